Source: an optimization exercise on an open RTL-to-GDS flow (aim: small area). Production flows keep margins and buffers that such runs may drop.
Where RTL was checked, it was by simulation tests only, not by an equivalence proof against the original.
Runs are listed by start time; runs that overlapped did not see each other's results, and the first one shown may already differ from the original design.
Not every run is shown, and edits may drop behaviour that the tests do not exercise.
Only the layout flow was run in run 2; the RTL was not checked for function there.
The clock port is modelled as an ideal driver; clocking choices that lean on that would not hold on a real chip.
Power figures rest on the tool's default switching activity, not on a simulated workload.

==> flow/constraint.sdc <==
create_clock -name core_clock -period 25.0 [get_ports {clk}]
set_input_delay 5.0000 -clock core_clock [delete_from_list [all_inputs] [get_ports {clk}]]
set_output_delay 5.0000 -clock core_clock [all_outputs]
set_load 0.01 [all_outputs]
==> flow/config.mk <==
export PLATFORM = sky130hd
export DESIGN_NAME = radar_system
export DESIGN_NICKNAME = radar_system
export VERILOG_FILES = /design/flow/design.v
export SDC_FILE = /design/flow/constraint.sdc
export NUM_CORES = 4
export LEC_CHECK = 0
export CAP_MARGIN = 20
export CORE_MARGIN = 2
export CORE_UTILIZATION = 40
export SLEW_MARGIN = 20
==> flow/design.v <==
module servo_motor (
    input wire clk,                  
    input wire rst,                  
    input wire [7:0] duty_cycle,     
    output reg servo_control         
);
    parameter CLOCK_FREQ = 100_000_000;  
    parameter PWM_PERIOD = 2_000_000;    
    reg [31:0] counter;              
    reg [31:0] pwm_high_time;        
    always @(posedge clk or posedge rst) begin
        if (rst) begin
            counter <= 0;
            pwm_high_time <= 0;
            servo_control <= 0;
        end
        else begin
        pwm_high_time <= (1000 + (duty_cycle * 1000 / 180)) * (CLOCK_FREQ / 1_000_000);
        if (counter >= PWM_PERIOD) begin
            counter <= 0;
        end else begin
            counter <= counter + 1;
        end
        if (counter < pwm_high_time) begin
            servo_control <= 1;
        end else begin
            servo_control <= 0;
        end
        end
    end
endmodule
module ultrasonic_sensor(
    input clk,
    input rst,
    output reg trig,
    input echo, 
    output reg [15:0] distance
    );
    reg [19:0] trig_counter;
    reg [19:0] echo_counter;
    reg measuring;
    always @(posedge clk or posedge rst) begin
        if (rst) begin
            trig_counter <= 0;
            echo_counter <= 0;
            trig <= 0;
            measuring <= 0;
            distance <= 0;
        end
        else begin
            if (trig_counter < 1000)   
                trig <= 1;
            else
                trig <= 0;
            trig_counter <= trig_counter + 1;
            if (echo == 1) begin
                echo_counter <= echo_counter + 1;
                measuring <= 1;
            end
            else if (measuring) begin
                distance <= echo_counter / 58;   
                echo_counter <= 0;
                measuring <= 0;
            end
            if (trig_counter >= 1200000)   
                trig_counter <= 0;
        end
    end
endmodule
module radar_system(
    input wire clk,              
    input wire rst,              
    output wire pwm,             
    output wire trig,            
    input wire echo,             
    input wire [7:0] angle,      
    output wire [15:0] distance  
);
    servo_motor servo_inst(
        .clk(clk),
        .rst(rst),
        .duty_cycle(angle),
        .servo_control(pwm)
    );
    ultrasonic_sensor sensor_inst(
        .clk(clk),
        .rst(rst),
        .trig(trig),
        .echo(echo),
        .distance(distance)
    );
endmodule
==> flow/run.sh <==
#!/bin/bash
# synth_recipe.tcl (not shown) runs the flow's synth.tcl, then flattens the netlist and writes it again
# the make line also repeats each setting of config.mk as NAME=value (left out here)
make -C /OpenROAD-flow-scripts/flow DESIGN_CONFIG=/design/flow/config.mk WORK_HOME=/design/flow/orfs CLKGATE_MAP_FILE= SYNTH_SCRIPT=/design/flow/synth_recipe.tcl finish
==> results of run 1 <==
-- layer usage --
metal | vias to the layer above | share of wire
met5 | - | 0
met4 | 0 | 0.014
met3 | 51 | 0.040
met2 | 329 | 0.46
met1 | 5965 | 0.48
li1 | 6211 | -
-- kinds of logic (layout without fill, tap and decap cells) --
kind of cell    after synthesis  in the layout  share of synthesized area
buf+inv                     168            141                     0.0518
flops                       108            108                      0.198
simple gates                584            584                      0.216
fa+ha+maj                   143            143                      0.146
compound gates              521            521                      0.287
other cells                   1             12                   0.000275
xor+xnor                    105            105                     0.0711
mux                          41             41                     0.0313
-- stage by stage --
step / utilization / setup WS [ns]
after global placement: 0.423 / 3.47
after detailed placement: 0.423 / 3.29
after CTS: 0.433 / 3.63
final: 0.433 / 3.50
after floorplan: - / 6.37
after global routing: 0.433 / 2.10
-- critical path, delay by kind of cell --
kind            cells  cell delay [ns]
buf+inv             4             0.98
compound gates     31             7.87
fa+ha+maj          10             4.07
simple gates        9             3.48
xor+xnor            2             0.38
-- layout by cell type, fill, tap and decap left out, drive strengths merged, types with 16 or more instances in the layout --
cell type and instances:
nor4 23, a21o 20, fa 29, mux2i 30, and3 21, xnor2 79
nor3 40, o211ai 22, nor2 140, nand2b 17, nand2 132, nor2b 18
a211oi 26, inv 92, ha 106, or2 20, nand3 72, a21oi 81
xor2 25, o21a 16, a31oi 18, o21ai 106, or3 24, and2 22
dfrtp 108, o31ai 30, nand4 25, clkdlybuf4s50 27
-- sequential cells by signal, indices dropped and copies added, names as in the netlist --
signal / flops
sensor_inst.distance: 15
sensor_inst.echo_counter: 20
sensor_inst.measuring: 1
sensor_inst.trig: 1
sensor_inst.trig_counter: 20
servo_inst.counter: 32
servo_inst.pwm_high_time: 18
servo_inst.servo_control: 1
-- path summary, 6_finish.rpt --
path	slack, ns	from	endpoint
worst max-delay path	3.50	angle[1]	servo_inst.pwm_high_time[18]
worst min-delay path	0.48	sensor_inst.distance[4]	sensor_inst.distance[4]
worst max register to register	14.16	sensor_inst.echo_counter[19]	sensor_inst.distance[0]
worst min register to register	0.48	sensor_inst.distance[4]	sensor_inst.distance[4]
max in group asynchronous	18.73	rst	sensor_inst.echo_counter[16]
min in group asynchronous	5.09	rst	sensor_inst.distance[10]
-- final cells by class --
cell class                      count  share of cell area
Multi-Input combinational cell   1406               0.707
Clock inverter                      7             0.00688
Sequential cell                   108               0.186
Inverter                           89              0.0231
Clock buffer                        9              0.0155
Tap cell                          448              0.0385
Timing Repair Buffer               36              0.0232
==> impl_metrics.env, run 1 <==
export IMPL_outcome="no timing/DRC/antenna violations"
export IMPL_cts_tree="done"
export IMPL_post_route_drc_count=0
export IMPL_grt_max_degree=59
export IMPL_placed_area_um2=14200
export IMPL_synth_seq_cells=108
export IMPL_dr_pass1_iters=6
export IMPL_met2_usage=0.312
export IMPL_final_nets=1796
export IMPL_die_h_um=189
export IMPL_fin_skew_ns=0.0140
export IMPL_cp_slowest_cell="nor4bb_1"
export IMPL_slew_headroom=0.347
export IMPL_avgSynthCellArea_um2=8.17
export IMPL_drt_wl_total_um=33000
export IMPL_synth_most_common_cell="nor2_1"
export IMPL_grt_antenna_before_repair=0
export IMPL_ys_dominant_reg_cell="dfrtp_1"
export IMPL_numCtsBuffers=9
export IMPL_multi_input_area_um2=10300
export IMPL_timing_setup_tns_ns=0
export IMPL_vias=12600
export IMPL_synth_edf_count=0
export IMPL_cp_data_required_time_ns=25.28
export IMPL_yosys_area_top_type="dfrtp_1"
export IMPL_via_per_inst=5.97
export IMPL_hold_path_class="register to register"
export IMPL_clkSinkCount=108
export IMPL_clockBufferDepth=2
export IMPL_tightestPinTransition_ns=0.973
export IMPL_ctsResizeCount=0
export IMPL_regArea_um2=2700
export IMPL_grt_ovfl_total=0
export IMPL_busiest_layer="met2"
export IMPL_start_kind="input port"
export IMPL_netlist_top_cells_count="138 x nor2_1, 130 x nand2_1, 108 x dfrtp_1"
export IMPL_io_pins=29
export IMPL_synth_cells=1671
export IMPL_fmax_mhz=46.5
export IMPL_cpPeakStageDelay_ns=0.83
export IMPL_grt_use_met1=0.256
export IMPL_final_cell_area_um2=14600
export IMPL_gp_congestion=0.918
export IMPL_setup_violations=0
export IMPL_first_global_vias=11900
export IMPL_slew_viol_final=0
export IMPL_cts_setup_buffers=0
export IMPL_finalHoldViolations=0
export IMPL_clk_latency_ns=0.36
export IMPL_dieArea_um2=35600
export IMPL_critPathCaptureType="register"
export IMPL_dieWidth_um=189
export IMPL_core_area_um2=33600
export IMPL_ys_seq_area_frac=0.198
export IMPL_grtUsageMet3=0.0197
export IMPL_crit_top_cell="a21oi_1"
export IMPL_htree_num_levels=3
export IMPL_cp_max_fo=15
export IMPL_area_growth_pct=6.55
export IMPL_period_share=0.860
export IMPL_async_reset_ff_frac=1.00
export IMPL_n_antenna_cell=0
export IMPL_timing_hold_ws_ns=0.480
export IMPL_antenna_left=0
export IMPL_r2r_cells=32
export IMPL_clk_pin_slew_ns=0.08
export IMPL_syn_area_um2=13700
export IMPL_fillers=3349
export IMPL_grt_pass1_wl_um=56700
export IMPL_drtIter0Drc=1138
export IMPL_drive_gt1_frac=0.0647
export IMPL_max_cap_violations=0
export IMPL_fin_cells=2103
export IMPL_critical_path_class="input port to register"
export IMPL_place_inst=2087
export IMPL_dpl_hpwl_um=25000
export IMPL_synthTopCellsByArea="dfrtp_1 20%, ha_1 9.7%, xnor2_1 4.7%"
export IMPL_initial_utilization=0.406
export IMPL_synth_cell_type_count=123
export IMPL_rsz0062_at_grt="false"
export IMPL_synth_top_area_share=0.198
export IMPL_port_buffers=27
export IMPL_fin_crit_ns=21.50
export IMPL_rows=67
export IMPL_grt_use_total=0.185
export IMPL_ctsHoldBuffers=0
export IMPL_min_path_cells=2
export IMPL_yosysWarningCount=2
export IMPL_arrival_ns=21.78
export IMPL_drt_wirelength_per_cell_um=15.7
export IMPL_cts_root_buf="clkbuf_16"
Power of run 1 is not shown: default switching activity piles up to over one toggle a cycle in this logic, so the estimate is an artifact.
==> run 2, diff against run 1 <==
==> flow/design.v (replaced) <==
module servo_motor (
    input wire clk,
    input wire rst,
    input wire [7:0] duty_cycle,
    output reg servo_control
);
    reg [6:0]  clo;    
    reg [5:0]  r;      
    reg [11:0] g;      
    reg [7:0]  a;      
    wire step = (clo[6] & clo[5] & clo[1] & clo[0]);            
    wire wrap = g[11] & g[10] & ~g[9] & g[8] & g[6] & g[4] & g[3] & g[2] & g[0];  
    wire first = g[11] & g[10] & g[9] & ~g[8];                  
    wire rlast = r[5] & r[4] & r[0];                             
    wire ginc = step & (r == 6'd4 || r == 6'd10 || r == 6'd15 || r == 6'd21 || r == 6'd26 ||
                        r == 6'd32 || r == 6'd37 || r == 6'd43 || r == 6'd49);
    wire neg  = g[11] & g[10] & g[9] & g[8];                     
    wire mid  = (g[11:8] == 4'd0);                               
    always @(posedge clk or posedge rst) begin
        if (rst) begin
            clo <= 0;
            r <= 0;
            g <= 12'hE4D;
            servo_control <= 0;
        end else begin
            clo <= step ? 7'd0 : clo + {6'd0, ~wrap};
            if (step) r <= rlast ? 6'd0 : r + 6'd1;
            g <= (wrap | first) ? 12'hF4D : g + {11'd0, ginc};
            servo_control <= neg | (mid & (a >= g[7:0]));
        end
    end
    always @(posedge clk) a <= duty_cycle;
endmodule
module ultrasonic_sensor(
    input clk,
    input rst,
    output trig,
    input echo,
    output reg [15:0] distance
    );
    reg [19:0] t;
    reg [14:0] q;
    reg [5:0]  e;
    reg        m;      
    assign trig = (t[19:10] == 10'd0) & (t[9:0] != 10'd0) & (t[9:0] <= 10'd1000);
    wire elast = e[5] & e[4] & e[3] & e[0];                        
    wire ewrap = q[14] & q[10] & q[9] & q[7] & q[4] & q[3] & q[2] & q[1]
               & e[5] & e[4] & e[1] & e[0];                         
    always @(posedge clk or posedge rst) begin
        if (rst) begin
            t <= 0;
            m <= 0;
            distance <= 0;
        end else begin
            t <= t + 20'd1;
            m <= echo;
            if (~echo & m) distance <= {1'b0, q};
        end
    end
    always @(posedge clk) begin
        if (~m) begin
            q <= 0;
            e <= 6'd1;
        end else if (ewrap) begin
            q <= 0;
            e <= 0;
        end else if (elast) begin
            q <= q + 15'd1;
            e <= 0;
        end else
            e <= e + 6'd1;
    end
endmodule
module radar_system(
    input wire clk,              
    input wire rst,              
    output wire pwm,             
    output wire trig,            
    input wire echo,             
    input wire [7:0] angle,      
    output wire [15:0] distance  
);
    servo_motor servo_inst(
        .clk(clk),
        .rst(rst),
        .duty_cycle(angle),
        .servo_control(pwm)
    );
    ultrasonic_sensor sensor_inst(
        .clk(clk),
        .rst(rst),
        .trig(trig),
        .echo(echo),
        .distance(distance)
    );
endmodule
==> impl_metrics.env, run 2 <==
export IMPL_outcome="no timing/DRC/antenna violations"
export IMPL_grt_ovfl_total=0
export IMPL_antenna_left=0
export IMPL_dpl_hpwl_um=4960
export IMPL_power_frac_clock=0.394
export IMPL_ys_dominant_reg_cell="dfrtp_1"
export IMPL_gp_congestion=0.778
export IMPL_dieArea_um2=11200
export IMPL_regMostFlops="sensor_inst.t"
export IMPL_port_buffers=27
export IMPL_n_antenna_cell=0
export IMPL_core_area_um2=10200
export IMPL_timing_setup_tns_ns=0
export IMPL_htree_num_levels=3
export IMPL_cts_root_buf="clkbuf_8"
export IMPL_largest_register_ffs=20
export IMPL_numCtsBuffers=9
export IMPL_synth_seq_cells=91
export IMPL_grt_use_met1=0.193
export IMPL_synth_cell_type_count=39
export IMPL_vias=2844
export IMPL_synth_edf_count=0
export IMPL_ctsResizeCount=0
export IMPL_final_common_cell="dfrtp_1"
export IMPL_area_growth_pct=15.0
export IMPL_power_share_switching=0.241
export IMPL_hold_path_class="register to register"
export IMPL_final_util=0.468
export IMPL_hp_start="sensor_inst.e[0]"
export IMPL_start_kind="register"
export IMPL_post_route_drc_count=0
export IMPL_grt_pass1_wl_um=12900
export IMPL_dieWidth_um=106
export IMPL_internal_power_mw=0.197
export IMPL_initial_utilization=0.407
export IMPL_pre_cts_slack_ns=18.39
export IMPL_setup_violations=0
export IMPL_r2r_start="servo_inst.r[0]"
export IMPL_grt_max_degree=63
export IMPL_r2r_cells=12
export IMPL_clockBufferDepth=2
export IMPL_grt_antenna_before_repair=0
export IMPL_slew_headroom=0.469
export IMPL_cp_max_fo=4
export IMPL_fmax_mhz=143
export IMPL_yosysWarningCount=2
export IMPL_synthTopCellsByArea="dfrtp_1 33%, dfxtp_1 14%, xnor2_1 7.4%"
export IMPL_final_nets=457
export IMPL_tightestPinTransition_ns=0.796
export IMPL_async_reset_ff_frac=0.681
export IMPL_cts_setup_buffers=0
export IMPL_first_global_vias=2784
export IMPL_clkSinkCount=91
export IMPL_p_total_mw=0.259
export IMPL_critPathCaptureType="primary output"
export IMPL_synth_most_common_cell="dfrtp_1"
export IMPL_p_sw_mw=0.0626
export IMPL_setup_worst_path_start="sensor_inst.t[0]"
export IMPL_synth_top_area_share=0.332
export IMPL_fin_crit_ns=6.99
export IMPL_ys_seq_area_frac=0.516
export IMPL_max_cap_violations=0
export IMPL_peakVddDrop_v=0.0000290
export IMPL_synth_cells=397
export IMPL_drtIter0Drc=61
export IMPL_yosys_area_top_type="dfrtp_1"
export IMPL_drt_wl_total_um=7180
export IMPL_die_h_um=106
export IMPL_cp_data_required_time_ns=20.00
export IMPL_drt_wirelength_per_cell_um=12.7
export IMPL_mostFrequentLayoutCells="55 x dfrtp_1, 35 x xnor2_1, 34 x nor2_1, 30 x nand3_1, 29 x dfxtp_1"
export IMPL_rows=37
export IMPL_io_pins=29
export IMPL_cts_tree="done"
export IMPL_ctsHoldBuffers=0
export IMPL_setup_ws_ns=18.01
export IMPL_via_per_inst=5.02
export IMPL_reg_top3="sensor_inst.t: 20 flops, sensor_inst.distance: 15 flops, sensor_inst.q: 15 flops"
export IMPL_fin_skew_ns=0.0139
export IMPL_grt_use_total=0.142
export IMPL_pwr_density_cell_nw_per_um2=54.3
export IMPL_dr_pass1_iters=4
export IMPL_p_seq_frac=0.575
export IMPL_comb_power_share=0.032
export IMPL_drive_gt1_frac=0.107
export IMPL_syn_area_um2=4150
export IMPL_arrival_ns=1.99
export IMPL_netlist_top_cells_count="55 x dfrtp_1, 35 x xnor2_1, 34 x nor2_1"
export IMPL_critical_path_class="register to primary output"
export IMPL_clk_latency_ns=0.36
export IMPL_slew_viol_final=0
export IMPL_met2_usage=0.218
export IMPL_clk_pin_slew_ns=0.09
export IMPL_grtUsageMet3=0.0241
export IMPL_leakage_nw=1.95
export IMPL_avgSynthCellArea_um2=10.5
export IMPL_rsz0062_at_grt="false"
export IMPL_min_path_cells=1
export IMPL_finalHoldViolations=0
export IMPL_busiest_layer="met2"
export IMPL_period_share=0.280
run 2: cells by family (layout without fill, tap and decap cells):
logic type | after synthesis | in the layout | share of synthesized area
flip-flops | 91 | 91 | 0.516
adder cells (fa/ha/maj) | 20 | 20 | 0.0603
other | 1 | 1 | 0.000904
multiplexers | 18 | 18 | 0.0482
buffers and inverters | 34 | 68 | 0.0317
XOR/XNOR | 49 | 49 | 0.103
AND/OR/NAND/NOR | 155 | 155 | 0.192
AO/OA/AOI/OAI | 29 | 29 | 0.0473
run 2: path summary, 6_finish.rpt:
check / end / slack, ns
min reg2reg: sensor_inst.e[0] / 0.46
min in group asynchronous: sensor_inst.t[1] / 5.16
min: sensor_inst.e[0] / 0.46
max reg2reg: servo_inst.g[8] / 22.37
max: trig / 18.01
max in group asynchronous: sensor_inst.distance[4] / 19.29
run 2: per-layer routing:
layer / vias up / part of all wire
li1: 1433 / -
met5: - / 0
met3: 9 / 0.018
met4: 0 / 0.018
met2: 30 / 0.45
met1: 1372 / 0.51
run 2: worst max-delay path, cell delays in order, from the launching register on:
cell             delay [ns]
dfrtp_1                0.40
inv_1                  0.07
ha_1                   0.19
nand2b_1               0.08
nand3b_1               0.11
nand4_1                0.09
a21oi_1                0.15
clkdlybuf4s50_1        0.56
run 2: power groups by stage:
| stage | sequential [mW] | clock (mW) | combinational [mW] |
|---|---|---|---|
| global route | 0.149 | 0.112 | 0.00948 |
| global placement | 0.152 | 0 | 0.00821 |
| detailed placement | 0.152 | 0 | 0.00846 |
| finish | 0.149 | 0.102 | 0.00817 |
| floorplan | 0.152 | 0 | 0.00508 |
| CTS | 0.149 | 0.107 | 0.00852 |
run 2: layout make-up:
type	count	area, µm²
Inverter	22	82.6
Sequential cell	91	2140
Clock buffer	10	149
Clock inverter	6	57.6
Multi-Input combinational cell	272	1880
Timing Repair Buffer	30	293
Tap cell	136	170
Fill cell	974	5410
run 2: per-stage QoR:
stage / std cells / hold WS, ns / cell area (µm²)
after global placement: 551 / 0.432 / 4560
final: 567 / 0.462 / 4770
after CTS: 567 / 0.462 / 4770
after floorplan: 397 / 0.408 / 4150
after detailed placement: 551 / 0.442 / 4560
after global routing: 567 / 0.503 / 4770
==> run 3, diff against run 2 <==
--- a/flow/design.v
+++ b/flow/design.v
@@ -34,7 +34,7 @@
 module ultrasonic_sensor(
     input clk,
     input rst,
-    output trig,
+    output reg trig,
     input echo,
     output reg [15:0] distance
     );
@@ -42,17 +42,21 @@
     reg [14:0] q;
     reg [5:0]  e;
     reg        m;      
-    assign trig = (t[19:10] == 10'd0) & (t[9:0] != 10'd0) & (t[9:0] <= 10'd1000);
-    wire elast = e[5] & e[4] & e[3] & e[0];                        
+    wire tz = (t[18:0] == 19'd0);
+    wire tset = tz & ~t[19];                                        
+    wire tclr = t[16] & t[15] & t[10] & t[7] & t[6] & t[2];         
+    wire elast = e[4] & e[3] & e[2] & e[1] & e[0];                 
     wire ewrap = q[14] & q[10] & q[9] & q[7] & q[4] & q[3] & q[2] & q[1]
-               & e[5] & e[4] & e[1] & e[0];                         
+               & e[3] & e[2] & e[1] & e[0];                         
     always @(posedge clk or posedge rst) begin
         if (rst) begin
             t <= 0;
+            trig <= 0;
             m <= 0;
             distance <= 0;
         end else begin
-            t <= t + 20'd1;
+            t <= {t[18:0], t[19] ^ t[16] ^ tz};
+            trig <= tset | (trig & ~tclr);
             m <= echo;
             if (~echo & m) distance <= {1'b0, q};
         end
@@ -60,7 +64,7 @@
     always @(posedge clk) begin
         if (~m) begin
             q <= 0;
-            e <= 6'd1;
+            e <= 6'd1;                                              
         end else if (ewrap) begin
             q <= 0;
             e <= 0;
@@ -68,7 +72,7 @@
             q <= q + 15'd1;
             e <= 0;
         end else
-            e <= e + 6'd1;
+            e <= {e[4:0], ~(e[5] ^ e[0])};
     end
 endmodule
 module radar_system(
==> flow/flow/run.sh (new file) <==
#!/bin/bash
# The standard layout (standard.sh, unchanged synthesis), with two changes:
# each port gets a buf_1 as its port buffer, and clock tree synthesis adds no dummy loads.
set -euo pipefail
export BUFFER_PORTS_ARGS="-buffer_cell sky130_fd_sc_hd__buf_1"
export CTS_ARGS="-sink_clustering_enable -repair_clock_nets -dont_use_dummy_load"
bash standard.sh > standard_make.log 2>&1
==> flow/standard.sh (new file) <==
#!/bin/bash
# synth_recipe.tcl (not shown) runs the flow's synth.tcl, then flattens the netlist and writes it again
# the make line also repeats each setting of config.mk as NAME=value (left out here)
make -C /OpenROAD-flow-scripts/flow DESIGN_CONFIG=/design/flow/config.mk WORK_HOME=/design/flow/orfs CLKGATE_MAP_FILE= SYNTH_SCRIPT=/design/flow/synth_recipe.tcl "${@:-finish}"
removed: flow/run.sh
==> impl_metrics.env, run 3 <==
export IMPL_die_h_um=102
export IMPL_fin_skew_ns=0.0292
export IMPL_synth_cell_type_count=44
export IMPL_synth_top_area_share=0.366
export IMPL_cp_buffers_inverters=1
export IMPL_initial_utilization=0.414
export IMPL_synth_most_common_cell="dfrtp_1"
export IMPL_grt_ovfl_total=0
export IMPL_avgSynthCellArea_um2=11.0
export IMPL_clockBufferDepth=2
export IMPL_dieWidth_um=102
export IMPL_ys_dominant_reg_cell="dfrtp_1"
export IMPL_regMostFlops="sensor_inst.t"
export IMPL_top_layer="met4"
export IMPL_r2r_cells=12
export IMPL_timing_setup_tns_ns=0
export IMPL_via_per_inst=4.87
export IMPL_grt_pass1_wl_um=11200
export IMPL_critical_path_class="register to primary output"
export IMPL_cp_slowest_cell="dfrtp_1"
export IMPL_synthTopCellsByArea="dfrtp_1 37%, dfxtp_1 15%, ha_1 5.6%"
export IMPL_min_path_cells=0
export IMPL_syn_area_um2=3830
export IMPL_clk_latency_ns=0.36
export IMPL_async_reset_ff_frac=0.685
export IMPL_setup_ws_ns=19.12
export IMPL_final_common_cell="dfrtp_1"
export IMPL_drt_wl_total_um=6450
export IMPL_yosysWarningCount=2
export IMPL_place_inst=493
export IMPL_dpl_hpwl_um=4380
export IMPL_cp_max_fo=2
export IMPL_grt_max_degree=64
export IMPL_cts_setup_buffers=0
export IMPL_fin_cells=502
export IMPL_vias=2443
export IMPL_drt_met1_wl_um=3370
export IMPL_htree_num_levels=3
export IMPL_ctsResizeCount=0
export IMPL_port_buffers=27
export IMPL_slew_viol_final=0
export IMPL_wl_met2_um=2730
export IMPL_hold_path_class="register to register"
export IMPL_dr_pass1_iters=4
export IMPL_mostFrequentLayoutCells="56 x dfrtp_1, 29 x dfxtp_1, 27 x buf_1, 25 x nand2_1, 24 x nand3_1"
export IMPL_grt_antenna_before_repair=0
export IMPL_io_pins=29
export IMPL_r2r_slack_ns=22.56
export IMPL_p_total_mw=0.232
export IMPL_antenna_left=0
export IMPL_start_kind="register"
export IMPL_first_global_vias=2353
export IMPL_drive_gt1_frac=0.105
export IMPL_synth_seq_cells=92
export IMPL_ctsHoldBuffers=0
export IMPL_clkSinkCount=92
export IMPL_rows=35
export IMPL_ys_seq_area_frac=0.566
export IMPL_numCtsBuffers=9
export IMPL_gp_congestion=0.792
export IMPL_period_share=0.235
export IMPL_area_growth_pct=9.19
export IMPL_peakVddDrop_v=0.0000240
export IMPL_yosys_area_top_type="dfrtp_1"
export IMPL_setup_violations=0
export IMPL_max_cap_violations=0
export IMPL_synth_edf_count=0
export IMPL_final_nets=403
export IMPL_critPathCaptureType="primary output"
export IMPL_clk_pin_slew_ns=0.09
export IMPL_synth_cells=347
export IMPL_largest_register_ffs=20
export IMPL_cts_tree="done"
export IMPL_wl_met3_um=225
export IMPL_drt_wirelength_per_cell_um=12.9
export IMPL_outcome="no timing/DRC/antenna violations"
export IMPL_cpPeakStageDelay_ns=0.39
export IMPL_core_area_um2=9240
export IMPL_pre_cts_slack_ns=19.07
export IMPL_fmax_mhz=170
export IMPL_netlist_top_cells_count="56 x dfrtp_1, 29 x dfxtp_1, 25 x nand2_1"
export IMPL_path_cells="buf_1"
export IMPL_pwr_density_cell_nw_per_um2=55.6
export IMPL_path_delay_family="flip-flops"
export IMPL_drtIter0Drc=73
export IMPL_cp_data_required_time_ns=20.00
export IMPL_arrival_ns=0.88
export IMPL_dieArea_um2=10400
export IMPL_n_antenna_cell=0
export IMPL_post_route_drc_count=0
export IMPL_slew_headroom=0.304
export IMPL_cp_depth=1
export IMPL_fin_crit_ns=5.88
export IMPL_reg_top3="sensor_inst.t: 20 flops, sensor_inst.distance: 15 flops, sensor_inst.q: 15 flops"
export IMPL_tightestPinTransition_ns=1.04
export IMPL_grt_use_total=0.139
export IMPL_leakage_nw=1.76
export IMPL_rsz0062_at_grt="false"
export IMPL_cts_root_buf="clkbuf_8"
export IMPL_finalHoldViolations=0
==> run 3: cell types whose count changed after synthesis, moves of 3 or more <==
cell | before | now
nand3_1 | 30 | 24
nor2_1 | 34 | 22
xor2_1 | 14 | 10
nand4_1 | 17 | 6
inv_1 | 22 | 19
ha_1 | 20 | 17
o21ai_0 | 6 | 13
nor4_1 | 13 | 6
xnor2_1 | 35 | 18
==> run 3: kinds of logic after synthesis <==
| logic type | share of synthesized area |
|---|---|
| multiplexers | 0.0494 |
| buffers and inverters | 0.0317 |
| AO/OA/AOI/OAI | 0.0602 |
| adder cells (fa/ha/maj) | 0.0556 |
| XOR/XNOR | 0.0641 |
| flip-flops | 0.566 |
| other | 0.000980 |
| AND/OR/NAND/NOR | 0.172 |
==> run 3: power by group <==
group | switching (mW) | internal, mW | leakage [nW]
sequential | 0.000734 | 0.149 | 1.06
clock | 0.0436 | 0.0323 | 0.0647
combinational | 0.00410 | 0.00206 | 0.638
==> run 3: area by class of cell <==
type	instances	area [µm²]
multi-input cells	224	1540
clock buffers	9	124
repair buffers	29	116
inverters	19	71.3
fillers	895	5060
flip-flops and latches	92	2170
well taps	129	161
==> run 3: per-stage QoR <==
step	area [µm²]	utilization	hold WS, ns
2_1_floorplan	3830	-	0.346
3_3_place_gp	4050	0.439	0.353
3_5_place_dp	4050	0.439	0.356
4_1_cts	4180	0.452	0.376
5_1_grt	4180	0.452	0.384
6_report	4180	0.452	0.372
==> run 3: final timing paths <==
check | to | start
max | distance[1] | sensor_inst.distance[1]
min | sensor_inst.t[4] | sensor_inst.t[3]
min in group asynchronous | sensor_inst.distance[1] | rst
max reg2reg | servo_inst.g[10] | servo_inst.r[0]
min reg2reg | sensor_inst.t[4] | sensor_inst.t[3]
max in group asynchronous | sensor_inst.distance[6] | rst
==> run 3: layer usage <==
layer,global-route usage,vias up
met5,0,-
met4,0.0655,0
met3,0.0366,10
met2,0.191,29
met1,0.203,1156
li1,-,1248
==> run 4, diff against run 3 <==
==> flow/flow/run.sh (replaced) <==
#!/bin/bash
# The standard layout (standard.sh) with three changes:
#  - synthesis is synth_recipe.tcl unchanged, but abc uses flow/area.abc (area-oriented mapping);
#  - each port gets a buf_1 as its port buffer;
#  - clock tree synthesis adds no dummy loads.
set -euo pipefail
W=$PWD
export AREA_ABC_SCRIPT=$W/flow/area.abc
export FLOW_SYNTH_TCL=$W/synth_recipe.tcl
export BUFFER_PORTS_ARGS="-buffer_cell sky130_fd_sc_hd__buf_1"
export CTS_ARGS="-sink_clustering_enable -repair_clock_nets -dont_use_dummy_load"
sed "s#SYNTH_SCRIPT=[^ ]*#SYNTH_SCRIPT=$W/flow/synth.tcl#" standard.sh > standard_area.sh
grep -q "SYNTH_SCRIPT=$W/flow/synth.tcl" standard_area.sh
bash standard_area.sh > standard_make.log 2>&1
==> flow/flow/area.abc (new file) <==
strash
&get -n
&deepsyn -T 30
&put
dch -f
amap
strash
dch -f
amap
topo
stime -c
==> flow/flow/synth.tcl (new file) <==
# The standard synthesis (synth_recipe.tcl, sourced unchanged), except that abc maps the
# logic with flow/area.abc, an area-oriented script, instead of ORFS's speed script.
proc abc {args} {
  set i [lsearch $args -script]
  if {$i >= 0} { lset args [expr {$i + 1}] $::env(AREA_ABC_SCRIPT) }
  yosys abc {*}$args
}
source $::env(FLOW_SYNTH_TCL)
==> impl_metrics.env, run 4 <==
export IMPL_cp_max_fo=22
export IMPL_drive_gt1_frac=0.0525
export IMPL_async_reset_ff_frac=0.685
export IMPL_avgSynthCellArea_um2=10.4
export IMPL_fillers=848
export IMPL_ctsResizeCount=0
export IMPL_critPathCaptureType="register"
export IMPL_r2r_cells=17
export IMPL_gp_congestion=0.768
export IMPL_first_global_vias=2406
export IMPL_min_path_cells=0
export IMPL_peakVddDrop_v=0.0000217
export IMPL_area_growth_pct=10.5
export IMPL_final_nets=411
export IMPL_hp_start="sensor_inst.t[9]"
export IMPL_grt_use_total=0.132
export IMPL_r2r_slack_ns=22.21
export IMPL_io_pins=29
export IMPL_final_common_cell="dfrtp_1"
export IMPL_drt_wl_total_um=5870
export IMPL_htree_num_levels=3
export IMPL_arrival_ns=6.62
export IMPL_cp_data_required_time_ns=25.22
export IMPL_clk_pin_slew_ns=0.09
export IMPL_reg_top3="sensor_inst.t: 20 flops, sensor_inst.distance: 15 flops, sensor_inst.q: 15 flops"
export IMPL_clk_latency_ns=0.35
export IMPL_setup_worst_path_start="echo"
export IMPL_n_antenna_cell=0
export IMPL_die_h_um=98.4
export IMPL_rsz0062_at_grt="false"
export IMPL_synth_cells=343
export IMPL_max_cap_violations=0
export IMPL_drtIter0Drc=105
export IMPL_clockBufferDepth=2
export IMPL_leakage_nw=1.61
export IMPL_ys_dominant_reg_cell="dfrtp_1"
export IMPL_post_route_drc_count=0
export IMPL_yosys_area_top_type="dfrtp_1"
export IMPL_grt_max_degree=64
export IMPL_via_per_inst=4.93
export IMPL_rows=34
export IMPL_mostFrequentLayoutCells="56 x dfrtp_1, 38 x clkinv_1, 38 x nor2_1, 34 x nand2_1, 29 x dfxtp_1"
export IMPL_fmax_mhz=156
export IMPL_critical_path_class="input port to register"
export IMPL_synth_top_area_share=0.393
export IMPL_grt_antenna_before_repair=0
export IMPL_initial_utilization=0.410
export IMPL_ctsHoldBuffers=0
export IMPL_dieArea_um2=9680
export IMPL_grt_ovfl_total=0
export IMPL_regMostFlops="sensor_inst.t"
export IMPL_yosysWarningCount=2
export IMPL_drt_wirelength_per_cell_um=12.0
export IMPL_start_kind="input port"
export IMPL_timing_rr_end="servo_inst.g[11]"
export IMPL_grt_pass1_wl_um=10400
export IMPL_slew_headroom=0.488
export IMPL_slew_viol_final=0
export IMPL_cts_root_buf="clkbuf_8"
export IMPL_numCtsBuffers=9
export IMPL_cts_setup_buffers=0
export IMPL_antenna_left=0
export IMPL_synth_edf_count=0
export IMPL_holdPathEnd="sensor_inst.t[10]"
export IMPL_ys_seq_area_frac=0.608
export IMPL_synth_cell_type_count=29
export IMPL_synthTopCellsByArea="dfrtp_1 39%, dfxtp_1 16%, ha_1 6.0%"
export IMPL_setup_violations=0
export IMPL_dieWidth_um=98.4
export IMPL_outcome="no timing/DRC/antenna violations"
export IMPL_port_buffers=27
export IMPL_dr_pass1_iters=4
export IMPL_dpl_hpwl_um=4110
export IMPL_finalHoldViolations=0
export IMPL_tightestPinTransition_ns=0.767
export IMPL_synth_seq_cells=92
export IMPL_timing_setup_tns_ns=0
export IMPL_core_area_um2=8680
export IMPL_synth_most_common_cell="dfrtp_1"
export IMPL_fin_skew_ns=0.0202
export IMPL_largest_register_ffs=20
export IMPL_pwr_density_cell_nw_per_um2=58.9
export IMPL_p_total_mw=0.232
export IMPL_cts_tree="done"
export IMPL_fin_crit_ns=6.41
export IMPL_period_share=0.256
export IMPL_vias=2411
export IMPL_syn_area_um2=3560
export IMPL_netlist_top_cells_count="56 x dfrtp_1, 39 x clkinv_1, 38 x nor2_1"
export IMPL_r2r_start="servo_inst.r[1]"
export IMPL_clkSinkCount=92
export IMPL_hold_path_class="register to register"
==> run 4: cell count changes after synthesis, sizes merged, moves of 15 or more <==
cell,previous run,this run
inv,19,0
mux2,15,0
nor2,22,38
clkinv,0,39
nand3,24,8
xnor2,18,0
==> run 4: worst max-delay path: stages <==
cell	delay, ns
buf_1	0.08
nor2b_1	0.51
clkinv_1	0.64
a22o_1	0.38
==> run 4: power by group <==
group          switching [mW]  internal, mW
Sequential           0.000477         0.149
Clock                  0.0434        0.0323
Combinational         0.00432       0.00182
==> run 4: layout make-up <==
| type | count | area, µm² | share of cell area |
|---|---|---|---|
| clock buffers | 9 | 124 | 0.0315 |
| inverters | 39 | 146 | 0.0372 |
| multi-input cells | 211 | 1240 | 0.316 |
| flip-flops and latches | 92 | 2170 | 0.550 |
| well taps | 108 | 135 | 0.0343 |
| repair buffers | 30 | 121 | 0.0308 |
==> run 4: worst max path at each step <==
| stage | endpoint | slack [ns] | depth (start not counted) |
|---|---|---|---|
| after detailed placement | sensor_inst.distance[1] | 18.22 | 4 |
| after CTS | sensor_inst.distance[10] | 18.56 | 4 |
| final | sensor_inst.distance[7] | 18.59 | 4 |
| after global placement | sensor_inst.distance[10] | 18.40 | 4 |
| after floorplan | sensor_inst.distance[10] | 18.78 | 3 |
| after global routing | sensor_inst.distance[10] | 18.36 | 4 |
==> run 4: cell families after synthesis <==
group           share of synthesized area
flops                               0.608
simple gates                        0.154
buf+inv                            0.0432
fa+ha+maj                          0.0597
compound gates                      0.134
other cells                       0.00105
==> run 4: layer usage <==
layer / global-route usage / share of wire
met1: 0.173 / 0.50
met2: 0.210 / 0.45
met3: 0.0293 / 0.030
met4: 0.0601 / 0.017
met5: 0 / 0
==> run 4: metrics by stage <==
stage / cells / hold slack (ns) / setup WS, ns / utilization / instance area (µm²)
2_1_floorplan: 343 / 0.354 / 18.78 / - / 3560
4_1_cts: 488 / 0.365 / 18.56 / 0.453 / 3930
6_report: 489 / 0.360 / 18.59 / 0.453 / 3940
3_3_place_gp: 479 / 0.359 / 18.40 / 0.439 / 3810
5_1_grt: 489 / 0.362 / 18.36 / 0.453 / 3940
3_5_place_dp: 479 / 0.362 / 18.22 / 0.439 / 3810
==> run 5, diff against run 4 <==
==> flow/flow/run.sh (replaced) <==
#!/bin/bash
# The standard layout (standard.sh) with three changes:
#  - synthesis is synth_recipe.tcl unchanged, but abc uses flow/area.abc (area-oriented mapping),
#    and adders are left to abc instead of being mapped to ha/fa cells first (no ADDER_MAP_FILE);
#  - each port gets a buf_1 as its port buffer;
#  - clock tree synthesis adds no dummy loads.
set -euo pipefail
W=$PWD
export AREA_ABC_SCRIPT=$W/flow/area.abc
export FLOW_SYNTH_TCL=$W/synth_recipe.tcl
export ADDER_MAP_FILE=
export BUFFER_PORTS_ARGS="-buffer_cell sky130_fd_sc_hd__buf_1"
export CTS_ARGS="-sink_clustering_enable -repair_clock_nets -dont_use_dummy_load"
sed "s#SYNTH_SCRIPT=[^ ]*#SYNTH_SCRIPT=$W/flow/synth.tcl#" standard.sh > standard_area.sh
grep -q "SYNTH_SCRIPT=$W/flow/synth.tcl" standard_area.sh
bash standard_area.sh > standard_make.log 2>&1
==> impl_metrics.env, run 5 <==
export IMPL_outcome="no timing/DRC/antenna violations"
export IMPL_critPathCaptureType="register"
export IMPL_timing_setup_tns_ns=0
export IMPL_hold_path_class="register to register"
export IMPL_timing_hold_ws_ns=0.370
export IMPL_dieArea_um2=9100
export IMPL_async_reset_ff_frac=0.685
export IMPL_period_share=0.239
export IMPL_ctsResizeCount=0
export IMPL_synth_cells=336
export IMPL_final_nets=385
export IMPL_avgSynthCellArea_um2=9.95
export IMPL_cts_tree="done"
export IMPL_busiest_layer="met2"
export IMPL_arrival_ns=6.23
export IMPL_clkSinkCount=92
export IMPL_synth_seq_cells=92
export IMPL_fin_crit_ns=5.98
export IMPL_final_cell_area_um2=3700
export IMPL_grt_use_total=0.137
export IMPL_clk_pin_slew_ns=0.09
export IMPL_yosysWarningCount=2
export IMPL_synth_edf_count=0
export IMPL_start_kind="input port"
export IMPL_largest_register_ffs=20
export IMPL_leakage_nw=1.46
export IMPL_synth_top_area_share=0.419
export IMPL_cp_data_required_time_ns=25.25
export IMPL_rsz0062_at_grt="false"
export IMPL_finalHoldViolations=0
export IMPL_grtUsageMet3=0.0451
export IMPL_dr_pass1_iters=4
export IMPL_drt_wl_total_um=5760
export IMPL_port_buffers=27
export IMPL_fin_skew_ns=0.0301
export IMPL_vias=2311
export IMPL_regMostFlops="sensor_inst.t"
export IMPL_drt_wirelength_per_cell_um=12.1
export IMPL_critical_path_class="input port to register"
export IMPL_drive_gt1_frac=0.0484
export IMPL_initial_utilization=0.409
export IMPL_ys_dominant_reg_cell="dfrtp_1"
export IMPL_drtIter0Drc=111
export IMPL_synth_cell_type_count=30
export IMPL_via_per_inst=4.84
export IMPL_clockBufferDepth=2
export IMPL_ctsHoldBuffers=0
export IMPL_grt_use_met1=0.187
export IMPL_ys_seq_area_frac=0.648
export IMPL_syn_area_um2=3340
export IMPL_die_h_um=95.4
export IMPL_n_antenna_cell=0
export IMPL_gp_congestion=0.788
export IMPL_cts_setup_buffers=0
export IMPL_dieWidth_um=95.4
export IMPL_area_growth_pct=10.7
export IMPL_grt_antenna_before_repair=0
export IMPL_first_global_vias=2113
export IMPL_tightestPinTransition_ns=1.01
export IMPL_grt_ovfl_total=0
export IMPL_fmax_mhz=167
export IMPL_cp_max_fo=28
export IMPL_synth_most_common_cell="dfrtp_1"
export IMPL_netlist_top_cells_count="56 x dfrtp_1, 52 x nor2_1, 44 x clkinv_1"
export IMPL_final_common_cell="dfrtp_1"
export IMPL_met2_usage=0.212
export IMPL_core_area_um2=8180
export IMPL_setup_violations=0
export IMPL_reg_top3="sensor_inst.t: 20 flops, sensor_inst.distance: 15 flops, sensor_inst.q: 15 flops"
export IMPL_numCtsBuffers=9
export IMPL_peakVddDrop_v=0.0000256
export IMPL_fillers=817
export IMPL_grt_max_degree=64
export IMPL_placed_area_um2=3570
export IMPL_pre_cts_slack_ns=18.62
export IMPL_synthTopCellsByArea="dfrtp_1 42%, dfxtp_1 17%, nor2_1 5.8%"
export IMPL_slew_viol_final=0
export IMPL_clk_latency_ns=0.36
export IMPL_mostFrequentLayoutCells="56 x dfrtp_1, 52 x nor2_1, 43 x clkinv_1, 35 x nand2_1, 29 x dfxtp_1"
export IMPL_cts_root_buf="clkbuf_8"
export IMPL_htree_num_levels=3
export IMPL_max_cap_violations=0
export IMPL_dpl_hpwl_um=4030
export IMPL_post_route_drc_count=0
export IMPL_rows=33
export IMPL_setup_ws_ns=19.02
export IMPL_antenna_left=0
export IMPL_slew_headroom=0.321
export IMPL_pwr_density_cell_nw_per_um2=62.4
export IMPL_yosys_area_top_type="dfrtp_1"
export IMPL_grt_pass1_wl_um=9670
export IMPL_io_pins=29
run 5: changes by cell type after synthesis, sizes merged, moves of 3 or more:
cell	delta
ha	-17
nor2	+14
a22o	-6
nand3	-6
o21ai	+6
clkinv	+5
o21a	-5
a211oi	+4
a21oi	-4
nor2b	-4
nor3	+4
a22oi	-3
a311oi	-3
and2	+3
run 5: through the flow:
stage               total power [mW]  std cells   util
finish                         0.231        477  0.452
floorplan                      0.156        336      -
detailed placement             0.158        468  0.437
global placement               0.158        468  0.437
global route                   0.240        477  0.452
CTS                            0.234        477  0.452
run 5: cells by family after synthesis:
logic type      after synthesis  share of synthesized area
compound gates               63                      0.118
buf+inv                      45                     0.0517
flops                        92                      0.648
other cells                   1                    0.00112
simple gates                135                      0.182
run 5: path summary, 6_finish.rpt:
| kind | from | to | slack [ns] | depth (start not counted) |
|---|---|---|---|---|
| max in group asynchronous | rst | servo_inst.g[5] | 19.61 | 3 |
| worst max-delay path | echo | sensor_inst.distance[2] | 19.02 | 4 |
| worst max register to register | servo_inst.r[0] | servo_inst.g[11] | 21.72 | 18 |
| worst min-delay path | sensor_inst.t[1] | sensor_inst.t[2] | 0.37 | 0 |
| worst min register to register | sensor_inst.t[1] | sensor_inst.t[2] | 0.37 | 0 |
| min in group asynchronous | rst | sensor_inst.distance[2] | 4.86 | 3 |
run 5: layer usage:
layer / vias to the layer above / part of all wire
met5: - / 0
met4: 0 / 0.0076
met3: 4 / 0.033
met2: 27 / 0.46
met1: 1083 / 0.50
li1: 1197 / -
run 5: report_power, final:
group,switching [mW],internal (mW)
clock network,0.0441,0.0323
registers,0.000546,0.149
logic,0.00384,0.000858
run 5: critical path: stages:
cell and delay [ns]:
buf_1 0.09, nor2_1 0.18, clkinv_1 0.55, a22o_1 0.40
run 5: layout make-up:
class	count	area [µm²]	share of cell area
flip-flops and latches	92	2170	0.586
multi-input cells	199	1000	0.271
inverters	44	165	0.0447
well taps	105	131	0.0355
clock buffers	9	124	0.0335
repair buffers	28	109	0.0294
==> run 6, diff against run 5 <==
--- a/flow/design.v
+++ b/flow/design.v
@@ -4,29 +4,28 @@
     input wire [7:0] duty_cycle,
     output reg servo_control
 );
-    reg [6:0]  clo;    
-    reg [5:0]  r;      
-    reg [11:0] g;      
-    reg [7:0]  a;      
-    wire step = (clo[6] & clo[5] & clo[1] & clo[0]);            
-    wire wrap = g[11] & g[10] & ~g[9] & g[8] & g[6] & g[4] & g[3] & g[2] & g[0];  
-    wire first = g[11] & g[10] & g[9] & ~g[8];                  
-    wire rlast = r[5] & r[4] & r[0];                             
-    wire ginc = step & (r == 6'd4 || r == 6'd10 || r == 6'd15 || r == 6'd21 || r == 6'd26 ||
-                        r == 6'd32 || r == 6'd37 || r == 6'd43 || r == 6'd49);
-    wire neg  = g[11] & g[10] & g[9] & g[8];                     
-    wire mid  = (g[11:8] == 4'd0);                               
+    reg [6:0] clo;    
+    reg [5:0] f;
+    reg [9:0] h;
+    reg [7:0] a;      
+    wire step  = clo[6] & clo[5] & clo[1] & clo[0];       
+    wire wrap  = h[9] & ~h[8] & h[6] & h[5];               
+    wire first = h[9] & h[8] & ~h[7];                      
+    wire neg   = h[9] & h[8] & h[7];                       
+    wire mid   = ~h[9] & ~h[8];                            
+    wire fine  = (f < 6'd9);
+    wire hinc  = step & (mid ? fine : (f == 6'd0));
     always @(posedge clk or posedge rst) begin
         if (rst) begin
             clo <= 0;
-            r <= 0;
-            g <= 12'hE4D;
+            f <= 6'd41;
+            h <= 10'd768;
             servo_control <= 0;
         end else begin
             clo <= step ? 7'd0 : clo + {6'd0, ~wrap};
-            if (step) r <= rlast ? 6'd0 : r + 6'd1;
-            g <= (wrap | first) ? 12'hF4D : g + {11'd0, ginc};
-            servo_control <= neg | (mid & (a >= g[7:0]));
+            if (step) f <= fine ? f + 6'd41 : f - 6'd9;
+            h <= (wrap | first) ? 10'd1004 : h + {9'd0, hinc};
+            servo_control <= neg | (mid & (a > h[7:0]));
         end
     end
     always @(posedge clk) a <= duty_cycle;
==> impl_metrics.env, run 6 <==
export IMPL_first_global_vias=2046
export IMPL_die_h_um=93.9
export IMPL_ctsResizeCount=0
export IMPL_antenna_left=0
export IMPL_htree_num_levels=3
export IMPL_setup_ws_ns=19.00
export IMPL_outcome="no timing/DRC/antenna violations"
export IMPL_initial_utilization=0.416
export IMPL_synth_edf_count=0
export IMPL_mostFrequentLayoutCells="56 x dfrtp_1, 42 x nor2_1, 40 x nand2_1, 39 x clkinv_1, 30 x o21ai_0"
export IMPL_cts_tree="done"
export IMPL_power_frac_clock=0.329
export IMPL_timing_setup_tns_ns=0
export IMPL_tightestPinTransition_ns=0.813
export IMPL_timing_hold_ws_ns=0.379
export IMPL_dpl_hpwl_um=3690
export IMPL_peakVddDrop_v=0.0000273
export IMPL_synthTopCellsByArea="dfrtp_1 43%, dfxtp_1 18%, nor2_1 4.9%"
export IMPL_final_nets=370
export IMPL_syn_area_um2=3230
export IMPL_arrival_ns=6.22
export IMPL_core_area_um2=7770
export IMPL_rsz0062_at_grt="false"
export IMPL_regMostFlops="sensor_inst.t"
export IMPL_p_seq_frac=0.650
export IMPL_port_buffers=27
export IMPL_drt_wirelength_per_cell_um=11.5
export IMPL_ys_dominant_reg_cell="dfrtp_1"
export IMPL_clk_latency_ns=0.34
export IMPL_via_per_inst=4.82
export IMPL_period_share=0.240
export IMPL_async_reset_ff_frac=0.678
export IMPL_pwr_density_cell_nw_per_um2=62.9
export IMPL_ctsHoldBuffers=0
export IMPL_drt_wl_total_um=5260
export IMPL_dr_pass1_iters=4
export IMPL_leakage_nw=1.49
export IMPL_fmax_mhz=167
export IMPL_gp_congestion=0.733
export IMPL_post_route_drc_count=0
export IMPL_hold_path_class="register to register"
export IMPL_cts_root_buf="clkbuf_8"
export IMPL_slew_headroom=0.453
export IMPL_clockBufferDepth=2
export IMPL_comb_power_share=0.021
export IMPL_start_kind="input port"
export IMPL_fin_cells=459
export IMPL_clkSinkCount=90
export IMPL_largest_register_ffs=20
export IMPL_dieArea_um2=8810
export IMPL_final_cell_area_um2=3580
export IMPL_p_total_mw=0.225
export IMPL_n_antenna_cell=0
export IMPL_max_cap_violations=0
export IMPL_final_util=0.461
export IMPL_ys_seq_area_frac=0.654
export IMPL_synth_most_common_cell="dfrtp_1"
export IMPL_synth_cells=321
export IMPL_p_sw_mw=0.0461
export IMPL_synth_cell_type_count=30
export IMPL_grt_antenna_before_repair=0
export IMPL_yosysWarningCount=2
export IMPL_dieWidth_um=93.9
export IMPL_fin_crit_ns=6.00
export IMPL_finalHoldViolations=0
export IMPL_grt_max_degree=62
export IMPL_grt_ovfl_total=0
export IMPL_power_share_switching=0.205
export IMPL_placed_area_um2=3460
export IMPL_numCtsBuffers=9
export IMPL_drtIter0Drc=78
export IMPL_grt_use_total=0.134
export IMPL_clk_pin_slew_ns=0.08
export IMPL_synth_seq_cells=90
export IMPL_grt_pass1_wl_um=9210
export IMPL_critPathCaptureType="register"
export IMPL_area_growth_pct=10.9
export IMPL_internal_power_mw=0.179
export IMPL_drive_gt1_frac=0.0448
export IMPL_cp_data_required_time_ns=25.23
export IMPL_yosys_area_top_type="dfrtp_1"
export IMPL_slew_viol_final=0
export IMPL_vias=2213
export IMPL_place_inst=450
export IMPL_io_pins=29
export IMPL_reg_top3="sensor_inst.t: 20 flops, sensor_inst.distance: 15 flops, sensor_inst.q: 15 flops"
export IMPL_rows=32
export IMPL_cts_setup_buffers=0
export IMPL_pre_cts_slack_ns=18.63
export IMPL_final_common_cell="dfrtp_1"
export IMPL_avgSynthCellArea_um2=10.1
export IMPL_critical_path_class="input port to register"
export IMPL_synth_top_area_share=0.434
export IMPL_netlist_top_cells_count="56 x dfrtp_1, 42 x nor2_1, 40 x clkinv_1, 40 x nand2_1, 30 x o21ai_0"
export IMPL_setup_violations=0
export IMPL_cp_max_fo=28
export IMPL_fin_skew_ns=0.0180
## run 6: cell count changes after synthesis, sizes merged, moves of 2 or more
cell | before | now
nand2 | 35 | 40
nor3 | 17 | 10
a31oi | 3 | 1
a21boi | 0 | 2
a211oi | 12 | 8
nor2 | 52 | 42
dfstp | 7 | 5
o211a | 0 | 3
clkinv | 44 | 40
or3 | 2 | 0
nor4 | 5 | 9
o21ai | 26 | 30
## run 6: path summary, 6_finish.rpt
| kind | depth (start not counted) | from | slack, ns | endpoint |
|---|---|---|---|---|
| setup / recovery | 4 | echo | 19.00 | sensor_inst.distance[3] |
| hold / removal | 0 | sensor_inst.t[8] | 0.38 | sensor_inst.t[9] |
| setup reg to reg | 13 | sensor_inst.e[2] | 21.66 | sensor_inst.q[14] |
| hold reg to reg | 0 | sensor_inst.t[8] | 0.38 | sensor_inst.t[9] |
| max in group asynchronous | 3 | rst | 19.65 | servo_inst.clo[1] |
| min in group asynchronous | 3 | rst | 4.83 | sensor_inst.t[14] |
## run 6: logic make-up (layout without fill, tap and decap cells)
family / Yosys count / in the layout / synth area share
other: 1 / 1 / 0.00116
and+or+nand+nor: 121 / 121 / 0.167
buffers and inverters: 41 / 77 / 0.0488
DFF: 90 / 90 / 0.654
AOI/OAI and AO/OA: 68 / 68 / 0.129
## run 6: final cells by class
class	instances	area, µm²
inverter	40	150
sequential	90	2110
tap	102	128
multi-input combinational	190	958
fill	779	4190
clock buffer	9	124
timing repair buffer	28	109
## run 6: critical path: stages
cell and delay, ns:
buf_1 0.08, nor2_1 0.18, clkinv_1 0.55, a22o_1 0.40
## run 6: power by group through the flow
stage	Combinational (mW)	Sequential, mW	Clock [mW]
3_5_place_dp	0.00494	0.150	0
5_1_grt	0.00557	0.147	0.0840
3_3_place_gp	0.00481	0.149	0
4_1_cts	0.00493	0.147	0.0771
6_report	0.00469	0.147	0.0741
2_1_floorplan	0.00329	0.149	0
## run 6: metal layers
| metal | wire length (µm) | share of wire | vias to the layer above | track usage |
|---|---|---|---|---|
| met5 | 0 | 0 | - | 0 |
| met4 | 104 | 0.020 | 0 | 0.0652 |
| met3 | 155 | 0.029 | 9 | 0.0337 |
| met2 | 2370 | 0.45 | 25 | 0.201 |
| met1 | 2630 | 0.50 | 1025 | 0.182 |
| li1 | - | - | 1154 | - |
==> run 7, diff against run 6 <==
--- a/flow/design.v
+++ b/flow/design.v
@@ -7,7 +7,7 @@
     reg [6:0] clo;    
     reg [5:0] f;
     reg [9:0] h;
-    reg [7:0] a;      
+    reg       gt;     
     wire step  = clo[6] & clo[5] & clo[1] & clo[0];       
     wire wrap  = h[9] & ~h[8] & h[6] & h[5];               
     wire first = h[9] & h[8] & ~h[7];                      
@@ -15,6 +15,7 @@
     wire mid   = ~h[9] & ~h[8];                            
     wire fine  = (f < 6'd9);
     wire hinc  = step & (mid ? fine : (f == 6'd0));
+    wire [9:0] hn = (wrap | first) ? 10'd1004 : h + {9'd0, hinc};
     always @(posedge clk or posedge rst) begin
         if (rst) begin
             clo <= 0;
@@ -24,11 +25,11 @@
         end else begin
             clo <= step ? 7'd0 : clo + {6'd0, ~wrap};
             if (step) f <= fine ? f + 6'd41 : f - 6'd9;
-            h <= (wrap | first) ? 10'd1004 : h + {9'd0, hinc};
-            servo_control <= neg | (mid & (a > h[7:0]));
+            h <= hn;
+            servo_control <= neg | (mid & gt);
         end
     end
-    always @(posedge clk) a <= duty_cycle;
+    always @(posedge clk) gt <= duty_cycle > hn[7:0];
 endmodule
 module ultrasonic_sensor(
     input clk,
@@ -38,7 +39,8 @@
     output reg [15:0] distance
     );
     reg [19:0] t;
-    reg [14:0] q;
+    reg [14:0] qn;    
+    wire [14:0] q = ~qn;
     reg [5:0]  e;
     reg        m;      
     wire tz = (t[18:0] == 19'd0);
@@ -62,13 +64,13 @@
     end
     always @(posedge clk) begin
         if (~m) begin
-            q <= 0;
+            qn <= 15'h7fff;
             e <= 6'd1;                                              
         end else if (ewrap) begin
-            q <= 0;
+            qn <= 15'h7fff;
             e <= 0;
         end else if (elast) begin
-            q <= q + 15'd1;
+            qn <= qn - 15'd1;
             e <= 0;
         end else
             e <= {e[4:0], ~(e[5] ^ e[0])};
==> flow/flow/run.sh (replaced) <==
#!/bin/bash
# The standard layout (standard.sh) with these changes:
#  - synthesis is synth_recipe.tcl unchanged except for the abc call that maps the logic
#    (flow/synth.tcl): it tries the area-oriented scripts flow/abc_*.abc and keeps the
#    smallest result; adders are left to abc (no ADDER_MAP_FILE), not mapped to ha/fa cells;
#  - each port gets a buf_1 as its port buffer;
#  - the clock is distributed by flow/clock_tree.tcl (run just before the CTS step): the
#    registers are split by position into CLK_GROUPS groups, each driven by one clock buffer
#    at its centre, and a root buffer drives the group buffers, so the clock port drives one
#    cell; TritonCTS then finds the clock already buffered and adds nothing.
set -euo pipefail
W=$PWD
export FLOW_SYNTH_TCL=$W/synth_recipe.tcl
export AREA_ABC_SCRIPTS="$(ls $W/flow/abc_*.abc | tr '\n' ' ')"
export ADDER_MAP_FILE=
export BUFFER_PORTS_ARGS="-buffer_cell sky130_fd_sc_hd__buf_1"
export PRE_CTS_TCL=$W/flow/clock_tree.tcl
export CLK_GROUPS=6
export CLK_BUF_CELL=sky130_fd_sc_hd__clkbuf_8
export CLK_ROOT_CELL=sky130_fd_sc_hd__clkbuf_4
export CTS_ARGS="-sink_clustering_enable -repair_clock_nets -dont_use_dummy_load"
sed "s#SYNTH_SCRIPT=[^ ]*#SYNTH_SCRIPT=$W/flow/synth.tcl#" standard.sh > standard_area.sh
grep -q "SYNTH_SCRIPT=$W/flow/synth.tcl" standard_area.sh
bash standard_area.sh > standard_make.log 2>&1
==> flow/flow/abc_a1.abc (new file) <==
strash
&get -n
&deepsyn -T 30
&put
dch -f
amap
strash
dch -f
amap
topo
stime -c
==> flow/flow/abc_a3.abc (new file) <==
strash
&get -n
&deepsyn -T 90
&put
dch -f
amap
topo
stime -c
==> flow/flow/abc_a4.abc (new file) <==
strash
&get -n
&deepsyn -T 30
&dch -f
&nf -R 1000
&put
topo
stime -c
==> flow/flow/abc_a7.abc (new file) <==
strash
&get -n
&deepsyn -T 45 -S 7
&put
dch -f
amap
topo
stime -c
==> flow/flow/abc_a8.abc (new file) <==
strash
&get -n
&deepsyn -T 45 -S 3
&dch -f
&nf -R 1000
&put
topo
stime -c
==> flow/flow/clock_tree.tcl (new file) <==
# Clock distribution made here instead of by TritonCTS: the registers are split into
# CLK_GROUPS groups by position (k-means), and one clock buffer at each group's centre
# drives that group's clock pins; the clock port drives only those buffers.
set block [ord::get_db_block]
set dbu [$block getDbUnitsPerMicron]
set regs {}
foreach i [$block getInsts] {
  if {[string match "sky130_fd_sc_hd__df*" [[$i getMaster] getName]]} {
    set bb [$i getBBox]
    lappend regs [list [$i getName] [expr {([$bb xMin] + [$bb xMax]) / 2.0 / $dbu}] [expr {([$bb yMin] + [$bb yMax]) / 2.0 / $dbu}]]
  }
}
set k $::env(CLK_GROUPS)
# initial centres: registers spread along the sorted x+y order
set sorted [lsort -real -index 1 $regs]
set n [llength $regs]
set cent {}
for {set j 0} {$j < $k} {incr j} {
  set r [lindex $sorted [expr {int(($j + 0.5) * $n / $k)}]]
  lappend cent [list [lindex $r 1] [lindex $r 2]]
}
for {set it 0} {$it < 50} {incr it} {
  set groups {}
  for {set j 0} {$j < $k} {incr j} { lappend groups {} }
  foreach r $regs {
    set best 0; set bd 1e18
    for {set j 0} {$j < $k} {incr j} {
      set c [lindex $cent $j]
      set d [expr {pow([lindex $r 1] - [lindex $c 0], 2) + pow([lindex $r 2] - [lindex $c 1], 2)}]
      if {$d < $bd} { set bd $d; set best $j }
    }
    lset groups $best [concat [lindex $groups $best] [list $r]]
  }
  set cent {}
  foreach g $groups {
    set sx 0; set sy 0
    foreach r $g { set sx [expr {$sx + [lindex $r 1]}]; set sy [expr {$sy + [lindex $r 2]}] }
    set m [expr {max(1, [llength $g])}]
    lappend cent [list [expr {$sx / $m}] [expr {$sy / $m}]]
  }
}
for {set j 0} {$j < $k} {incr j} {
  set g [lindex $groups $j]
  if {[llength $g] == 0} continue
  set pins {}
  foreach r $g { lappend pins [get_pins [lindex $r 0]/CLK] }
  set c [lindex $cent $j]
  puts "clock buffer $j at $c drives [llength $g] registers"
  insert_buffer -buffer_cell $::env(CLK_BUF_CELL) -net clk -load_pins $pins -location $c \
    -buffer_name clkbuf_leaf_$j -net_name clk_leaf_$j
}
if {[info exists ::env(CLK_ROOT_CELL)] && $::env(CLK_ROOT_CELL) ne ""} {
  set sx 0; set sy 0; set m 0
  foreach c $cent { set sx [expr {$sx + [lindex $c 0]}]; set sy [expr {$sy + [lindex $c 1]}]; incr m }
  set pins [get_pins -of_objects [get_nets clk] -filter "direction == input"]
  puts "root clock buffer drives [llength $pins] pins"
  insert_buffer -buffer_cell $::env(CLK_ROOT_CELL) -net clk -load_pins $pins \
    -location [list [expr {$sx / $m}] [expr {$sy / $m}]] -buffer_name clkbuf_root -net_name clk_root
}
==> flow/flow/synth.tcl (replaced) <==
# The standard synthesis (synth_recipe.tcl, sourced unchanged), except for the one abc call
# that maps the logic: it is run once with each area-oriented script in AREA_ABC_SCRIPTS,
# each time from the same netlist, and the smallest result is kept. Registers are mapped
# before this step, so they are the standard synthesis's.
proc abc {args} {
  set i [lsearch $args -script]
  if {$i < 0} { yosys abc {*}$args; return }
  set lib [lindex $args [expr {[lsearch $args -liberty] + 1}]]
  yosys design -save pre_abc
  set best ""
  set best_area 1e30
  foreach s $::env(AREA_ABC_SCRIPTS) {
    yosys design -load pre_abc
    lset args [expr {$i + 1}] $s
    yosys abc {*}$args
    set rpt $::env(OBJECTS_DIR)/abc_area_[file rootname [file tail $s]].txt
    yosys tee -q -o $rpt stat -liberty $lib
    set f [open $rpt r]; set txt [read $f]; close $f
    if {[regexp {Chip area for module '[^']*': ([0-9.]+)} $txt -> area]} {
      puts "abc script $s: area $area"
      if {$area < $best_area} {
        set best_area $area
        set best $s
        yosys design -save best_abc
      }
    }
  }
  puts "abc: keeping the result of $best (area $best_area)"
  yosys design -load best_abc
}
source $::env(FLOW_SYNTH_TCL)
removed: flow/flow/area.abc
==> impl_metrics.env, run 7 <==
export IMPL_outcome="no timing/DRC/antenna violations"
export IMPL_timing_hold_ws_ns=0.382
export IMPL_reg_top3="sensor_inst.t: 20 flops, sensor_inst.distance: 15 flops, sensor_inst.qn: 15 flops"
export IMPL_synth_xor_area_frac=0
export IMPL_fin_cells=432
export IMPL_dr_pass1_iters=4
export IMPL_final_util=0.459
export IMPL_leakage_nw=1.40
export IMPL_final_common_cell="nor2_1"
export IMPL_yosys_area_top_type="dfrtp_1"
export IMPL_drtIter0Drc=66
export IMPL_largest_register_ffs=20
export IMPL_synth_edf_count=0
export IMPL_fin_skew_ns=0.0122
export IMPL_port_buffers=27
export IMPL_grt_pass1_wl_um=8800
export IMPL_internal_power_mw=0.164
export IMPL_tightestPinTransition_ns=0.880
export IMPL_cp_slowest_cell="dfrtp_1"
export IMPL_place_inst=425
export IMPL_synth_top_family_by_area="simple AND/OR/NAND/NOR gates"
export IMPL_path_cells="buf_1"
export IMPL_critPathCaptureType="primary output"
export IMPL_slew_viol_final=0
export IMPL_clk_pin_slew_ns=0.09
export IMPL_antenna_left=0
export IMPL_grt_antenna_before_repair=0
export IMPL_dpl_hpwl_um=3430
export IMPL_dieWidth_um=90.9
export IMPL_grt_use_total=0.122
export IMPL_grt_max_degree=62
export IMPL_start_kind="register"
export IMPL_final_nets=346
export IMPL_slew_headroom=0.407
export IMPL_hold_path_class="register to register"
export IMPL_via_per_inst=4.84
export IMPL_fmax_mhz=168
export IMPL_avgSynthCellArea_um2=10.1
export IMPL_vias=2090
export IMPL_cp_buffers_inverters=1
export IMPL_path_delay_family="flip-flops"
export IMPL_comb_power_share=0.054
export IMPL_yosysWarningCount=2
export IMPL_drt_wl_total_um=4900
export IMPL_setup_ws_ns=19.04
export IMPL_final_cell_area_um2=3350
export IMPL_area_growth_pct=10.9
export IMPL_muxShareOfSynthArea=0
export IMPL_gp_congestion=0.703
export IMPL_syn_area_um2=3020
export IMPL_critical_path_class="register to primary output"
export IMPL_cp_data_required_time_ns=20.00
export IMPL_timing_setup_tns_ns=0
export IMPL_mostFrequentLayoutCells="58 x nor2_1, 56 x dfrtp_1, 30 x clkinv_1, 27 x buf_1, 23 x a21oi_1"
export IMPL_period_share=0.238
export IMPL_synthTopCellsByArea="dfrtp_1 46%, dfxtp_1 15%, nor2_1 7.3%"
export IMPL_pre_cts_slack_ns=18.75
export IMPL_p_total_mw=0.212
export IMPL_finalHoldViolations=0
export IMPL_cts_setup_buffers=0
export IMPL_n_antenna_cell=0
export IMPL_pwr_density_cell_nw_per_um2=63.2
export IMPL_first_global_vias=1927
export IMPL_p_seq_frac=0.656
export IMPL_clk_latency_ns=0.41
export IMPL_placed_area_um2=3250
export IMPL_netlist_top_cells_count="59 x nor2_1, 56 x dfrtp_1, 31 x clkinv_1"
export IMPL_post_route_drc_count=0
export IMPL_synth_compound_area_frac=0.131
export IMPL_arrival_ns=0.96
export IMPL_rsz0062_at_grt="false"
export IMPL_rows=31
export IMPL_p_sw_mw=0.0479
export IMPL_synth_most_common_cell="nor2_1"
export IMPL_io_pins=29
export IMPL_synth_top_area_share=0.464
export IMPL_synth_seq_cells=83
export IMPL_drive_gt1_frac=0.0480
export IMPL_fin_crit_ns=5.96
export IMPL_power_share_switching=0.226
export IMPL_ctsHoldBuffers=0
export IMPL_ys_seq_area_frac=0.654
export IMPL_dieArea_um2=8260
export IMPL_synth_cell_type_count=30
export IMPL_synth_cells=298
export IMPL_initial_utilization=0.414
export IMPL_cpPeakStageDelay_ns=0.39
export IMPL_ys_dominant_reg_cell="dfrtp_1"
export IMPL_max_cap_violations=0
export IMPL_regMostFlops="sensor_inst.t"
export IMPL_die_h_um=90.9
export IMPL_power_frac_clock=0.290
export IMPL_synth_simple_gate_area_share=0.173
export IMPL_grt_ovfl_total=0
export IMPL_core_area_um2=7290
export IMPL_ctsResizeCount=0
export IMPL_cp_max_fo=2
export IMPL_peakVddDrop_v=0.0000378
export IMPL_synthAdderAreaFrac=0
export IMPL_setup_violations=0
export IMPL_async_reset_ff_frac=0.735
export IMPL_drt_wirelength_per_cell_um=11.3
run 7: changes by cell type after synthesis, sizes merged, moves of 3 or more:
cell / previous run / this run
clkinv: 40 / 31
or2: 6 / 2
o22ai: 3 / 6
dfxtp: 29 / 22
o21ai: 30 / 12
o211ai: 0 / 6
nand2: 40 / 22
o211a: 3 / 0
nor2: 42 / 59
a211oi: 8 / 0
a211o: 0 / 6
and3: 3 / 6
a21oi: 10 / 23
run 7: worst paths after layout:
path                                    startpoint            endpoint  slack [ns]  depth (start not counted)
max                        sensor_inst.distance[2]         distance[2]       19.04                          1
min                               sensor_inst.t[5]    sensor_inst.t[6]        0.38                          0
max reg2reg                       sensor_inst.e[2]  sensor_inst.qn[13]       21.64                         17
min reg2reg                       sensor_inst.t[5]    sensor_inst.t[6]        0.38                          0
max in group asynchronous                      rst     servo_inst.h[5]       19.75                          3
min in group asynchronous                      rst     servo_inst.f[2]        4.77                          3
run 7: routing by layer:
layer,GRT usage,part of all wire,vias up
met5,0,0,-
met4,0.0189,0.020,0
met3,0.0167,0.040,9
met2,0.200,0.46,26
met1,0.177,0.48,966
li1,-,-,1089
run 7: cells by family (layout without fill, tap and decap cells):
logic type / Yosys count / in the layout
simple gates: 118 / 118
flops: 83 / 83
compound gates: 64 / 64
buf+inv: 32 / 67
other cells: 1 / 1
run 7: cell type report, clock buffers not listed:
class,instances,area [µm²]
sequential,83,1970
inverter,31,116
multi-input combinational,183,930
tap,99,124
fill,728,3940
timing repair buffer,29,116
run 7: power by group through the flow:
stage / combinational (mW) / clock, mW / sequential, mW
floorplan: 0.00575 / 0 / 0.143
global placement: 0.0114 / 0 / 0.142
detailed placement: 0.0116 / 0 / 0.142
CTS: 0.0117 / 0.0470 / 0.142
global route: 0.0132 / 0.0692 / 0.139
finish: 0.0114 / 0.0615 / 0.139
==> run 8, diff against run 7 <==
--- a/flow/design.v
+++ b/flow/design.v
@@ -5,8 +5,10 @@
     output reg servo_control
 );
     reg [6:0] clo;    
-    reg [5:0] f;
-    reg [9:0] h;
+    reg [5:0] fb;     
+    wire [5:0] f = ~fb;
+    reg [9:0] hb;     
+    wire [9:0] h = ~hb;
     reg       gt;     
     wire step  = clo[6] & clo[5] & clo[1] & clo[0];       
     wire wrap  = h[9] & ~h[8] & h[6] & h[5];               
@@ -19,13 +21,13 @@
     always @(posedge clk or posedge rst) begin
         if (rst) begin
             clo <= 0;
-            f <= 6'd41;
-            h <= 10'd768;
+            fb <= ~6'd41;
+            hb <= ~10'd768;
             servo_control <= 0;
         end else begin
             clo <= step ? 7'd0 : clo + {6'd0, ~wrap};
-            if (step) f <= fine ? f + 6'd41 : f - 6'd9;
-            h <= hn;
+            if (step) fb <= ~(fine ? f + 6'd41 : f - 6'd9);
+            hb <= ~hn;
             servo_control <= neg | (mid & gt);
         end
     end
==> impl_metrics.env, run 8 <==
export IMPL_synth_most_common_cell="dfrtp_1"
export IMPL_area_growth_pct=11.1
export IMPL_wl_met2_um=2290
export IMPL_die_h_um=90.4
export IMPL_fin_crit_ns=5.96
export IMPL_dr_pass1_iters=4
export IMPL_yosysWarningCount=2
export IMPL_synth_compound_area_frac=0.134
export IMPL_path_delay_family="flip-flops"
export IMPL_setup_violations=0
export IMPL_ys_seq_area_frac=0.664
export IMPL_pwr_density_cell_nw_per_um2=63.4
export IMPL_drt_wl_total_um=4930
export IMPL_cp_buffers_inverters=1
export IMPL_arrival_ns=0.96
export IMPL_final_util=0.457
export IMPL_ctsHoldBuffers=0
export IMPL_rows=31
export IMPL_synth_top_family_by_area="simple AND/OR/NAND/NOR gates"
export IMPL_power_share_switching=0.220
export IMPL_cts_setup_buffers=0
export IMPL_reg_top3="sensor_inst.t: 20 flops, sensor_inst.distance: 15 flops, sensor_inst.qn: 15 flops"
export IMPL_syn_area_um2=2980
export IMPL_dieWidth_um=90.4
export IMPL_period_share=0.238
export IMPL_fmax_mhz=168
export IMPL_cp_slowest_cell="dfrtp_1"
export IMPL_yosys_area_top_type="dfrtp_1"
export IMPL_vias=1998
export IMPL_synth_top_area_share=0.419
export IMPL_first_global_vias=1923
export IMPL_post_route_drc_count=0
export IMPL_synth_seq_cells=83
export IMPL_rsz0062_at_grt="false"
export IMPL_synth_edf_count=0
export IMPL_path_cells="buf_1"
export IMPL_start_kind="register"
export IMPL_outcome="no timing/DRC/antenna violations"
export IMPL_dieArea_um2=8170
export IMPL_leakage_nw=1.40
export IMPL_via_per_inst=4.96
export IMPL_internal_power_mw=0.164
export IMPL_initial_utilization=0.411
export IMPL_avgSynthCellArea_um2=11.1
export IMPL_ys_dominant_reg_cell="dfrtp_1"
export IMPL_place_inst=396
export IMPL_grt_antenna_before_repair=0
export IMPL_drive_gt1_frac=0.0724
export IMPL_n_antenna_cell=0
export IMPL_ctsResizeCount=0
export IMPL_mostFrequentLayoutCells="50 x dfrtp_1, 30 x nor2_1, 29 x a21oi_1, 27 x buf_1, 26 x o21ai_0"
export IMPL_port_buffers=27
export IMPL_clk_latency_ns=0.40
export IMPL_synthAdderAreaFrac=0.00335
export IMPL_final_nets=317
export IMPL_fin_skew_ns=0.00735
export IMPL_grt_pass1_wl_um=8760
export IMPL_largest_register_ffs=20
export IMPL_wl_met3_um=179
export IMPL_r2r_slack_ns=21.12
export IMPL_synth_xor_area_frac=0.0294
export IMPL_io_pins=29
export IMPL_tightestPinTransition_ns=0.734
export IMPL_top_layer="met4"
export IMPL_grt_ovfl_total=0
export IMPL_p_seq_frac=0.661
export IMPL_core_area_um2=7250
export IMPL_cp_data_required_time_ns=20.00
export IMPL_finalHoldViolations=0
export IMPL_synth_cell_type_count=31
export IMPL_max_cap_violations=0
export IMPL_p_sw_mw=0.0463
export IMPL_critical_path_class="register to primary output"
export IMPL_comb_power_share=0.053
export IMPL_async_reset_ff_frac=0.735
export IMPL_fillers=729
export IMPL_fin_cells=403
export IMPL_regMostFlops="sensor_inst.t"
export IMPL_slew_headroom=0.511
export IMPL_power_frac_clock=0.286
export IMPL_drtIter0Drc=82
export IMPL_grt_max_degree=62
export IMPL_drt_wirelength_per_cell_um=12.2
export IMPL_cp_max_fo=2
export IMPL_drt_met1_wl_um=2360
export IMPL_final_common_cell="dfrtp_1"
export IMPL_timing_setup_tns_ns=0
export IMPL_dpl_hpwl_um=3410
export IMPL_netlist_top_cells_count="50 x dfrtp_1, 31 x nor2_1, 29 x a21oi_1"
export IMPL_grt_use_total=0.123
export IMPL_antenna_left=0
export IMPL_synth_cells=269
export IMPL_gp_congestion=0.767
export IMPL_cpPeakStageDelay_ns=0.39
export IMPL_synthTopCellsByArea="dfrtp_1 42%, dfxtp_1 15%, dfstp_2 9.7%"
export IMPL_slew_viol_final=0
export IMPL_placed_area_um2=3220
export IMPL_muxShareOfSynthArea=0
export IMPL_peakVddDrop_v=0.0000402
export IMPL_hold_path_class="register to register"
export IMPL_critPathCaptureType="primary output"
export IMPL_final_cell_area_um2=3310
export IMPL_synth_simple_gate_area_share=0.164
export IMPL_clk_pin_slew_ns=0.08
run 8: layer usage:
metal / global-route usage / vias to the layer above
li1: - / 1023
met1: 0.174 / 945
met2: 0.207 / 21
met3: 0.0159 / 9
met4: 0.0218 / 0
met5: 0 / -
run 8: per-stage QoR:
stage	setup WS, ns	hold slack (ns)	power (mW)
after global placement	18.75	0.358	0.153
final	19.04	0.379	0.210
after detailed placement	18.72	0.362	0.153
after CTS	18.71	0.362	0.200
after floorplan	18.74	0.354	0.148
after global routing	18.99	0.391	0.222
run 8: cell type report, clock buffers not listed:
cell class | instances | area (µm²) | share of cell area
multi-input combinational | 183 | 996 | 0.300
sequential | 83 | 1980 | 0.598
inverter | 2 | 7.51 | 0.00227
tap | 99 | 124 | 0.0374
timing repair buffer | 29 | 116 | 0.0351
run 8: power groups by stage:
stage	combinational [mW]	sequential (mW)	clock, mW
6_report	0.0111	0.139	0.0601
3_5_place_dp	0.0114	0.142	0
2_1_floorplan	0.00550	0.143	0
4_1_cts	0.0114	0.142	0.0470
5_1_grt	0.0128	0.139	0.0697
3_3_place_gp	0.0111	0.142	0
run 8: kinds of logic after synthesis:
family,count (synthesis)
fa+ha+maj,1
compound gates,72
simple gates,99
xor+xnor,10
other cells,1
flops,83
buf+inv,3
run 8: worst paths after layout:
path,endpoint,cells after the start,startpoint
worst max-delay path,distance[5],1,sensor_inst.distance[5]
worst min-delay path,sensor_inst.t[1],0,sensor_inst.t[0]
worst max register to register,sensor_inst.qn[14],12,sensor_inst.e[0]
worst min register to register,sensor_inst.t[1],0,sensor_inst.t[0]
max in group asynchronous,sensor_inst.distance[5],3,rst
min in group asynchronous,sensor_inst.t[5],3,rst
==> run 9, diff against run 8 <==
--- a/flow/design.v
+++ b/flow/design.v
@@ -22,7 +22,7 @@
         if (rst) begin
             clo <= 0;
             fb <= ~6'd41;
-            hb <= ~10'd768;
+            hb <= ~10'd895;
             servo_control <= 0;
         end else begin
             clo <= step ? 7'd0 : clo + {6'd0, ~wrap};
==> impl_metrics.env, run 9 <==
export IMPL_cp_slowest_cell="dfrtp_1"
export IMPL_cts_setup_buffers=0
export IMPL_finalHoldViolations=0
export IMPL_dpl_hpwl_um=3420
export IMPL_start_kind="register"
export IMPL_async_reset_ff_frac=0.735
export IMPL_via_per_inst=4.97
export IMPL_p_total_mw=0.211
export IMPL_ctsResizeCount=0
export IMPL_syn_area_um2=2980
export IMPL_synth_top_family_by_area="simple AND/OR/NAND/NOR gates"
export IMPL_synth_edf_count=0
export IMPL_area_growth_pct=11.1
export IMPL_hold_path_class="register to register"
export IMPL_cpPeakStageDelay_ns=0.39
export IMPL_post_route_drc_count=0
export IMPL_synthTopCellsByArea="dfrtp_1 48%, dfxtp_1 15%, a21oi_1 4.9%"
export IMPL_vias=2004
export IMPL_rows=31
export IMPL_yosysWarningCount=2
export IMPL_fillers=708
export IMPL_drt_wirelength_per_cell_um=12.6
export IMPL_tightestPinTransition_ns=0.768
export IMPL_outcome="no timing/DRC/antenna violations"
export IMPL_initial_utilization=0.412
export IMPL_io_pins=29
export IMPL_synth_compound_area_frac=0.134
export IMPL_path_delay_family="flip-flops"
export IMPL_drtIter0Drc=121
export IMPL_rsz0062_at_grt="false"
export IMPL_grt_antenna_before_repair=0
export IMPL_pwr_density_cell_nw_per_um2=63.9
export IMPL_drt_wl_total_um=5090
export IMPL_avgSynthCellArea_um2=11.1
export IMPL_reg_top3="sensor_inst.t: 20 flops, sensor_inst.distance: 15 flops, sensor_inst.qn: 15 flops"
export IMPL_leakage_nw=1.43
export IMPL_clk_latency_ns=0.41
export IMPL_gp_congestion=0.755
export IMPL_fmax_mhz=167
export IMPL_mostFrequentLayoutCells="57 x dfrtp_1, 30 x nor2_1, 29 x a21oi_1, 27 x buf_1, 26 x o21ai_0"
export IMPL_drive_gt1_frac=0.0493
export IMPL_multi_input_area_um2=996
export IMPL_grt_max_degree=62
export IMPL_path_cells="buf_1"
export IMPL_clk_pin_slew_ns=0.09
export IMPL_synth_most_common_cell="dfrtp_1"
export IMPL_cp_buffers_inverters=1
export IMPL_muxShareOfSynthArea=0
export IMPL_cp_max_fo=2
export IMPL_synth_top_area_share=0.479
export IMPL_ctsHoldBuffers=0
export IMPL_synth_cells=269
export IMPL_final_common_cell="dfrtp_1"
export IMPL_final_nets=317
export IMPL_core_area_um2=7210
export IMPL_setup_violations=0
export IMPL_slew_viol_final=0
export IMPL_ys_seq_area_frac=0.663
export IMPL_grt_use_total=0.127
export IMPL_synthAdderAreaFrac=0.00336
export IMPL_peakVddDrop_v=0.0000353
export IMPL_dr_pass1_iters=4
export IMPL_dieArea_um2=8140
export IMPL_die_h_um=90.2
export IMPL_synth_xor_area_frac=0.0294
export IMPL_synth_seq_cells=83
export IMPL_regMostFlops="sensor_inst.t"
export IMPL_grt_pass1_wl_um=9040
export IMPL_ys_dominant_reg_cell="dfrtp_1"
export IMPL_arrival_ns=0.97
export IMPL_dieWidth_um=90.2
export IMPL_fin_crit_ns=5.97
export IMPL_synth_simple_gate_area_share=0.164
export IMPL_synth_cell_type_count=31
export IMPL_max_cap_violations=0
export IMPL_critical_path_class="register to primary output"
export IMPL_fin_skew_ns=0.0186
export IMPL_timing_setup_tns_ns=0
export IMPL_period_share=0.239
export IMPL_n_antenna_cell=0
export IMPL_grt_ovfl_total=0
export IMPL_critPathCaptureType="primary output"
export IMPL_netlist_top_cells_count="57 x dfrtp_1, 31 x nor2_1, 29 x a21oi_1"
export IMPL_slew_headroom=0.488
export IMPL_largest_register_ffs=20
export IMPL_cp_data_required_time_ns=20.00
export IMPL_first_global_vias=2016
export IMPL_yosys_area_top_type="dfrtp_1"
export IMPL_regArea_um2=1970
export IMPL_antenna_left=0
export IMPL_port_buffers=27
## run 9: changes by cell type after synthesis
cell / change
dfstp_2: -7
dfrtp_1: +7
## run 9: logic make-up after synthesis
family	count (synthesis)
simple gates	99
compound gates	72
other cells	1
buf+inv	3
fa+ha+maj	1
flops	83
xor+xnor	10
## run 9: report_power, final
part	total, mW	switching, mW	leakage [nW]	internal [mW]
Combinational	0.0112	0.00760	0.427	0.00358
Sequential	0.139	0.00198	0.952	0.137
Clock	0.0611	0.0378	0.0477	0.0233
## run 9: cell type report, clock buffers not listed
class,count,share of cell area
well taps,99,0.0375
repair buffers,29,0.0352
inverters,2,0.00227
flip-flops and latches,83,0.597
multi-input cells,183,0.301
## run 9: worst paths after layout
check	from	end	slack, ns	depth (start not counted)
hold reg to reg	sensor_inst.t[0]	sensor_inst.t[1]	0.38	0
setup reg to reg	sensor_inst.e[0]	sensor_inst.qn[13]	21.13	12
setup / recovery	sensor_inst.distance[5]	distance[5]	19.03	1
min in group asynchronous	rst	sensor_inst.t[16]	4.78	3
hold / removal	sensor_inst.t[0]	sensor_inst.t[1]	0.38	0
max in group asynchronous	rst	sensor_inst.distance[12]	19.70	3
## run 9: metal layers
metal	vias up	global-route usage	part of all wire
li1	1024	-	-
met1	953	0.184	0.49
met2	20	0.208	0.45
met3	7	0.0184	0.037
met4	0	0.0205	0.017
met5	-	0	0
## run 9: metrics by stage
stage,util,std cells,hold WS [ns],area (µm²),worst slack (ns)
2_1_floorplan,-,269,0.354,2980,18.74
6_report,0.458,403,0.380,3310,19.03
3_5_place_dp,0.445,396,0.359,3210,18.71
4_1_cts,0.458,403,0.363,3300,18.70
3_3_place_gp,0.445,396,0.359,3210,18.76
5_1_grt,0.458,403,0.394,3310,18.94
==> run 10, diff against run 9 <==
--- a/flow/design.v
+++ b/flow/design.v
@@ -10,7 +10,8 @@
     reg [9:0] hb;     
     wire [9:0] h = ~hb;
     reg       gt;     
-    wire step  = clo[6] & clo[5] & clo[1] & clo[0];       
+    wire cz6   = (clo[5:0] == 6'd0);
+    wire step  = clo[6] & cz6;                             
     wire wrap  = h[9] & ~h[8] & h[6] & h[5];               
     wire first = h[9] & h[8] & ~h[7];                      
     wire neg   = h[9] & h[8] & h[7];                       
@@ -25,7 +26,8 @@
             hb <= ~10'd895;
             servo_control <= 0;
         end else begin
-            clo <= step ? 7'd0 : clo + {6'd0, ~wrap};
+            clo <= {clo[5], clo[4], clo[3] ^ (~clo[6] & cz6 & ~wrap), clo[2], clo[1], clo[0],
+                    clo[6] ^ clo[5] ^ (cz6 & ~wrap)};
             if (step) fb <= ~(fine ? f + 6'd41 : f - 6'd9);
             hb <= ~hn;
             servo_control <= neg | (mid & gt);
==> impl_metrics.env, run 10 <==
export IMPL_outcome="no timing/DRC/antenna violations"
export IMPL_io_pins=29
export IMPL_pwr_density_cell_nw_per_um2=64.5
export IMPL_fmax_mhz=168
export IMPL_grt_antenna_before_repair=0
export IMPL_tightestPinTransition_ns=0.720
export IMPL_synthTopCellsByArea="dfrtp_1 49%, dfxtp_1 15%, a21oi_1 4.3%"
export IMPL_post_route_drc_count=0
export IMPL_ctsResizeCount=0
export IMPL_pre_cts_slack_ns=18.71
export IMPL_clk_pin_slew_ns=0.10
export IMPL_synth_compound_area_frac=0.126
export IMPL_netlist_top_cells_count="57 x dfrtp_1, 28 x nor2_1, 25 x a21oi_1"
export IMPL_synth_edf_count=0
export IMPL_dr_pass1_iters=4
export IMPL_area_growth_pct=11.3
export IMPL_via_per_inst=4.85
export IMPL_regMostFlops="sensor_inst.t"
export IMPL_final_util=0.454
export IMPL_core_area_um2=7180
export IMPL_drtIter0Drc=95
export IMPL_path_cells="buf_1"
export IMPL_muxShareOfSynthArea=0
export IMPL_drt_wirelength_per_cell_um=12.0
export IMPL_synth_top_area_share=0.487
export IMPL_critPathCaptureType="primary output"
export IMPL_setup_ws_ns=19.03
export IMPL_first_global_vias=1767
export IMPL_start_kind="register"
export IMPL_reg_top3="sensor_inst.t: 20 flops, sensor_inst.distance: 15 flops, sensor_inst.qn: 15 flops"
export IMPL_final_common_cell="dfrtp_1"
export IMPL_placed_area_um2=3160
export IMPL_yosysWarningCount=2
export IMPL_dieArea_um2=8020
export IMPL_final_cell_area_um2=3260
export IMPL_avgSynthCellArea_um2=11.4
export IMPL_slew_viol_final=0
export IMPL_peakVddDrop_v=0.0000311
export IMPL_cp_buffers_inverters=1
export IMPL_rsz0062_at_grt="false"
export IMPL_drt_wl_total_um=4710
export IMPL_async_reset_ff_frac=0.735
export IMPL_ys_seq_area_frac=0.673
export IMPL_port_buffers=27
export IMPL_yosys_area_top_type="dfrtp_1"
export IMPL_slew_headroom=0.514
export IMPL_synthAdderAreaFrac=0
export IMPL_die_h_um=89.6
export IMPL_finalHoldViolations=0
export IMPL_timing_setup_tns_ns=0
export IMPL_grt_pass1_wl_um=7930
export IMPL_place_inst=384
export IMPL_fin_crit_ns=5.97
export IMPL_grt_ovfl_total=0
export IMPL_dieWidth_um=89.6
export IMPL_mostFrequentLayoutCells="57 x dfrtp_1, 27 x nor2_1, 27 x buf_1, 25 x a21oi_1, 22 x dfxtp_1"
export IMPL_timing_hold_ws_ns=0.364
export IMPL_final_nets=305
export IMPL_grt_max_degree=51
export IMPL_fin_cells=391
export IMPL_hold_path_class="register to register"
export IMPL_grt_use_total=0.120
export IMPL_period_share=0.239
export IMPL_gp_congestion=0.762
export IMPL_critical_path_class="register to primary output"
export IMPL_fin_skew_ns=0.0222
export IMPL_synth_cell_type_count=38
export IMPL_clk_latency_ns=0.41
export IMPL_synth_xor_area_frac=0.0389
export IMPL_n_antenna_cell=0
export IMPL_synth_seq_cells=83
export IMPL_max_cap_violations=0
export IMPL_synth_most_common_cell="dfrtp_1"
export IMPL_dpl_hpwl_um=3160
export IMPL_initial_utilization=0.408
export IMPL_leakage_nw=1.42
export IMPL_syn_area_um2=2930
export IMPL_synth_cells=257
export IMPL_drive_gt1_frac=0.0514
export IMPL_cp_slowest_cell="dfrtp_1"
export IMPL_largest_register_ffs=20
export IMPL_cpPeakStageDelay_ns=0.37
export IMPL_cts_setup_buffers=0
export IMPL_path_delay_family="flip-flops"
export IMPL_setup_violations=0
export IMPL_ys_dominant_reg_cell="dfrtp_1"
export IMPL_vias=1896
export IMPL_arrival_ns=0.97
export IMPL_cp_max_fo=2
export IMPL_synth_top_family_by_area="simple AND/OR/NAND/NOR gates"
export IMPL_antenna_left=0
export IMPL_r2r_slack_ns=21.13
export IMPL_synth_simple_gate_area_share=0.153
export IMPL_ctsHoldBuffers=0
export IMPL_cp_data_required_time_ns=20.00
export IMPL_rows=31
export IMPL_p_total_mw=0.210
-- run 10: changes by cell type after synthesis, sizes merged, moves of 3 or more --
cell,change
o21ai,-10
a21oi,-4
nor2,-3
nor4,-3
-- run 10: cell families after synthesis --
| kind of cell | Yosys count |
|---|---|
| AO/OA/AOI/OAI | 62 |
| XOR/XNOR | 13 |
| buffers and inverters | 5 |
| flip-flops | 83 |
| other | 1 |
| AND/OR/NAND/NOR | 93 |
-- run 10: layout make-up, clock buffers not listed --
cell class | instances | area, µm²
fillers | 672 | 3920
inverters | 4 | 15.0
multi-input cells | 169 | 942
flip-flops and latches | 83 | 1970
well taps | 99 | 124
repair buffers | 29 | 116
-- run 10: per-layer routing --
| layer | routed length, µm | global-route usage | up-vias |
|---|---|---|---|
| li1 | - | - | 969 |
| met1 | 2390 | 0.177 | 897 |
| met2 | 2070 | 0.193 | 23 |
| met3 | 142 | 0.0137 | 7 |
| met4 | 98 | 0.0217 | 0 |
| met5 | 0 | 0 | - |
-- run 10: power breakdown --
| group | internal, mW | switching [mW] |
|---|---|---|
| Sequential | 0.137 | 0.00172 |
| Combinational | 0.00359 | 0.00768 |
| Clock | 0.0233 | 0.0371 |
| Total | 0.164 | 0.0465 |
-- run 10: worst paths after layout --
check | start | endpoint | cells past startpoint
max reg2reg | servo_inst.clo[3] | servo_inst.gt | 15
min reg2reg | servo_inst.clo[4] | servo_inst.clo[5] | 0
max in group asynchronous | rst | servo_inst.clo[4] | 3
max | sensor_inst.distance[4] | distance[4] | 1
min in group asynchronous | rst | sensor_inst.t[19] | 2
min | servo_inst.clo[4] | servo_inst.clo[5] | 0

separate check: timing with driven ports:
The flow's constraints put no driver on any port. The routed layouts listed below were extracted and timed again, unchanged, in two steps. Step 1 (the two cells are an assumption about what drives the block):
set clk [get_ports {clk}]
set_driving_cell -lib_cell sky130_fd_sc_hd__clkbuf_16 $clk
set_driving_cell -lib_cell sky130_fd_sc_hd__buf_2 [delete_from_list [all_inputs] $clk]
Step 2 times the ports against the registers' clock, not the clock port: input delays grow and output delays shrink by t, the midpoint of the rising clock arrivals with the driver on. Slacks: ideal / step 1 / step 2; pairs: ideal / step 1.
| run | shift t [ns] | setup WS [ns] | worst setup path after step 2 | pins driven straight from the clock port |
|---|---|---|---|---|
| run 1 | 0.407 | 3.500 / 3.527 / 3.119 | input to register | 1 |
| run 2 | 0.387 | 18.008 / 17.977 / 18.364 | register to output | 1 |
| run 3 | 0.369 | 19.119 / 19.090 / 19.072 | input to register | 1 |
| run 4 | 0.369 | 18.594 / 18.603 / 18.234 | input to register | 1 |
| run 5 | 0.370 | 19.018 / 19.027 / 18.656 | input to register | 1 |
| run 6 | 0.364 | 19.005 / 19.015 / 18.651 | input to register | 1 |
| run 7 | 0.432 | 19.041 / 19.014 / 18.799 | input to register | 1 |
| run 8 | 0.424 | 19.038 / 19.012 / 18.711 | input to register | 1 |
| run 9 | 0.429 | 19.027 / 18.999 / 18.688 | input to register | 1 |
| run 10 | 0.425 | 19.034 / 19.007 / 18.930 | input to register | 1 |
After both steps every run listed still meets setup and hold. For run 1, which loses most, drivers alone change the setup slack by +0.027 ns; drivers and shift together by -0.381 ns.
